From an optimization exercise on the open Yosys and OpenROAD flow, aimed at small area; shortcuts taken in it are not production practice.
In this exercise RTL edits were held to simulation tests only and were not proved equivalent to the original.
Order is by start time. A run may have started before the one above it ended, and the first run may already hold edits.
Not every run is shown, and edits may drop behaviour that the tests do not exercise.
The clock port is modelled as an ideal driver, which makes a skipped or thinned clock tree look cheaper than it is; a real chip needs a root buffer or a tree.
Power is estimated from default activity; no workload was simulated.

==> design/flow/design.v <==
module clk_40_gen(
	input clk_in,
	input rst,
	output reg clk_out,  
	output tick  
);
reg [11:0] counter;  
wire [11:0] counter_inc = counter + 12'h001;
assign tick = (counter_inc == 12'h271) && (clk_out == 1'b0);
always @(posedge clk_in)
begin
	if (rst)
	begin
		clk_out <= 1'b0;
		counter <= 12'h000;
	end
	else if (counter_inc == 12'h271)
	begin
		clk_out <= ~clk_out;
		counter <= 12'h000;
	end
	else
		counter <= counter_inc;
end
endmodule
module shift_sampler(
	input clk,  
	input rst,  
	input en,  
	input signal,  
	output reg [79:0] sample,  
	output reg sample_flag,  
	output [79:0] sample_next,  
	output done  
);
reg [6:0] counter;  
reg [79:0] s;
reg f;
reg [6:0] c;
always @(*)
begin
	s = sample;
	f = sample_flag;
	c = counter;
	if (en)
	begin
		if (f == 1'b0 && signal == 1'b1)
			f = 1'b1;
		if (f == 1'b1 && c > 7'b0000000)
		begin
			s[c] = signal;
			c = c - 7'b0000001;
		end
		if (c == 7'b0000000)
		begin
			s[c] = signal;
			c = 7'b1001111;
			f = 1'b0;
		end
	end
end
assign sample_next = s;
assign done = sample_flag & ~f;  
always @(posedge clk)
begin
	sample <= s;
	if (rst)
	begin
		sample_flag <= 1'b0;
		counter <= 7'b1001111;  
	end
	else
	begin
		sample_flag <= f;
		counter <= c;
	end
end
endmodule
module sample_decoder(
	input clk,  
	input rst,  
	input done,  
	input [79:0] sample,  
	output reg [7:0] code  
);
integer i;  
integer j;  
reg [3:0] window_sum;  
reg [7:0] code_reg;  
always @(*)
begin
	for (i = 0; i <= 7; i = i + 1)
	begin
		window_sum = 4'h0;  
		for (j = i * 10; j <= ((i + 1) * 10) - 1; j = j + 1)
			window_sum = window_sum + sample[j];
		if (window_sum >= 4'h3)  
			code_reg[i] = 1'b1;
		else
			code_reg[i] = 1'b0;
	end
end
always @(posedge clk)
begin
	if (rst)
		code <= 8'h00;
	else if (done)  
		code <= code_reg;
end
endmodule
module HEX_display(
	input clk,  
	input rst,  
	input [7:0] code,
	output reg [6:0] HEX0
);
always @(posedge clk)
begin
	if (rst)
		HEX0 <= 7'b1111111;  
	else if (code == 8'b10000000)
		HEX0 <= 7'b1000000;  
	else if (code == 8'b10100000)
		HEX0 <= 7'b1111001;  
	else if (code == 8'b10101000)
		HEX0 <= 7'b0100100;  
	else if (code == 8'b10101010)
		HEX0 <= 7'b0110000;  
end
endmodule
module CWRU_Transceiver_RX(
	input CLOCK_50,  
	input rst,  
	input [35:0] GPIO_1,  
	output [6:0] HEX0  
);
wire clk_40, tick_40, sample_flag, sample_done;
wire [79:0] sample, sample_next;
wire [7:0] code;
clk_40_gen c(CLOCK_50, rst, clk_40, tick_40);  
shift_sampler s(CLOCK_50, rst, tick_40, GPIO_1[15], sample, sample_flag, sample_next, sample_done);  
sample_decoder d(CLOCK_50, rst, sample_done, sample_next, code);  
HEX_display h(CLOCK_50, rst, code, HEX0);  
endmodule
==> design/flow/run.sh <==
#!/bin/bash
# synth_recipe.tcl (not shown) runs the flow's synth.tcl, then flattens the netlist and writes it again
# the make line also repeats each setting of config.mk as NAME=value (left out here)
make -C /OpenROAD-flow-scripts/flow DESIGN_CONFIG=/design/flow/config.mk WORK_HOME=/design/flow/orfs CLKGATE_MAP_FILE= SYNTH_SCRIPT=/design/flow/synth_recipe.tcl finish
==> design/flow/config.mk <==
export PLATFORM = sky130hd
export DESIGN_NAME = CWRU_Transceiver_RX
export DESIGN_NICKNAME = CWRU_Transceiver_RX
export VERILOG_FILES = /design/flow/design.v
export SDC_FILE = /design/flow/constraint.sdc
export NUM_CORES = 4
export LEC_CHECK = 0
export CAP_MARGIN = 20
export CORE_MARGIN = 2
export CORE_UTILIZATION = 40
export SLEW_MARGIN = 20
==> design/flow/constraint.sdc <==
create_clock -name core_clock -period 20.0 [get_ports {CLOCK_50}]
set_input_delay 4.0000 -clock core_clock [delete_from_list [all_inputs] [get_ports {CLOCK_50}]]
set_output_delay 4.0000 -clock core_clock [all_outputs]
set_load 0.01 [all_outputs]
==> results of run 1 <==
[cells by family (layout without fill, tap and decap cells)]
group	count (synthesis)	after routing	share of synthesized area
adders and majority gates	94	94	0.1949
buffers and inverters	129	132	0.06507
DFF	115	115	0.2920
and+or+nand+nor	277	277	0.1808
xor gates and xnor gates	21	21	0.02333
muxes	69	69	0.09300
AOI/OAI and AO/OA	163	163	0.1509
[cells in the final DEF (no fill, tap or decap), types with 9 or more instances in the layout]
cell / instances
clkdlybuf4s50_1: 9
a31oi_1: 12
xnor2_1: 11
a2bb2oi_1: 10
nor3_1: 21
mux2i_1: 35
ha_1: 46
xor2_1: 10
nand3_1: 58
nand2_1: 72
nor2b_1: 9
nand4_1: 17
mux2_2: 32
o2bb2ai_1: 24
clkbuf_16: 17
inv_1: 71
a21oi_1: 17
nor2_1: 44
buf_4: 19
o21ai_0: 39
o21a_1: 9
fa_1: 48
dfxtp_1: 115
[metrics by stage]
| stage | instances | area, µm² | hold slack, ps |
|---|---|---|---|
| after floorplan | 868 | 7884 | 433.3 |
| after global placement | 1104 | 8214 | 433.6 |
| after detailed placement | 1104 | 8214 | 443.9 |
| after CTS | 1136 | 8790 | 456.4 |
| after global routing | 1136 | 8790 | 480.5 |
| final | 1136 | 8790 | 450.6 |
[critical path, cell delays in order]
cell and delay (ps):
clkdlybuf4s50_1 450, buf_4 460, nor2_1 210, a21oi_1 690, o21ai_0 260, ha_1 330
or4_1 530, nor3_1 430, mux2_2 410, ha_1 270, inv_1 40, fa_1 450
fa_1 490, inv_1 50, fa_1 460, fa_1 420, inv_1 80, fa_1 150
inv_1 50, o21ai_0 320, nand4_1 230, or2_0 290, o211a_1 120
[metal layers]
metal | track usage | routed length, µm | share of wire
met5 | 0 | 0 | 0
met4 | 0.06490 | 371 | 0.020
met3 | 0.03907 | 1009 | 0.054
met2 | 0.2906 | 8255 | 0.44
met1 | 0.2610 | 8977 | 0.48
[worst min-delay path by stage]
stage,slack [ps],end,depth (start not counted)
global placement,430,h.HEX0[1]$_SDFFE_PP1P_,1
global route,480,s.sample[19]$_DFF_P_,1
floorplan,430,s.sample[17]$_DFF_P_,1
finish,450,h.HEX0[1]$_SDFFE_PP1P_,1
detailed placement,440,h.HEX0[1]$_SDFFE_PP1P_,1
CTS,460,h.HEX0[1]$_SDFFE_PP1P_,1
[synth_stat cells (3+ instances only)]
cell	count	area, µm²
or3_1	7	43.79
buf_4	4	30.03
or2_2	4	25.02
a21o_1	7	52.55
fa_1	48	960.9
o21a_1	9	67.56
o2bb2ai_1	24	210.2
and3_1	5	31.28
nor2b_1	9	56.30
a21oi_1	17	85.08
nor4_1	3	18.77
xnor2_1	11	96.34
nand2_1	72	270.3
nand2b_1	7	43.79
clkbuf_1	41	153.9
and2_1	7	43.79
o22ai_1	3	18.77
o21ai_0	39	195.2
o21ba_2	3	30.03
a2bb2oi_1	10	87.58
or3b_2	3	26.28
nor3_1	21	105.1
o31ai_1	7	52.55
nand4_1	17	106.4
buf_2	10	50.05
inv_1	71	266.5
o21bai_1	4	30.03
a211oi_1	3	22.52
xor2_1	10	87.58
mux2i_1	35	350.3
o211a_1	5	50.05
a21boi_0	3	22.52
ha_1	46	575.6
mux2_2	32	360.4
dfxtp_1	115	2302
nand3_1	58	290.3
a31o_2	4	35.03
a31oi_1	12	75.07
nor2_1	44	165.2
[final cells by class]
cell class / count / area [µm²] / share of cell area
clock inverter: 9 / 77.57 / 0.008826
sequential: 115 / 2302 / 0.2619
timing repair buffer: 28 / 232.7 / 0.02648
tap: 265 / 331.6 / 0.03772
multi-input combinational: 624 / 5077 / 0.5777
clock buffer: 23 / 498.0 / 0.05665
inverter: 72 / 270.3 / 0.03075
[power by group]
part / switching [µW] / total [µW] / leakage, µW / internal, µW
clock: 107 / 293 / 0.000281 / 186
sequential: 1.12 / 231 / 0.000927 / 230
combinational: 6.98 / 9.57 / 0.00240 / 2.59
==> summary.txt, run 1 <==
worst-path maximum fanout: 50
post-synth cell types: 70
CTS resizes: 0
WL final: 18,610 µm
crit path from: GPIO_1[15]
Synth Register Bits: 115
drt wl/cell: 16.38 µm
Fin Clk Skew: 11.60 ps
GP Congestion: 0.9524
Total Power: 533.5 µW
Die W: 144.4 µm
Worst-Margin Slew: 830.9 ps
Largest register FFs: 80
Worst Hold Class: register to register
CTS tree: yes
Final setup viols: 0
Post-synth EDFFs: 0
DIE HEIGHT: 144.4 µm
R2R cell count: 23
unrepaired setup endpoints after global routing: no
# hold bufs at CTS: 0
Avg Vias per Cell: 5.339
Async SR Flop Fraction: 0
GR Overflow Total: 0
Antenna Cells: 0
pre-CTS setup slack: 8719 ps
I/O Buffers: 9
starting density of the core: 0.4064
worst r2r dst: d.code[0]$_SDFFE_PP0P_
H-tree depth: 4
Rows: 51
initial antenna violation count: 0
Slew HR: 0.4460
Vias: 6,065
fillers: 1,886
fmax: 91.71 MHz
pwr dens: 60.69 nW/µm²
Critical Path Source Type: primary input
worst setup path end: d.code[0]$_SDFFE_PP0P_
Routed Antenna Nets: 0
Final min period: 10,900 ps
Iter 0 DRT Violations: 270
Max IR drop VDD: 0.05887 mV
Hold Crit Start: h.HEX0[1]$_SDFFE_PP1P_
Net count, final: 990
Post-Synthesis Cells: 868
first-pass GRT wire length: 29,900 µm
post-DP HPWL: 13,170 µm
WP data required: 20,310 ps
GRT Overall Usage: 0.1880
Pre-antenna DRT Iters: 5
Leakage: 0.003611 µW
Syn. warnings: 4
Setup TNS Final: 0 ps
Ports: 45
number of buffers created by CTS: 17
clock buffer depth: 2
final setup margin: 9095 ps
vias in the first global route: 5,651
number of failing hold endpoints at the final stage: 0
syn nets: 1,000
CP Class: primary input to register
status: finished clean
Skew-Pair Late Insertion Delay: 420 ps
max-cap check violation count: 0
Post-synth top flop: dfxtp_1
mean post-synth cell area: 9.083 µm²
P&R area growth vs syn: 11.49%
fin util: 0.4531
worst r2r src: s.counter[0]$_SDFFE_PP1P_
total core area: 19,400 µm²
Clock transition at path regs: 50 ps
die outline area: 20,850 µm²
Seq/Total Area, Yosys: 0.2920
part of the cycle the worst path needs: 0.5452
Slew Limit Fails: 0
layout cells sized above 1: 0.1274
Post-Synthesis Cell Area: 7884 µm²
Critical Path AT: 11,210 ps
largest net degree at the start of global routing: 51
R2R Setup Slk: 12,410 ps
CTS sink count: 115
CTS root buffer: clkbuf_16
DR DRC count: 0
Setup Fix Bufs, Post-CTS: 0
Critical Path Sink Type: register
==> run 2, diff against run 1 <==
==> design/flow/design.v (replaced) <==
module clk_40_gen(
	input clk,
	input rst,
	output tick  
);
localparam [10:0] POL = 11'b01010101010;
reg [10:0] q;
wire [10:0] v = q ^ POL;
assign tick = (v == 11'd1753);
wire fb = v[10] ^ v[1] ^ tick;
always @(posedge clk)
begin
	if (rst)
		q <= 11'd1770 ^ POL;
	else
		q <= {v[9:0], fb} ^ POL;
end
endmodule
module sample_decoder(
	input clk,  
	input rst,  
	input en,  
	input signal,  
	output idle,  
	output reg [2:0] st  
);
localparam [3:0] P9 = 4'b0111, P1 = 4'b1001, P0 = 4'b0011;
reg [2:0] win;
reg [3:0] pos;
reg ca, cb;  
wire at_p0 = (pos == P0);
assign idle = (win == 3'd7) && (pos == P9);
wire go = en && (!idle || signal);  
wire last = (win == 3'd0) && (pos == P1);  
wire wend = at_p0 || last;  
wire bit_set = (ca & ~cb) | (signal & (last ? (ca | cb) : (ca & cb)));
wire [3:0] pos_step = {pos[2:0], pos[3] ^ pos[2] ^ at_p0};
wire [2:0] win_dec = {win[2] ^ ~(win[1] | win[0]), ~(win[1] ^ win[0]), ~win[0]};
always @(posedge clk)
begin
	if (rst || (go && last))
		pos <= P9;
	else if (go)
		pos <= pos_step;
	if (rst)
		win <= 3'd7;
	else if (go && wend)
		win <= win_dec;
	if (rst || (go && wend))
	begin
		ca <= 1'b0;
		cb <= 1'b0;
	end
	else if (en && signal)
	begin
		ca <= ca | cb;
		cb <= ~ca;
	end
	if (rst)
		st <= 3'b111;
	else if (go && wend)
	begin
		case (win)
			3'd7: st <= bit_set ? 3'b100 : 3'b111;
			3'd5: st[1] <= st[1] | bit_set;
			3'd3: if (bit_set) st <= {~st[1] | st[0], ~st[1] | st[0], 1'b1};
			3'd1: if (bit_set) st <= {st[2], 1'b1, st[2]};
			default: if (bit_set) st <= 3'b111;
		endcase
	end
end
endmodule
module HEX_display(
	input clk,  
	input rst,  
	input load,  
	input [2:0] st,  
	output [6:0] HEX0
);
reg [2:0] h;
always @(posedge clk)
begin
	if (rst)
		h <= 3'b111;  
	else if (load && !(&st))
		h <= st;
end
assign HEX0[6] = h[2];
assign HEX0[5] = ~h[2] | h[1] | h[0];
assign HEX0[4] = h[1];
assign HEX0[3] = h[2] & h[1];
assign HEX0[2] = h[0];
assign HEX0[1] = &h;
assign HEX0[0] = h[2] & h[1];
endmodule
module CWRU_Transceiver_RX(
	input CLOCK_50,  
	input rst,  
	input [35:0] GPIO_1,  
	output [6:0] HEX0  
);
wire tick_40, idle;
wire [2:0] result;
clk_40_gen c(CLOCK_50, rst, tick_40);  
sample_decoder d(CLOCK_50, rst, tick_40, GPIO_1[15], idle, result);  
HEX_display h(CLOCK_50, rst, idle, result, HEX0);  
endmodule
--- a/design/flow/config.mk
+++ b/design/flow/config.mk
@@ -9,3 +9,6 @@
 export CORE_MARGIN = 2
 export CORE_UTILIZATION = 40
+export CTS_BUF_LIST = sky130_fd_sc_hd__clkbuf_8
+export CTS_CLUSTER_DIAMETER = 100
+export CTS_CLUSTER_SIZE = 30
 export SLEW_MARGIN = 20
==> summary.txt, run 2 <==
number of failing hold endpoints at the final stage: 0 (unchanged)
post-synth cell types: 35 (-50%)
vias in the first global route: 867 (-85%)
Die W: 58.37 µm (-60%)
Ports: 45 (unchanged)
Largest register FFs: 11 (-86%)
Post-Synthesis Cell Area: 1182 µm² (-85%)
Iter 0 DRT Violations: 43 (-84%)
CTS sink count: 26 (-77%)
H-tree depth: 1 (-3)
Slew Limit Fails: 0 (unchanged)
top post-synthesis cells by count: 26 x dfxtp_1, 19 x nor2_1, 10 x nand2_1, 8 x inv_1
CTS root buffer: clkbuf_8
DR DRC count: 0 (unchanged)
fillers: 280 (-85%)
Final min period: 5514 ps (-5391 ps)
Top reg by flops: c.q
Top Family by Delay on Critical Path: compound AO/OA/AOI/OAI gates
Final setup viols: 0 (unchanged)
starting density of the core: 0.4251 (+0.01869)
P&R area growth vs syn: 15.34%
Critical Path Source Type: primary input
number of buffers created by CTS: 3 (-14)
max incr delay on CP: 550 ps (-140 ps)
Setup Fix Bufs, Post-CTS: 0 (unchanged)
Setup TNS Final: 0 ps (unchanged)
CTS resizes: 0 (unchanged)
Skew-Pair Late Insertion Delay: 260 ps (-160 ps)
largest family of logic cells by synthesized area: simple AND/OR/NAND/NOR gates
Critical Path AT: 5670 ps (-5540 ps)
Cell Count, Final, Fillers Out: 170 (-85%)
Critical Path Sink Type: register
mux cell area share after synthesis: 0.03492 (-0.05808)
Pre-antenna DRT Iters: 4 (-1)
Post-synth EDFFs: 0 (unchanged)
GRT Overall Usage: 0.1446 (-0.04342)
unrepaired setup endpoints after global routing: no
drt wl/cell: 12.74 µm (-22%)
post-synthesis simple-gate area fraction: 0.2593 (+0.07849)
Async SR Flop Fraction: 0 (unchanged)
Rows: 19 (-63%)
Synth top area share: 0.4402 (+0.1482)
Post-Synthesis Cells: 130 (-85%)
Antenna Cells: 0 (unchanged)
die outline area: 3407 µm² (-84%)
worst-path maximum fanout: 4 (-92%)
clock buffer depth: 2 (unchanged)
pwr dens: 73.55 nW/µm² (+21%)
total core area: 2781 µm² (-86%)
adder-cell share of the synthesized area: 0.07407 (-0.1208)
syn nets: 175 (-83%)
fin util: 0.4903 (+0.03722)
part of the cycle the worst path needs: 0.2757 (-0.2695)
dominant cell type by area after synthesis: dfxtp_1
placed cell count: 166 (-85%)
CP Cell Sequence: clkdlybuf4s50_1 -> mux2_2 -> o21ai_2 -> a2111oi_4 -> a21boi_1 -> a311o_1
Routed Antenna Nets: 0 (unchanged)
most frequent cells in the layout: 26 x dfxtp_1, 19 x nor2_1, 10 x nand2_1
Synth Register Bits: 26 (-77%)
status: finished clean
fmax: 181.4 MHz (+98%)
most common cell after layout, fill and taps aside: dfxtp_1
post-synthesis xor/xnor area fraction: 0.02222 (-0.001107)
Clock transition at path regs: 90 ps (+40 ps)
Synth Area in Compound Gates: 0.1280 (-0.02289)
layout cells sized above 1: 0.07914 (-0.04830)
Max IR drop VDD: 0.04130 mV (-30%)
Vias: 911 (-85%)
initial antenna violation count: 0 (unchanged)
mean post-synth cell area: 9.095 µm² (+0.14%)
largest cells by area after synthesis: dfxtp_1 44%, ha_1 7.4%, nor2_1 6.0%
slowest CP cell: clkdlybuf4s50_1
post-DP HPWL: 1623 µm (-88%)
# hold bufs at CTS: 0 (unchanged)
WP data required: 20,160 ps (-150 ps)
DIE HEIGHT: 58.37 µm (-60%)
cell with the most instances after synthesis: dfxtp_1
GP Congestion: 0.8306 (-13%)
Avg Vias per Cell: 5.359 (+0.37%)
CTS tree: yes
Leakage: 0.0005546 µW (-85%)
max-cap check violation count: 0 (unchanged)
Seq/Total Area, Yosys: 0.4402 (+0.1482)
largest net degree at the start of global routing: 17 (-67%)
largest registers: c.q (11), d.pos (4)
Syn. warnings: 3 (-1)
Net count, final: 185 (-81%)
WP buf/inv: 1 (-5)
Post-synth top flop: dfxtp_1
Total Power: 100.3 µW (-81%)
I/O Buffers: 9 (unchanged)
Worst-Margin Slew: 619.1 ps (-211.8 ps)
Slew HR: 0.5859 (+0.1399)
GR Overflow Total: 0 (unchanged)
first-pass GRT wire length: 3850 µm (-87%)
CP Class: primary input to register
Fin Clk Skew: 3.142 ps (-8.463 ps)
Worst Hold Class: register to register
WL final: 2165 µm (-88%)
==> run 2: metal layers <==
metal	vias to the layer above	GRT usage	part of all wire	wire, µm
met5	-	0	0	0
met1	430	0.1867	0.49	1054
met4	0	0.02990	0	0
li1	471	-	-	-
met2	10	0.2520	0.49	1056
met3	0	0.02637	0.025	54
==> run 2: kinds of logic (layout without fill, tap and decap cells) <==
group,count (synthesis),count (layout)
AND/OR/NAND/NOR,56,56
flip-flops,26,26
AO/OA/AOI/OAI,22,22
buffers and inverters,12,21
adder cells (fa/ha/maj),7,7
multiplexers,4,4
XOR/XNOR,3,3
==> run 2: layout make-up <==
type,instances,area [µm²],share of cell area
Clock buffer,3,41.29,0.03028
Timing Repair Buffer,9,90.09,0.06605
Inverter,8,30.03,0.02202
Tap cell,31,38.79,0.02844
Sequential cell,26,520.5,0.3817
Clock inverter,1,30.03,0.02202
Multi-Input combinational cell,92,613.1,0.4495
==> run 2: power by group <==
| group | total (µW) | switching (µW) | internal, µW |
|---|---|---|---|
| Sequential | 54.0 | 0.818 | 53.2 |
| Combinational | 3.29 | 1.94 | 1.35 |
| Clock | 43.0 | 16.2 | 26.7 |
| Total | 100 | 19.0 | 81.3 |
==> run 2: final timing paths <==
kind | startpoint | to | slack (ps) | cells past startpoint
worst max register to register | d.win[1]$_SDFFE_PP1P_ | d.st[0]$_SDFFE_PP1P_ | 17860 | 8
worst min-delay path | c.q[5]$_SDFF_PP0_ | c.q[6]$_SDFF_PP1_ | 390 | 1
worst min register to register | c.q[5]$_SDFF_PP0_ | c.q[6]$_SDFF_PP1_ | 390 | 1
worst max-delay path | GPIO_1[15] | d.st[0]$_SDFFE_PP1P_ | 14490 | 6
==> run 2: through the flow <==
| step | cell area [µm²] | hold slack [ps] | setup WS (ps) |
|---|---|---|---|
| after floorplan | 1182 | 353.6 | 14890 |
| after global placement | 1292 | 361.5 | 14210 |
| after detailed placement | 1292 | 376.2 | 14190 |
| after CTS | 1364 | 398.9 | 14480 |
| after global routing | 1364 | 404.7 | 14390 |
| final | 1364 | 394.6 | 14490 |
==> run 2: worst register-to-register path: cells and delay by family (launching register included) <==
family	cells	cell delay [ps]
DFF	1	340
buffers and inverters	1	90
AOI/OAI and AO/OA	4	960
adders and majority gates	2	350
and+or+nand+nor	1	300
==> run 3, diff against run 2 <==
==> design/flow/flow/run.sh (new file) <==
#!/bin/bash
# The standard layout (standard.sh), with two knobs of ORFS's own scripts set:
# port buffers of the smallest buffer cell, and clock tree synthesis without
# dummy loads and with one clock buffer type.
set -euo pipefail
export BUFFER_PORTS_ARGS="-buffer_cell sky130_fd_sc_hd__buf_1"
export CTS_ARGS="-sink_clustering_enable -repair_clock_nets -dont_use_dummy_load -buf_list sky130_fd_sc_hd__clkbuf_8"
bash standard.sh finish > standard_flow.log 2>&1
==> design/flow/standard.sh (new file) <==
#!/bin/bash
# synth_recipe.tcl (not shown) runs the flow's synth.tcl, then flattens the netlist and writes it again
# the make line also repeats each setting of config.mk as NAME=value (left out here)
make -C /OpenROAD-flow-scripts/flow DESIGN_CONFIG=/design/flow/config.mk WORK_HOME=/design/flow/orfs CLKGATE_MAP_FILE= SYNTH_SCRIPT=/design/flow/synth_recipe.tcl "${@:-finish}"
--- a/design/flow/config.mk
+++ b/design/flow/config.mk
@@ -9,6 +9,3 @@
 export CORE_MARGIN = 2
 export CORE_UTILIZATION = 40
-export CTS_BUF_LIST = sky130_fd_sc_hd__clkbuf_8
-export CTS_CLUSTER_DIAMETER = 100
-export CTS_CLUSTER_SIZE = 30
 export SLEW_MARGIN = 20
removed: design/flow/run.sh
==> summary.txt, run 3 <==
Top Family by Delay on Critical Path: compound AO/OA/AOI/OAI gates
Seq/Total Area, Yosys: 0.4402 (unchanged)
worst-path maximum fanout: 4 (unchanged)
pre-CTS setup slack: 14,540 ps (+348.0 ps)
Top reg by flops: c.q
GP Congestion: 0.8542 (+2.8%)
most frequent cells in the layout: 26 x dfxtp_1, 19 x nor2_1, 10 x nand2_1
largest net degree at the start of global routing: 17 (unchanged)
Routed Antenna Nets: 0 (unchanged)
Ports: 45 (unchanged)
adder-cell share of the synthesized area: 0.07407 (unchanged)
largest family of logic cells by synthesized area: simple AND/OR/NAND/NOR gates
Avg Vias per Cell: 5.497 (+2.6%)
Skew-Pair Late Insertion Delay: 270 ps (about the same)
post-DP HPWL: 1609 µm (-0.84%)
GR Overflow Total: 0 (unchanged)
mux cell area share after synthesis: 0.03492 (unchanged)
Clock transition at path regs: 80 ps (about the same)
Largest register FFs: 11 (unchanged)
largest registers: c.q (11), d.pos (4)
Die W: 58.37 µm (unchanged)
cell with the most instances after synthesis: dfxtp_1
Net count, final: 185 (unchanged)
# hold bufs at CTS: 0 (unchanged)
CTS tree: yes
FF+latch area: 520.5 µm² (unchanged)
largest cells by area after synthesis: dfxtp_1 44%, ha_1 7.4%, nor2_1 6.0%
Synth Area in Compound Gates: 0.1280 (unchanged)
pwr dens: 67.05 nW/µm² (-8.8%)
Synth top area share: 0.4402 (unchanged)
Post-Synthesis Cells: 130 (unchanged)
Critical Path Sink Type: register
WP data required: 20,160 ps (about the same)
most common cell after layout, fill and taps aside: dfxtp_1
Max IR drop VDD: 0.06823 mV (+65%)
Slew Limit Fails: 0 (unchanged)
Critical Path AT: 5340 ps (-330 ps)
area occupied by multi-input gates: 613.1 µm² (unchanged)
final setup margin: 14,820 ps (+334.1 ps)
fmax: 193.1 MHz (+6.5%)
Setup Fix Bufs, Post-CTS: 0 (unchanged)
initial antenna violation count: 0 (unchanged)
first-pass GRT wire length: 3760 µm (-2.3%)
post-route cell area: 1277 µm² (-6.3%)
CTS sink count: 26 (unchanged)
number of failing hold endpoints at the final stage: 0 (unchanged)
max incr delay on CP: 440 ps (-110 ps)
Antenna Cells: 0 (unchanged)
Critical Path Source Type: primary input
Final setup viols: 0 (unchanged)
dominant cell type by area after synthesis: dfxtp_1
Worst Hold Class: register to register
drt wl/cell: 13.00 µm (+2.1%)
CTS root buffer: clkbuf_8
unrepaired setup endpoints after global routing: no
WL final: 2197 µm (+1.5%)
Pre-antenna DRT Iters: 6 (+2)
Rows: 19 (unchanged)
Iter 0 DRT Violations: 29 (-33%)
Setup TNS Final: 0 ps (unchanged)
P&R area growth vs syn: 8.043%
status: finished clean
Post-Synthesis Cell Area: 1182 µm² (unchanged)
placed cell count: 166 (unchanged)
post-synth cell types: 35 (unchanged)
fillers: 259 (-7.5%)
placed inst area: 1236 µm² (-4.4%)
Post-synth EDFFs: 0 (unchanged)
Vias: 929 (+2.0%)
max-cap check violation count: 0 (unchanged)
CP Class: primary input to register
DR DRC count: 0 (unchanged)
number of buffers created by CTS: 3 (unchanged)
DIE HEIGHT: 58.37 µm (unchanged)
slowest CP cell: a2111oi_4
CP Cell Sequence: buf_1 -> mux2_2 -> o21ai_2 -> a2111oi_4 -> a21boi_1 -> a311o_1
Cell Count, Final, Fillers Out: 169 (-0.59%)
R2R Setup Slk: 17,890 ps (+30 ps)
clock buffer depth: 2 (unchanged)
CTS resizes: 0 (unchanged)
I/O Buffers: 9 (unchanged)
die outline area: 3407 µm² (unchanged)
H-tree depth: 1 (unchanged)
Slew HR: 0.5047 (-0.08125)
mean post-synth cell area: 9.095 µm² (unchanged)
top post-synthesis cells by count: 26 x dfxtp_1, 19 x nor2_1, 10 x nand2_1, 8 x inv_1
post-synthesis xor/xnor area fraction: 0.02222 (unchanged)
total core area: 2781 µm² (unchanged)
Post-synth top flop: dfxtp_1
Leakage: 0.0005122 µW (-7.6%)
starting density of the core: 0.4251 (unchanged)
WP buf/inv: 1 (unchanged)
Syn. warnings: 3 (unchanged)
vias in the first global route: 857 (-1.2%)
Worst-Margin Slew: 743.0 ps (+123.8 ps)
layout cells sized above 1: 0.07246 (-0.006673)
post-synthesis simple-gate area fraction: 0.2593 (unchanged)
Async SR Flop Fraction: 0 (unchanged)
GRT Overall Usage: 0.1447 (about the same)
Final min period: 5180 ps (-334.1 ps)
Fin Clk Skew: 4.994 ps (+1.852 ps)
Synth Register Bits: 26 (unchanged)
part of the cycle the worst path needs: 0.2590 (-0.01670)
syn nets: 175 (unchanged)
## run 3: cell types whose count changed in the layout (fill, tap and decap cells not counted), sizes merged
| cell | change |
|---|---|
| buf | +9 |
| clkdlybuf4s50 | -9 |
| bufinv | -1 |
## run 3: metrics by stage
step           hold slack (ps)    util  power (µW)
5_1_grt                  402.6  0.4593       89.42
2_1_floorplan            353.6       -       57.38
3_5_place_dp             370.6  0.4444       58.32
6_report                 394.4  0.4593       85.65
4_1_cts                  397.6  0.4593       87.17
3_3_place_gp             359.3  0.4444       58.16
## run 3: path summary, 6_finish.rpt
kind,start,endpoint,depth (start not counted)
setup / recovery,GPIO_1[15],d.st[0]$_SDFFE_PP1P_,6
hold / removal,c.q[5]$_SDFF_PP0_,c.q[6]$_SDFF_PP1_,1
setup reg to reg,d.win[0]$_SDFFE_PP1P_,d.st[0]$_SDFFE_PP1P_,8
hold reg to reg,c.q[5]$_SDFF_PP0_,c.q[6]$_SDFF_PP1_,1
## run 3: cell families (layout without fill, tap and decap cells)
group / count (synthesis) / count (layout)
fa+ha+maj: 7 / 7
mux: 4 / 4
simple gates: 56 / 56
compound gates: 22 / 22
xor+xnor: 3 / 3
flops: 26 / 26
buf+inv: 12 / 20
## run 3: final cells by class
type / count / share of cell area
clock buffer: 3 / 0.03232
tap: 31 / 0.03036
timing repair buffer: 9 / 0.02644
inverter: 8 / 0.02351
multi-input combinational: 92 / 0.4799
sequential: 26 / 0.4074
## run 3: routing by layer
| layer | up-vias | routed length, µm | global-route usage |
|---|---|---|---|
| li1 | 473 | - | - |
| met1 | 433 | 1030 | 0.1717 |
| met2 | 19 | 1064 | 0.2408 |
| met3 | 4 | 71 | 0.04176 |
| met4 | 0 | 31 | 0.06645 |
| met5 | - | 0 | 0 |
## run 3: worst register-to-register path, stage by stage, from the launching register on
cell and delay, ps:
dfxtp_1 350, inv_1 70, ha_1 140, ha_1 200
and4b_1 270, o21ai_2 110, a2111oi_4 440, a21boi_1 110
a311o_1 330
## run 3: power breakdown
group / total (µW) / switching (µW) / internal (µW)
registers: 54.0 / 0.786 / 53.2
logic: 3.07 / 1.98 / 1.09
clock network: 28.6 / 15.1 / 13.5
==> run 4, diff against run 3 <==
--- a/design/flow/flow/run.sh
+++ b/design/flow/flow/run.sh
@@ -5,4 +5,4 @@
 set -euo pipefail
 export BUFFER_PORTS_ARGS="-buffer_cell sky130_fd_sc_hd__buf_1"
-export CTS_ARGS="-sink_clustering_enable -repair_clock_nets -dont_use_dummy_load -buf_list sky130_fd_sc_hd__clkbuf_8"
+export CTS_ARGS="-sink_clustering_enable -repair_clock_nets -dont_use_dummy_load -buf_list sky130_fd_sc_hd__clkbuf_16 -root_buf sky130_fd_sc_hd__clkbuf_16 -sink_clustering_size 30 -sink_clustering_max_diameter 200"
 bash standard.sh finish > standard_flow.log 2>&1
==> summary.txt, run 4 <==
Async SR Flop Fraction: 0 (unchanged)
Syn. warnings: 3 (unchanged)
clock buffer depth: 2 (unchanged)
largest net degree at the start of global routing: 17 (unchanged)
P&R area growth vs syn: 10.90%
Critical Path AT: 5330 ps (about the same)
CTS sink count: 26 (unchanged)
CTS root buffer: clkbuf_16
Final setup viols: 0 (unchanged)
fin util: 0.4714 (+0.01215)
Synth Register Bits: 26 (unchanged)
Post-synth EDFFs: 0 (unchanged)
number of failing hold endpoints at the final stage: 0 (unchanged)
Routed Antenna Nets: 0 (unchanged)
initial antenna violation count: 0 (unchanged)
most frequent cells in the layout: 26 x dfxtp_1, 19 x nor2_1, 10 x nand2_1
Clock transition at path regs: 60 ps (-20 ps)
Slew Limit Fails: 0 (unchanged)
post-DP HPWL: 1609 µm (unchanged)
Iter 0 DRT Violations: 29 (unchanged)
total core area: 2781 µm² (unchanged)
die outline area: 3407 µm² (unchanged)
Skew-Pair Late Insertion Delay: 260 ps (about the same)
status: finished clean
largest registers: c.q (11), d.pos (4)
Rows: 19 (unchanged)
Largest register FFs: 11 (unchanged)
Vias: 915 (-1.5%)
Final min period: 5181 ps (+1.400 ps)
Pre-antenna DRT Iters: 4 (-2)
CP Class: primary input to register
Synth top area share: 0.4402 (unchanged)
Post-Synthesis Cell Area: 1182 µm² (unchanged)
Worst Hold Class: register to register
Post-synth top flop: dfxtp_1
DR DRC count: 0 (unchanged)
Seq/Total Area, Yosys: 0.4402 (unchanged)
WP data required: 20,140 ps (-20 ps)
GP Congestion: 0.8542 (unchanged)
Avg Vias per Cell: 5.414 (-1.5%)
I/O Buffers: 9 (unchanged)
starting density of the core: 0.4251 (unchanged)
Max IR drop VDD: 0.07927 mV (+16%)
post-synth cell types: 35 (unchanged)
Die W: 58.37 µm (unchanged)
Total Power: 100.1 µW (+17%)
number of buffers created by CTS: 3 (unchanged)
Critical Path Sink Type: register
cell with the most instances after synthesis: dfxtp_1
Top reg by flops: c.q
Fin Clk Skew: 3.517 ps (-1.478 ps)
unrepaired setup endpoints after global routing: no
post-route cell area: 1311 µm² (+2.6%)
mean post-synth cell area: 9.095 µm² (unchanged)
largest cells by area after synthesis: dfxtp_1 44%, ha_1 7.4%, nor2_1 6.0%
worst-path maximum fanout: 4 (unchanged)
top post-synthesis cells by count: 26 x dfxtp_1, 19 x nor2_1, 10 x nand2_1, 8 x inv_1
CTS tree: yes
# hold bufs at CTS: 0 (unchanged)
fillers: 257 (-0.77%)
layout cells sized above 1: 0.07246 (unchanged)
fmax: 193.0 MHz (about the same)
Net count, final: 185 (unchanged)
vias in the first global route: 834 (-2.7%)
placed inst area: 1236 µm² (unchanged)
part of the cycle the worst path needs: 0.2591 (about the same)
Critical Path Source Type: primary input
drt wl/cell: 13.01 µm (about the same)
CTS resizes: 0 (unchanged)
GR Overflow Total: 0 (unchanged)
Post-Synthesis Cells: 130 (unchanged)
dominant cell type by area after synthesis: dfxtp_1
Setup TNS Final: 0 ps (unchanged)
syn nets: 175 (unchanged)
max-cap check violation count: 0 (unchanged)
most common cell after layout, fill and taps aside: dfxtp_1
Ports: 45 (unchanged)
pwr dens: 76.35 nW/µm² (+14%)
DIE HEIGHT: 58.37 µm (unchanged)
H-tree depth: 1 (unchanged)
Setup Fix Bufs, Post-CTS: 0 (unchanged)
GRT Overall Usage: 0.1451 (+0.0003940)
first-pass GRT wire length: 3774 µm (+0.37%)
Antenna Cells: 0 (unchanged)
Leakage: 0.0005276 µW (+3.0%)
Worst-Margin Slew: 715.5 ps (-27.52 ps)
WL final: 2199 µm (about the same)
Slew HR: 0.5230 (+0.01834)
[run 4: routing by layer]
metal	vias up	GRT usage	routed length (µm)
met5	-	0	0
met1	422	0.1811	1007
met4	0	0.03654	13
met2	19	0.2424	1080
li1	472	-	-
met3	2	0.04615	98
[run 4: critical path: stages]
cell	delay (ps)
buf_1	180
mux2_2	200
o21ai_2	80
a2111oi_4	430
a21boi_1	110
a311o_1	330
[run 4: power breakdown]
part / leakage (µW) / total (µW) / internal [µW] / switching [µW]
registers: 0.000213 / 54.1 / 53.3 / 0.805
clock network: 0.0000370 / 43.0 / 26.4 / 16.5
logic: 0.000278 / 3.05 / 1.09 / 1.96
total: 0.000528 / 100 / 80.8 / 19.3
[run 4: final timing paths]
path	start	endpoint	slack, ps	depth (start not counted)
hold reg to reg	c.q[9]$_SDFF_PP0_	c.q[10]$_SDFF_PP1_	390	1
hold / removal	c.q[9]$_SDFF_PP0_	c.q[10]$_SDFF_PP1_	390	1
setup / recovery	GPIO_1[15]	d.st[0]$_SDFFE_PP1P_	14820	6
setup reg to reg	d.win[0]$_SDFFE_PP1P_	d.st[0]$_SDFFE_PP1P_	17900	8
[run 4: final cells by class]
class | instances | area (µm²) | area share
multi-input combinational | 92 | 613.1 | 0.4676
sequential | 26 | 520.5 | 0.3969
clock buffer | 3 | 75.07 | 0.05725
tap | 31 | 38.79 | 0.02958
timing repair buffer | 9 | 33.78 | 0.02576
inverter | 8 | 30.03 | 0.02290
[run 4: kinds of logic (layout without fill, tap and decap cells)]
group | Yosys count | in the layout | synth area share
flip-flops | 26 | 26 | 0.4402
buffers and inverters | 12 | 20 | 0.04127
AND/OR/NAND/NOR | 56 | 56 | 0.2593
adder cells (fa/ha/maj) | 7 | 7 | 0.07407
multiplexers | 4 | 4 | 0.03492
XOR/XNOR | 3 | 3 | 0.02223
AO/OA/AOI/OAI | 22 | 22 | 0.1281
[run 4: through the flow]
stage | std cells | hold slack, ps | worst slack, ps
global route | 169 | 396.8 | 14770
detailed placement | 166 | 370.6 | 14540
global placement | 166 | 359.3 | 14570
finish | 169 | 391.6 | 14820
CTS | 169 | 391.8 | 14820
floorplan | 130 | 353.6 | 14890
==> run 5, diff against run 4 <==
==> design/flow/flow/run.sh (replaced) <==
#!/bin/bash
# Own layout flow: the standard flow (standard.sh) with three changes.
#  1. After the standard synthesis, the logic between the registers is
#     re-mapped by ABC for area (flow/resyn.tcl, flow/area.abc); registers
#     keep their instances, names and cells.
#  2. Port buffers use the smallest buffer cell (buffer_ports -buffer_cell).
#  3. Clock tree synthesis without dummy loads, with clkbuf_8 tree buffers.
# Each tool's output goes to its own log file in this folder.
set -euo pipefail
W=$PWD
R=$W/orfs/results/$FLOW_PLATFORM/CWRU_Transceiver_RX/base
export BUFFER_PORTS_ARGS="-buffer_cell sky130_fd_sc_hd__buf_1"
export CTS_ARGS="-sink_clustering_enable -repair_clock_nets -dont_use_dummy_load -buf_list sky130_fd_sc_hd__clkbuf_8"

bash standard.sh synth > $W/log_1_standard_synth.log 2>&1
cp $R/1_2_yosys.v $W/standard_netlist.v

export LIB_FILE=$FLOW_HOME/platforms/$FLOW_PLATFORM/lib/sky130_fd_sc_hd__tt_025C_1v80.lib
export IN_NETLIST=$W/standard_netlist.v
export OUT_NETLIST=$W/resyn_netlist.v
export TOP=$FLOW_TOP
export ABC_SCRIPT=$W/flow/area.abc
DU=""
for c in probe_p_8 probec_p_8 lpflow_bleeder_1 lpflow_clkbufkapwr_1 lpflow_clkbufkapwr_16 \
  lpflow_clkbufkapwr_2 lpflow_clkbufkapwr_4 lpflow_clkbufkapwr_8 lpflow_clkinvkapwr_1 \
  lpflow_clkinvkapwr_16 lpflow_clkinvkapwr_2 lpflow_clkinvkapwr_4 lpflow_clkinvkapwr_8 \
  lpflow_decapkapwr_12 lpflow_decapkapwr_3 lpflow_decapkapwr_4 lpflow_decapkapwr_6 \
  lpflow_decapkapwr_8 lpflow_inputiso0n_1 lpflow_inputiso0p_1 lpflow_inputiso1n_1 \
  lpflow_inputiso1p_1 lpflow_inputisolatch_1 lpflow_isobufsrc_1 lpflow_isobufsrc_16 \
  lpflow_isobufsrc_2 lpflow_isobufsrc_4 lpflow_isobufsrc_8 lpflow_isobufsrckapwr_16 \
  lpflow_lsbuf_lh_hl_isowell_tap_1 lpflow_lsbuf_lh_hl_isowell_tap_2 \
  lpflow_lsbuf_lh_hl_isowell_tap_4 lpflow_lsbuf_lh_isowell_4 lpflow_lsbuf_lh_isowell_tap_1 \
  lpflow_lsbuf_lh_isowell_tap_2 lpflow_lsbuf_lh_isowell_tap_4; do
  DU="$DU -dont_use sky130_fd_sc_hd__$c"
done
export ABC_DONT_USE="$DU"
YOSYS=$(command -v yosys || echo $FLOW_HOME/../tools/install/yosys/bin/yosys)
if $YOSYS -c $W/flow/resyn.tcl > $W/log_2_resyn.log 2>&1 && [[ -s $OUT_NETLIST ]]; then
  cp $OUT_NETLIST $R/1_2_yosys.v
  rm -f $R/1_synth.odb $R/1_synth.sdc
fi

bash standard.sh finish > $W/log_3_standard_finish.log 2>&1
==> design/flow/flow/area.abc (new file) <==
&get -n
&st
&deepsyn -T 20
&dch -f
&nf -a -R 1000
&put
topo
==> design/flow/flow/resyn.tcl (new file) <==
# Re-map the combinational logic of the standard synthesis netlist for area.
# Registers are kept as they are (same instances, names and cells); only the
# logic between them is re-mapped by ABC. Reads IN_NETLIST, writes OUT_NETLIST.
yosys read_liberty -ignore_miss_func -ignore_miss_dir $::env(LIB_FILE)
# sequential cells stay as they are
foreach c [list sky130_fd_sc_hd__dfxtp_1 sky130_fd_sc_hd__dfxtp_2 sky130_fd_sc_hd__dfxtp_4 \
             sky130_fd_sc_hd__dfrtp_1 sky130_fd_sc_hd__dfstp_1 sky130_fd_sc_hd__edfxtp_1 \
             sky130_fd_sc_hd__dfxbp_1 sky130_fd_sc_hd__dfrbp_1 sky130_fd_sc_hd__sdfxtp_1] {
  yosys blackbox $c
}
yosys read_verilog $::env(IN_NETLIST)
yosys hierarchy -top $::env(TOP)
yosys flatten
yosys opt_clean -purge
yosys abc -liberty $::env(LIB_FILE) {*}$::env(ABC_DONT_USE) -script $::env(ABC_SCRIPT)
yosys opt_clean -purge
yosys hilomap -singleton -hicell sky130_fd_sc_hd__conb_1 HI -locell sky130_fd_sc_hd__conb_1 LO
yosys opt_clean -purge
yosys rename -hide w:*.*
yosys stat -liberty $::env(LIB_FILE)
yosys write_verilog -noattr -noexpr -nohex -nodec $::env(OUT_NETLIST)
==> summary.txt, run 5 <==
status: finished clean
crit path from: h.h[1]$_SDFFE_PP1P_
Critical Path Sink Type: primary output
Slew HR: 0.6514 (+0.1284)
Setup TNS Final: 0 ps (unchanged)
Pre-antenna DRT Iters: 4 (unchanged)
Iter 0 DRT Violations: 17 (-41%)
DIE HEIGHT: 53.71 µm (-8.0%)
Slew Limit Fails: 0 (unchanged)
Vias: 811 (-11%)
GR Overflow Total: 0 (unchanged)
Max IR drop VDD: 0.04739 mV (-40%)
max incr delay on CP: 390 ps (-40 ps)
first-pass GRT wire length: 2925 µm (-22%)
GRT Overall Usage: 0.1407 (-0.004406)
drt wl/cell: 10.77 µm (-17%)
layout cells sized above 1: 0.03101 (-0.04146)
CTS tree: yes
total core area: 2410 µm² (-13%)
Avg Vias per Cell: 5.101 (-5.8%)
Critical Path AT: 980 ps (-4350 ps)
I/O Buffers: 9 (unchanged)
fin util: 0.4600 (-0.01141)
Rows: 18 (-1)
Critical Path Source Type: register
max-cap check violation count: 0 (unchanged)
CP Class: register to primary output
number of failing hold endpoints at the final stage: 0 (unchanged)
WL final: 1712 µm (-22%)
initial antenna violation count: 0 (unchanged)
P&R area growth vs syn: 12.15%
largest registers: c.q (11), d.pos (4)
Antenna Cells: 0 (unchanged)
slowest CP cell: dfxtp_1
most common cell after layout, fill and taps aside: dfxtp_1
worst-path maximum fanout: 5 (+1)
WP data required: 16,000 ps (-4140 ps)
vias in the first global route: 707 (-15%)
CTS sink count: 26 (unchanged)
Post-Synthesis Cell Area: 988.4 µm² (-16%)
Skew-Pair Late Insertion Delay: 260 ps (about the same)
Top Family by Delay on Critical Path: flip-flops
number of buffers created by CTS: 3 (unchanged)
Setup Fix Bufs, Post-CTS: 0 (unchanged)
largest net degree at the start of global routing: 27 (+10)
pwr dens: 76.72 nW/µm² (+0.49%)
post-DP HPWL: 1266 µm (-21%)
# hold bufs at CTS: 0 (unchanged)
Leakage: 0.0004082 µW (-23%)
Syn. warnings: 3 (unchanged)
starting density of the core: 0.4102 (-0.01492)
Ports: 45 (unchanged)
die outline area: 2885 µm² (-15%)
Hold Crit Start: c.q[7]$_SDFF_PP0_
worst r2r src: d.pos[3]$_SDFFE_PP0P_
syn nets: 154 (-12%)
post-route cell area: 1109 µm² (-15%)
clock buffer depth: 2 (unchanged)
mean post-synth cell area: 8.521 µm² (-6.3%)
Worst Hold Class: register to register
most frequent cells in the layout: 26 x dfxtp_1, 21 x nor2_1, 10 x nand2_1, 10 x a21oi_1
placed cell count: 156 (-6.0%)
placed inst area: 1067 µm² (-14%)
fillers: 236 (-8.2%)
Final setup viols: 0 (unchanged)
CTS resizes: 0 (unchanged)
Routed Antenna Nets: 0 (unchanged)
CP Cell Sequence: and2_0 -> buf_1
DR DRC count: 0 (unchanged)
CTS root buffer: clkbuf_8
GP Congestion: 0.7311 (-14%)
Post-Synthesis Cells: 116 (-11%)
unrepaired setup endpoints after global routing: no
Die W: 53.71 µm (-8.0%)
Final min period: 4980 ps (-201.2 ps)
Net count, final: 169 (-8.6%)
part of the cycle the worst path needs: 0.2490 (-0.01006)
Cell Count, Final, Fillers Out: 159 (-5.9%)
Top reg by flops: c.q
Worst-Margin Slew: 518.1 ps (-197.4 ps)
H-tree depth: 1 (unchanged)
WP buf/inv: 1 (unchanged)
Clock transition at path regs: 80 ps (+20 ps)
fmax: 200.8 MHz (+4.0%)
Fin Clk Skew: 7.566 ps (+4.050 ps)
Largest register FFs: 11 (unchanged)
## run 5: final timing paths
kind	endpoint	slack [ps]	cells past startpoint
setup / recovery	HEX0[3]	15020	2
hold / removal	c.q[8]$_SDFF_PP0_	400	1
setup reg to reg	d.st[0]$_SDFFE_PP1P_	17400	9
hold reg to reg	c.q[8]$_SDFF_PP0_	400	1
## run 5: final cells by class
| type | instances | area [µm²] | area share |
|---|---|---|---|
| timing repair buffer | 10 | 41.29 | 0.03725 |
| inverter | 3 | 11.26 | 0.01016 |
| sequential | 26 | 520.5 | 0.4695 |
| multi-input combinational | 87 | 456.7 | 0.4120 |
| clock buffer | 3 | 41.29 | 0.03725 |
| tap | 30 | 37.54 | 0.03386 |
## run 5: stage by stage
step,power [µW],hold slack [ps],setup WS [ps]
CTS,86.51,401.9,14990
global placement,58.06,383.5,14860
finish,85.05,399.3,15020
floorplan,56.71,364.1,15100
detailed placement,58.14,383.8,14860
global route,89.04,426.1,14890
## run 5: metal layers
| metal | vias to the layer above | global-route usage | routed length, µm |
|---|---|---|---|
| li1 | 431 | - | - |
| met1 | 357 | 0.1693 | 874 |
| met2 | 19 | 0.2358 | 736 |
| met3 | 4 | 0.03333 | 75 |
| met4 | 0 | 0.06410 | 25 |
| met5 | - | 0 | 0 |
## run 5: power by group
group | total [µW] | switching (µW) | internal, µW | leakage [µW]
sequential | 54.2 | 1.00 | 53.2 | 0.000213
clock | 28.2 | 14.7 | 13.5 | 0.0000216
combinational | 2.66 | 1.50 | 1.17 | 0.000174
==> run 6, diff against run 5 <==
--- a/design/flow/config.mk
+++ b/design/flow/config.mk
@@ -7,5 +7,5 @@
 export LEC_CHECK = 0
 export CAP_MARGIN = 20
-export CORE_MARGIN = 2
-export CORE_UTILIZATION = 40
+export CORE_AREA = 2 2 64 64
+export DIE_AREA = 0 0 66 66
 export SLEW_MARGIN = 20
==> summary.txt, run 6 <==
Slew HR: 0.3336 (-0.3179)
DIE HEIGHT: 66 µm (+23%)
CP Class: primary input to register
combinational share of power: 0.031 (about the same)
CP Cell Sequence: buf_1 -> nand2b_1 -> or2_0 -> o31a_1
first-pass GRT wire length: 3318 µm (+13%)
vias in the first global route: 797 (+13%)
Slew Limit Fails: 0 (unchanged)
Critical Path AT: 5200 ps (+4220 ps)
GR Overflow Total: 0 (unchanged)
mean post-synth cell area: 8.521 µm² (unchanged)
CTS sink count: 26 (unchanged)
Routed Antenna Nets: 0 (unchanged)
Iter 0 DRT Violations: 31 (+14)
WL final: 1851 µm (+8.1%)
largest net degree at the start of global routing: 27 (unchanged)
starting density of the core: 0.2680 (-0.1422)
unrepaired setup endpoints after global routing: no
WP data required: 20,210 ps (+4210 ps)
die outline area: 4356 µm² (+51%)
Final min period: 4988 ps (+8.100 ps)
I/O Buffers: 9 (unchanged)
Setup TNS Final: 0 ps (unchanged)
Post-Synthesis Cells: 116 (unchanged)
P&R area growth vs syn: 13.67%
Net count, final: 168 (-0.59%)
pre-CTS setup slack: 14,740 ps (-121.4 ps)
Clock transition at path regs: 90 ps (about the same)
Skew-Pair Late Insertion Delay: 270 ps (about the same)
most common cell after layout, fill and taps aside: dfxtp_1
Ports: 45 (unchanged)
Psw: 17.56 µW (+2.0%)
CTS resizes: 0 (unchanged)
DR DRC count: 0 (unchanged)
Pre-antenna DRT Iters: 4 (unchanged)
fillers: 396 (+68%)
layout cells sized above 1: 0.02344 (-0.007570)
Largest register FFs: 11 (unchanged)
initial antenna violation count: 0 (unchanged)
H-tree depth: 1 (unchanged)
syn nets: 154 (unchanged)
Syn. warnings: 3 (unchanged)
Critical Path Source Type: primary input
max incr delay on CP: 720 ps (+330 ps)
Leakage: 0.0004034 µW (-1.2%)
GRT Overall Usage: 0.09703 (-0.04366)
CTS tree: yes
post-DP HPWL: 1334 µm (+5.4%)
slowest CP cell: buf_1
Critical Path Sink Type: register
clock buffer depth: 2 (unchanged)
Fin Clk Skew: 8.678 ps (+1.111 ps)
switching fraction of total power: 0.2059 (+0.003503)
cell internal pwr: 67.75 µW (-0.13%)
# hold bufs at CTS: 0 (unchanged)
total core area: 3689 µm² (+53%)
Worst Hold Class: register to register
largest registers: c.q (11), d.pos (4)
max-cap check violation count: 0 (unchanged)
Vias: 817 (+0.74%)
Sequential Power Share: 0.635 (-0.003)
Avg Vias per Cell: 4.642 (-9.0%)
Fin Hold WS: 397.8 ps (-1.562 ps)
status: finished clean
Clock power frac: 0.334 (+0.003)
Final setup viols: 0 (unchanged)
Top Family by Delay on Critical Path: buffers and inverters
fmax: 200.5 MHz (-0.16%)
Post-Synthesis Cell Area: 988.4 µm² (unchanged)
Top reg by flops: c.q
Rows: 22 (+4)
part of the cycle the worst path needs: 0.2494 (+0.0004050)
final setup margin: 15,010 ps (-8.100 ps)
worst-path maximum fanout: 26 (+21)
CTS root buffer: clkbuf_8
Die W: 66 µm (+23%)
Max IR drop VDD: 0.03428 mV (-28%)
number of failing hold endpoints at the final stage: 0 (unchanged)
GP Congestion: 0.7417 (+1.4%)
number of buffers created by CTS: 3 (unchanged)
Worst-Margin Slew: 999.6 ps (+481.6 ps)
pwr dens: 75.93 nW/µm² (-1.0%)
Antenna Cells: 0 (unchanged)
WP buf/inv: 1 (unchanged)
most frequent cells in the layout: 26 x dfxtp_1, 21 x nor2_1, 10 x nand2_1, 10 x a21oi_1
Setup Fix Bufs, Post-CTS: 0 (unchanged)
drt wl/cell: 10.52 µm (-2.3%)
==> run 6: layout make-up <==
type | count | area (µm²) | area share
clock buffer | 3 | 41.29 | 0.03675
inverter | 3 | 11.26 | 0.01002
multi-input combinational | 87 | 456.7 | 0.4065
sequential | 26 | 520.5 | 0.4633
tap | 48 | 60.06 | 0.05345
timing repair buffer | 9 | 33.78 | 0.03007
==> run 6: routing by layer <==
metal	track usage	share of wire
met1	0.1189	0.51
met5	0	0
met2	0.1654	0.43
met4	0.03827	0.015
met3	0.02044	0.038
==> run 6: power by group through the flow <==
| stage | clock [µW] | combinational (µW) | sequential (µW) |
|---|---|---|---|
| finish | 28.5 | 2.65 | 54.2 |
| global route | 31.6 | 3.12 | 54.4 |
| CTS | 29.5 | 2.68 | 54.2 |
| detailed placement | 0 | 2.66 | 55.4 |
| global placement | 0 | 2.51 | 55.4 |
| floorplan | 0 | 1.56 | 55.2 |
==> run 6: worst register-to-register path, cell delays in order, from the launching register on <==
cell      delay [ps]
dfxtp_1          340
clkinv_1         110
or4b_1           520
nor4_1           380
a21oi_1          110
nor2_1           280
o21ai_0          270
a21o_1           230
a21oi_1          130
o31ai_1           90
==> run 6: path summary, 6_finish.rpt <==
check	end	cells past startpoint	slack, ps	start
min reg2reg	c.q[8]$_SDFF_PP0_	1	400	c.q[7]$_SDFF_PP0_
max	d.pos[0]$_SDFFE_PP1P_	4	15010	rst
max reg2reg	d.st[0]$_SDFFE_PP1P_	9	17430	d.pos[3]$_SDFFE_PP0P_
min	c.q[8]$_SDFF_PP0_	1	400	c.q[7]$_SDFF_PP0_
==> run 6: per-stage QoR <==
| stage | total power [µW] | util | cells | area [µm²] |
|---|---|---|---|---|
| 6_report | 85.32 | 0.3046 | 176 | 1124 |
| 3_3_place_gp | 57.89 | 0.2934 | 173 | 1082 |
| 5_1_grt | 89.09 | 0.3046 | 176 | 1124 |
| 4_1_cts | 86.36 | 0.3046 | 176 | 1124 |
| 2_1_floorplan | 56.71 | - | 116 | 988.4 |
| 3_5_place_dp | 58.04 | 0.2934 | 173 | 1082 |
==> run 7, diff against run 6 <==
--- a/design/flow/flow/run.sh
+++ b/design/flow/flow/run.sh
@@ -2,8 +2,11 @@
 # Own layout flow: the standard flow (standard.sh) with three changes.
 #  1. After the standard synthesis, the logic between the registers is
-#     re-mapped by ABC for area (flow/resyn.tcl, flow/area.abc); registers
-#     keep their instances, names and cells.
+#     re-mapped by ABC for area (flow/resyn.tcl), several times with
+#     different seeds; the smallest netlist that a SAT check proves
+#     equivalent to the standard one (flow/cut.py, flow/equiv.tcl) is laid
+#     out. Registers keep their instances, names and cells.
 #  2. Port buffers use the smallest buffer cell (buffer_ports -buffer_cell).
-#  3. Clock tree synthesis without dummy loads, with clkbuf_8 tree buffers.
+#  3. Clock tree synthesis without dummy loads; afterwards (flow/post_cts.tcl)
+#     the root clock buffer drives all clock sinks through one net.
 # Each tool's output goes to its own log file in this folder.
 set -euo pipefail
@@ -11,4 +14,8 @@
 R=$W/orfs/results/$FLOW_PLATFORM/CWRU_Transceiver_RX/base
 export BUFFER_PORTS_ARGS="-buffer_cell sky130_fd_sc_hd__buf_1"
+export POST_CTS_TCL=$W/flow/post_cts.tcl
+export CLOCK_PORT_NET=CLOCK_50
+export CLOCK_ROOT_CELL=sky130_fd_sc_hd__clkbuf_2
+export CLOCK_COLLAPSE=0
 export CTS_ARGS="-sink_clustering_enable -repair_clock_nets -dont_use_dummy_load -buf_list sky130_fd_sc_hd__clkbuf_8"
 
@@ -17,8 +24,5 @@
 
 export LIB_FILE=$FLOW_HOME/platforms/$FLOW_PLATFORM/lib/sky130_fd_sc_hd__tt_025C_1v80.lib
-export IN_NETLIST=$W/standard_netlist.v
-export OUT_NETLIST=$W/resyn_netlist.v
 export TOP=$FLOW_TOP
-export ABC_SCRIPT=$W/flow/area.abc
 DU=""
 for c in probe_p_8 probec_p_8 lpflow_bleeder_1 lpflow_clkbufkapwr_1 lpflow_clkbufkapwr_16 \
@@ -36,6 +40,34 @@
 export ABC_DONT_USE="$DU"
 YOSYS=$(command -v yosys || echo $FLOW_HOME/../tools/install/yosys/bin/yosys)
-if $YOSYS -c $W/flow/resyn.tcl > $W/log_2_resyn.log 2>&1 && [[ -s $OUT_NETLIST ]]; then
-  cp $OUT_NETLIST $R/1_2_yosys.v
+PY=$(command -v python3)
+
+mkdir -p $W/resyn
+$PY $W/flow/cut.py $W/standard_netlist.v $W/resyn/gold_cut.v > $W/log_2_cut_gold.log 2>&1
+# candidates: deep AIG synthesis with different seeds and times, then area mapping
+run_cand() {
+  local k=$1 t=$2 s=$3
+  printf '&get -n\n&st\n&deepsyn -T %s -S %s\n&dch -f\n&nf -a -R 1000\n&st\n&dch -f\n&nf -a -R 1000\n&put\ntopo\n' $t $s > $W/resyn/c$k.abc
+  ( export ABC_SCRIPT=$W/resyn/c$k.abc IN_NETLIST=$W/standard_netlist.v OUT_NETLIST=$W/resyn/c$k.v
+    $YOSYS -c $W/flow/resyn.tcl > $W/log_2_resyn_c$k.log 2>&1 &&
+    $PY $W/flow/cut.py $W/resyn/c$k.v $W/resyn/c${k}_cut.v > $W/log_2_cut_c$k.log 2>&1 &&
+    GOLD_CUT=$W/resyn/gold_cut.v GATE_CUT=$W/resyn/c${k}_cut.v $YOSYS -c $W/flow/equiv.tcl > $W/log_2_equiv_c$k.log 2>&1 &&
+    grep -m1 "Chip area" $W/log_2_resyn_c$k.log | awk '{print $NF}' > $W/resyn/c$k.area ) || true
+}
+k=0
+for t in 20 40; do
+  for s in 1 2 3 4; do
+    k=$((k+1)); run_cand $k $t $s &
+  done
+  wait
+done
+best=""; best_area=""
+for a in $W/resyn/c*.area; do
+  [[ -s $a ]] || continue
+  v=$(cat $a)
+  if [[ -z $best_area ]] || awk -v x=$v -v y=$best_area 'BEGIN{exit !(x<y)}'; then best=${a%.area}; best_area=$v; fi
+done
+echo "best: $best $best_area" > $W/log_2_resyn_best.log
+if [[ -n $best ]]; then
+  cp $best.v $R/1_2_yosys.v
   rm -f $R/1_synth.odb $R/1_synth.sdc
 fi
==> design/flow/flow/cut.py (new file) <==
# Cut a flat gate netlist at its registers for a combinational equivalence
# check: each register's outputs become inputs of the module and its
# inputs (but the clock) become outputs. usage: cut.py IN.v OUT.v
import re, sys
SEQ = re.compile(r'sky130_fd_sc_hd__(dfxtp|dfrtp|dfstp|edfxtp|dfxbp|dfrbp|sdfxtp)_\d+$')
OUTPINS = {'Q', 'Q_N'}
src = re.sub(r'\(\*.*?\*\)', '', open(sys.argv[1]).read(), flags=re.S)
inst = re.compile(r'(sky130_fd_sc_hd__\w+)\s+(\\\S+|\w+)\s*\((.*?)\);', re.S)
pins = re.compile(r'\.(\w+)\(\s*([^()]*?)\s*\)')
ports, asg = [], []
def rep(m):
    cell, name, body = m.group(1), m.group(2), m.group(3)
    if not SEQ.match(cell):
        return m.group(0)
    key = re.sub(r'[^A-Za-z0-9_]', '_', name)
    for p, net in pins.findall(body):
        if p == 'CLK' or not net:
            continue
        if p in OUTPINS:
            ports.append(('input', f'QI_{key}_{p}')); asg.append(f'assign {net} = QI_{key}_{p};')
        else:
            ports.append(('output', f'DO_{key}_{p}')); asg.append(f'assign DO_{key}_{p} = {net};')
    return ''
body = inst.sub(rep, src)
m = re.search(r'module\s+(\S+)\s*\(([^)]*)\);', body)
body = body[:m.end(2)] + ''.join(', ' + n for _, n in ports) + body[m.end(2):]
i = body.index(');', m.start()) + 2
body = body[:i] + ''.join(f'\n  {d} {n};' for d, n in ports) + body[i:]
j = body.rindex('endmodule')
body = body[:j] + ''.join('\n  ' + a for a in asg) + '\n' + body[j:]
open(sys.argv[2], 'w').write(body)
print(len(ports), 'register pins cut')
==> design/flow/flow/equiv.tcl (new file) <==
# Combinational equivalence of two netlists cut at their registers
# (flow/cut.py): GOLD_CUT and GATE_CUT, top module TOP.
yosys read_liberty -ignore_miss_func -ignore_miss_dir $::env(LIB_FILE)
yosys read_verilog $::env(GOLD_CUT)
yosys rename $::env(TOP) gold
yosys read_verilog $::env(GATE_CUT)
yosys rename $::env(TOP) gate
yosys flatten gold gate
yosys opt_clean
yosys miter -equiv -flatten -make_assert gold gate miter
yosys hierarchy -top miter
yosys sat -verify -prove-asserts miter
==> design/flow/flow/post_cts.tcl (new file) <==
# After clock tree synthesis: with CLOCK_COLLAPSE 1, drive every clock sink
# from the root clock buffer through one net, replacing the leaf buffers of
# the small H-tree; either way size the root buffer as CLOCK_ROOT_CELL.
set block [ord::get_db_block]
set clk_port_net [$block findNet $::env(CLOCK_PORT_NET)]
set root ""
foreach it [$clk_port_net getITerms] {
  if {[$it isInputSignal] || [$it getIoType] eq "INPUT"} {
    set inst [$it getInst]
    if {[string match "sky130_fd_sc_hd__clkbuf_*" [[$inst getMaster] getName]]} { set root $inst }
  }
}
if {$root eq ""} { puts "post_cts: no root clock buffer found, tree left as is"; return }
set rootnet [[$root findITerm X] getNet]
if {!$::env(CLOCK_COLLAPSE)} {
  # keep the tree; only size the root buffer, which drives the leaf buffers
  replace_cell [$root getName] $::env(CLOCK_ROOT_CELL)
  detailed_placement
  check_placement -verbose
  estimate_parasitics -placement
  return
}
set leaves {}
foreach it [$rootnet getITerms] {
  set inst [$it getInst]
  if {$inst eq $root} continue
  if {[string match "sky130_fd_sc_hd__clkbuf_*" [[$inst getMaster] getName]]} { lappend leaves $inst }
}
set moved 0
foreach leaf $leaves {
  set lnet [[$leaf findITerm X] getNet]
  foreach it [$lnet getITerms] {
    if {[$it getInst] eq $leaf} continue
    $it disconnect
    $it connect $rootnet
    incr moved
  }
  [$leaf findITerm A] disconnect
  [$leaf findITerm X] disconnect
  odb::dbInst_destroy $leaf
  odb::dbNet_destroy $lnet
}
puts "post_cts: removed [llength $leaves] leaf clock buffers, moved $moved sinks to [$rootnet getName]"
replace_cell [$root getName] $::env(CLOCK_ROOT_CELL)
detailed_placement
check_placement -verbose
estimate_parasitics -placement
report_clock_min_period
removed: design/flow/flow/area.abc
==> summary.txt, run 7 <==
Hold Crit Start: c.q[9]$_SDFF_PP0_
total core area: 3689 µm² (unchanged)
Final min period: 5679 ps (+690.5 ps)
Leakage: 0.0004065 µW (+0.76%)
Pre-antenna DRT Iters: 3 (-1)
combinational share of power: 0.066 (+0.035)
Sequential Power Share: 0.644 (+0.009)
pre-CTS setup slack: 14,030 ps (-708.9 ps)
final setup margin: 14,320 ps (-690.5 ps)
Ports: 45 (unchanged)
post-DP HPWL: 1288 µm (-3.5%)
DIE HEIGHT: 66 µm (unchanged)
Net count, final: 163 (-3.0%)
GR Overflow Total: 0 (unchanged)
Critical Path Source Type: primary input
placed inst area: 1079 µm² (-0.35%)
switching fraction of total power: 0.2257 (+0.01986)
Max IR drop VDD: 0.03791 mV (+11%)
area occupied by multi-input gates: 456.7 µm² (unchanged)
post-route cell area: 1111 µm² (-1.1%)
part of the cycle the worst path needs: 0.2839 (+0.03453)
first-pass GRT wire length: 2925 µm (-12%)
crit path from: rst
Cell Count, Final, Fillers Out: 171 (-2.8%)
status: finished clean
Slew Limit Fails: 0 (unchanged)
worst-path maximum fanout: 24 (-7.7%)
GRT Overall Usage: 0.08834 (-0.008688)
cell internal pwr: 66.66 µW (-1.6%)
Setup TNS Final: 0 ps (unchanged)
die outline area: 4356 µm² (unchanged)
max-cap check violation count: 0 (unchanged)
Post-Synthesis Cells: 111 (-4.3%)
unrepaired setup endpoints after global routing: no
CP Class: primary input to register
WL final: 1708 µm (-7.7%)
DR DRC count: 0 (unchanged)
layout cells sized above 1: 0.02439 (+0.0009527)
P&R area growth vs syn: 12.83%
CTS sink count: 26 (unchanged)
Largest register FFs: 11 (unchanged)
Clock transition at path regs: 90 ps (about the same)
Top reg by flops: c.q
Fin Clk Skew: 10.40 ps (+1.727 ps)
number of failing hold endpoints at the final stage: 0 (unchanged)
Worst-Margin Slew: 930.1 ps (-69.52 ps)
Worst Hold Class: register to register
fmax: 176.1 MHz (-12%)
drt wl/cell: 9.988 µm (-5.0%)
fillers: 413 (+4.3%)
Die W: 66 µm (unchanged)
worst r2r src: c.q[8]$_SDFF_PP0_
Clock power frac: 0.290 (-0.044)
syn nets: 149 (-3.2%)
placed cell count: 168 (-2.9%)
most common cell after layout, fill and taps aside: dfxtp_1
I/O Buffers: 9 (unchanged)
Antenna Cells: 0 (unchanged)
starting density of the core: 0.2670 (-0.001018)
mean post-synth cell area: 8.871 µm² (+4.1%)
GP Congestion: 0.7413 (about the same)
CTS tree: yes
Syn. warnings: 3 (unchanged)
WP data required: 20,160 ps (-50 ps)
Vias: 776 (-5.0%)
Avg Vias per Cell: 4.538 (-2.2%)
Fin Hold WS: 400.3 ps (+2.483 ps)
most frequent cells in the layout: 26 x dfxtp_1, 19 x nor2_1, 10 x nor3_1
FF+latch area: 520.5 µm² (unchanged)
initial antenna violation count: 0 (unchanged)
largest registers: c.q (11), d.pos (4)
vias in the first global route: 695 (-13%)
pwr dens: 77.49 nW/µm² (+2.1%)
Iter 0 DRT Violations: 28 (-9.7%)
Final setup viols: 0 (unchanged)
Critical Path AT: 5840 ps (+640 ps)
Post-Synthesis Cell Area: 984.7 µm² (-0.38%)
largest net degree at the start of global routing: 25 (-7.4%)
Skew-Pair Late Insertion Delay: 290 ps (+20 ps)
Critical Path Sink Type: register
Rows: 22 (unchanged)
Psw: 19.43 µW (+11%)
Slew HR: 0.3799 (+0.04635)
Routed Antenna Nets: 0 (unchanged)
run 7: worst paths after layout:
check,to,slack [ps],cells past startpoint
max reg2reg,d.st[1]$_SDFFE_PP1P_,17300,10
min,c.q[10]$_SDFF_PP1_,400,1
min reg2reg,c.q[10]$_SDFF_PP1_,400,1
max,d.st[1]$_SDFFE_PP1P_,14320,7
run 7: final cells by class:
| class | instances | share of cell area |
|---|---|---|
| Timing Repair Buffer | 9 | 0.03041 |
| Inverter | 2 | 0.006757 |
| Sequential cell | 26 | 0.4685 |
| Multi-Input combinational cell | 83 | 0.4110 |
| Tap cell | 48 | 0.05405 |
| Clock buffer | 3 | 0.02928 |
run 7: power by group through the flow:
stage / sequential (µW) / combinational (µW) / clock [µW]
after floorplan: 56.4 / 3.60 / 0
after global placement: 56.6 / 5.58 / 0
after detailed placement: 56.7 / 5.75 / 0
after global routing: 55.8 / 6.64 / 28.3
final: 55.5 / 5.70 / 24.9
run 7: metrics by stage:
step | util | total power, µW
floorplan | - | 60.04
global placement | 0.2924 | 62.17
detailed placement | 0.2924 | 62.47
global route | 0.3012 | 90.76
finish | 0.3012 | 86.10
run 7: worst max-delay path, stage by stage:
cell	delay, ps
buf_1	670
a21oi_1	150
a21oi_1	270
a21boi_0	430
nand3_1	140
o21ai_0	100
a21oi_1	50
run 7: metal layers:
metal  vias to the layer above  GRT usage  share of wire
met4                         0    0.03061         0.0059
met5                         -          0              0
met3                         2    0.03578          0.044
met2                        12     0.1465           0.43
met1                       352     0.1028           0.52
li1                        410          -              -
==> run 8, diff against run 7 <==
--- a/design/flow/flow/run.sh
+++ b/design/flow/flow/run.sh
@@ -16,6 +16,6 @@
 export POST_CTS_TCL=$W/flow/post_cts.tcl
 export CLOCK_PORT_NET=CLOCK_50
-export CLOCK_ROOT_CELL=sky130_fd_sc_hd__clkbuf_2
-export CLOCK_COLLAPSE=0
+export CLOCK_ROOT_CELL=sky130_fd_sc_hd__clkbuf_16
+export CLOCK_COLLAPSE=1
 export CTS_ARGS="-sink_clustering_enable -repair_clock_nets -dont_use_dummy_load -buf_list sky130_fd_sc_hd__clkbuf_8"
 
==> summary.txt, run 8 <==
worst r2r src: c.q[8]$_SDFF_PP0_
Fin Hold WS: 402.5 ps (+2.189 ps)
unrepaired setup endpoints after global routing: no
Hold EP: c.q[8]$_SDFF_PP0_
Fin Clk Skew: 4.091 ps (-6.314 ps)
Critical Path Sink Type: register
placed inst area: 1079 µm² (unchanged)
Worst-Margin Slew: 915.5 ps (-14.61 ps)
pre-CTS setup slack: 14,030 ps (unchanged)
DIE HEIGHT: 66 µm (unchanged)
largest registers: c.q (11), d.pos (4)
Avg Vias per Cell: 4.734 (+4.3%)
Worst Hold Class: register to register
Critical Path Source Type: primary input
GRT Overall Usage: 0.1009 (+0.01252)
WP data required: 20,040 ps (-120 ps)
max incr delay on CP: 660 ps (about the same)
worst-path maximum fanout: 24 (unchanged)
Pre-antenna DRT Iters: 5 (+2)
syn nets: 149 (unchanged)
switching fraction of total power: 0.2127 (-0.01307)
DR DRC count: 0 (unchanged)
Hold Crit Start: c.q[7]$_SDFF_PP0_
number of failing hold endpoints at the final stage: 0 (unchanged)
Antenna Cells: 0 (unchanged)
Final min period: 5799 ps (+120.0 ps)
Vias: 800 (+3.1%)
Clock power frac: 0.264 (-0.026)
Psw: 17.69 µW (-9.0%)
max-cap check violation count: 0 (unchanged)
GP Congestion: 0.7413 (unchanged)
vias in the first global route: 677 (-2.6%)
WL final: 1722 µm (+0.82%)
Final setup viols: 0 (unchanged)
Leakage: 0.0004002 µW (-1.5%)
Post-Synthesis Cells: 111 (unchanged)
combinational share of power: 0.068 (+0.002)
layout cells sized above 1: 0.008264 (-0.01613)
part of the cycle the worst path needs: 0.2899 (+0.006000)
Rows: 22 (unchanged)
R2R Setup Slk: 17,300 ps (about the same)
Skew-Pair Late Insertion Delay: 160 ps (-130 ps)
slowest CP cell: buf_1
I/O Buffers: 9 (unchanged)
total core area: 3689 µm² (unchanged)
pwr dens: 75.36 nW/µm² (-2.7%)
Largest register FFs: 11 (unchanged)
most frequent cells in the layout: 26 x dfxtp_1, 19 x nor2_1, 10 x nor3_1
Slew HR: 0.3897 (+0.009737)
Post-Synthesis Cell Area: 984.7 µm² (unchanged)
initial antenna violation count: 0 (unchanged)
post-DP HPWL: 1288 µm (unchanged)
crit-path most repeated cell: a21oi_1
mean post-synth cell area: 8.871 µm² (unchanged)
Max IR drop VDD: 0.03578 mV (-5.6%)
first-pass GRT wire length: 2877 µm (-1.6%)
Top reg by flops: c.q
fmax: 172.5 MHz (-2.1%)
starting density of the core: 0.2670 (unchanged)
Setup TNS Final: 0 ps (unchanged)
Iter 0 DRT Violations: 66 (+140%)
CP Cell Sequence: buf_1 -> a21oi_1 -> a21oi_1 -> a21boi_0 -> nand3_1 -> o21ai_0 -> a21oi_1
Sequential Power Share: 0.667 (+0.023)
R2R cell count: 10 (unchanged)
worst r2r dst: d.st[1]$_SDFFE_PP1P_
Net count, final: 161 (-1.2%)
fillers: 411 (-0.48%)
GR Overflow Total: 0 (unchanged)
post-route cell area: 1104 µm² (-0.68%)
Die W: 66 µm (unchanged)
drt wl/cell: 10.19 µm (+2.0%)
worst hold path depth: 1 (unchanged)
final setup margin: 14,200 ps (-120.0 ps)
Slew Limit Fails: 0 (unchanged)
Routed Antenna Nets: 0 (unchanged)
Ports: 45 (unchanged)
cell internal pwr: 65.48 µW (-1.8%)
Clock transition at path regs: 100 ps (about the same)
die outline area: 4356 µm² (unchanged)
status: finished clean
CTS sink count: 26 (unchanged)
P&R area growth vs syn: 12.07%
CP Class: primary input to register
Critical Path AT: 5840 ps (about the same)
Syn. warnings: 3 (unchanged)
most common cell after layout, fill and taps aside: dfxtp_1
largest net degree at the start of global routing: 27 (+8.0%)
[run 8: worst max-delay path by stage]
stage                from                    to  slack (ps)  cells after the start
2_1_floorplan  GPIO_1[15]  d.st[1]$_SDFFE_PP1P_       14810                      8
3_3_place_gp          rst  d.st[1]$_SDFFE_PP1P_       14150                      7
3_5_place_dp          rst  d.st[1]$_SDFFE_PP1P_       14030                      7
5_1_grt               rst  d.st[1]$_SDFFE_PP1P_       13930                      7
6_report              rst  d.st[1]$_SDFFE_PP1P_       14200                      7
[run 8: layout make-up]
cell class / count / area (µm²) / area share
timing repair buffer: 9 / 33.78 / 0.03061
sequential: 26 / 520.5 / 0.4717
clock buffer: 1 / 25.02 / 0.02268
tap: 48 / 60.06 / 0.05442
inverter: 2 / 7.507 / 0.006803
multi-input combinational: 83 / 456.7 / 0.4138
[run 8: stage by stage]
stage                     total power, µW  utilization  std cells
after floorplan                     60.04            -        111
after global placement              62.17       0.2924        168
after detailed placement            62.47       0.2924        168
after global routing                87.27       0.2992        169
final                               83.17       0.2992        169
[run 8: power groups by stage]
stage                     Clock (µW)  Sequential (µW)  Combinational, µW
after global routing            24.8             55.8               6.64
after global placement             0             56.6               5.58
final                           22.0             55.5               5.70
after detailed placement           0             56.7               5.75
after floorplan                    0             56.4               3.60
[run 8: critical path, delay by kind of cell]
kind	cells	cell delay (ps)
buf+inv	1	660
compound gates	5	1010
simple gates	1	140
[run 8: routing by layer]
layer,vias to the layer above,part of all wire,global-route usage
li1,405,-,-
met1,361,0.47,0.1448
met2,34,0.44,0.1629
met3,0,0.083,0.02044
met4,0,0,0.007653
met5,-,0,0
==> run 9, diff against run 8 <==
--- a/design/flow/flow/run.sh
+++ b/design/flow/flow/run.sh
@@ -2,6 +2,6 @@
 # Own layout flow: the standard flow (standard.sh) with three changes.
 #  1. After the standard synthesis, the logic between the registers is
-#     re-mapped by ABC for area (flow/resyn.tcl), several times with
-#     different seeds; the smallest netlist that a SAT check proves
+#     re-mapped by ABC for area (flow/resyn.tcl), many times with
+#     different seeds and scripts; the smallest netlist that a SAT check proves
 #     equivalent to the standard one (flow/cut.py, flow/equiv.tcl) is laid
 #     out. Registers keep their instances, names and cells.
@@ -44,9 +44,14 @@
 mkdir -p $W/resyn
 $PY $W/flow/cut.py $W/standard_netlist.v $W/resyn/gold_cut.v > $W/log_2_cut_gold.log 2>&1
-# candidates: deep AIG synthesis with different seeds and times, then area mapping
+# candidates: deep AIG synthesis with different seeds, then area mapping by
+# &nf or by amap; two rounds, the second starting from the first's best
 run_cand() {
-  local k=$1 t=$2 s=$3
-  printf '&get -n\n&st\n&deepsyn -T %s -S %s\n&dch -f\n&nf -a -R 1000\n&st\n&dch -f\n&nf -a -R 1000\n&put\ntopo\n' $t $s > $W/resyn/c$k.abc
-  ( export ABC_SCRIPT=$W/resyn/c$k.abc IN_NETLIST=$W/standard_netlist.v OUT_NETLIST=$W/resyn/c$k.v
+  local k=$1 s=$2 m=$3 in=$4
+  if [[ $m == nf ]]; then
+    printf '&get -n\n&st\n&deepsyn -T 40 -S %s\n&dch -f\n&nf -a -R 1000\n&put\ntopo\n' $s > $W/resyn/c$k.abc
+  else
+    printf '&get -n\n&st\n&deepsyn -T 40 -S %s\n&put\ndch -f\namap\ntopo\n' $s > $W/resyn/c$k.abc
+  fi
+  ( export ABC_SCRIPT=$W/resyn/c$k.abc IN_NETLIST=$in OUT_NETLIST=$W/resyn/c$k.v
     $YOSYS -c $W/flow/resyn.tcl > $W/log_2_resyn_c$k.log 2>&1 &&
     $PY $W/flow/cut.py $W/resyn/c$k.v $W/resyn/c${k}_cut.v > $W/log_2_cut_c$k.log 2>&1 &&
@@ -54,17 +59,24 @@
     grep -m1 "Chip area" $W/log_2_resyn_c$k.log | awk '{print $NF}' > $W/resyn/c$k.area ) || true
 }
+pick_best() {
+  best=""; best_area=""
+  for a in $W/resyn/c*.area; do
+    [[ -s $a ]] || continue
+    v=$(cat $a)
+    if [[ -z $best_area ]] || awk -v x=$v -v y=$best_area 'BEGIN{exit !(x<y)}'; then best=${a%.area}; best_area=$v; fi
+  done
+}
 k=0
-for t in 20 40; do
-  for s in 1 2 3 4; do
-    k=$((k+1)); run_cand $k $t $s &
+for round in 1 2; do
+  in=$W/standard_netlist.v
+  if [[ $round == 2 ]]; then pick_best; [[ -n $best ]] && in=$best.v; fi
+  for m in nf amap; do
+    for s in 1 2 3 4; do
+      k=$((k+1)); run_cand $k $((round*10+s)) $m $in &
+    done
+    wait
   done
-  wait
 done
-best=""; best_area=""
-for a in $W/resyn/c*.area; do
-  [[ -s $a ]] || continue
-  v=$(cat $a)
-  if [[ -z $best_area ]] || awk -v x=$v -v y=$best_area 'BEGIN{exit !(x<y)}'; then best=${a%.area}; best_area=$v; fi
-done
+pick_best
 echo "best: $best $best_area" > $W/log_2_resyn_best.log
 if [[ -n $best ]]; then
==> summary.txt, run 9 <==
Final setup viols: 0 (unchanged)
Post-Synthesis Cell Area: 938.4 µm² (-4.7%)
crit path from: rst
busiest layer in global routing: met2
post-DP HPWL: 1303 µm (+1.1%)
most frequent cells in the layout: 26 x dfxtp_1, 22 x nor2_1, 13 x clkinv_1
P&R area growth vs syn: 12.67%
die outline area: 4356 µm² (unchanged)
combinational share of power: 0.059 (-0.009)
Pre-antenna DRT Iters: 6 (+1)
Setup TNS Final: 0 ps (unchanged)
worst hold path depth: 1 (unchanged)
Hold Crit Start: c.q[5]$_SDFF_PP0_
most common cell after layout, fill and taps aside: dfxtp_1
Leakage: 0.0003741 µW (-6.5%)
largest registers: c.q (11), d.pos (4)
Vias: 811 (+1.4%)
Skew-Pair Late Insertion Delay: 160 ps (about the same)
cell internal pwr: 64.79 µW (-1.1%)
vias in the first global route: 697 (+3.0%)
Die W: 66 µm (unchanged)
fin util: 0.2866 (-0.01255)
total core area: 3689 µm² (unchanged)
Rows: 22 (unchanged)
met3 Use GR: 0.02044 (unchanged)
fmax: 178.8 MHz (+3.7%)
Slew Limit Fails: 0 (unchanged)
largest net degree at the start of global routing: 27 (unchanged)
Net count, final: 162 (+0.62%)
worst r2r dst: d.st[0]$_SDFFE_PP1P_
max-cap check violation count: 0 (unchanged)
Sequential Power Share: 0.675 (+0.008)
Critical Path Source Type: primary input
Max IR drop VDD: 0.03130 mV (-13%)
Final min period: 5592 ps (-206.5 ps)
Largest register FFs: 11 (unchanged)
R2R Setup Slk: 17,230 ps (-70 ps)
drt wl/cell: 10.12 µm (-0.70%)
Top Family by Delay on Critical Path: buffers and inverters
WP data required: 20,040 ps (about the same)
slowest CP cell: clkinv_1
Worst-Margin Slew: 542.3 ps (-373.2 ps)
status: finished clean
part of the cycle the worst path needs: 0.2796 (-0.01033)
Syn. warnings: 3 (unchanged)
Slew HR: 0.6385 (+0.2488)
Critical Path Sink Type: register
GP Congestion: 0.8249 (+11%)
Clock transition at path regs: 100 ps (about the same)
WL final: 1720 µm (-0.12%)
CTS sink count: 26 (unchanged)
Routed Antenna Nets: 0 (unchanged)
starting density of the core: 0.2544 (-0.01255)
Fin Hold WS: 400.9 ps (-1.597 ps)
worst r2r src: c.q[7]$_SDFF_PP0_
Hold EP: c.q[6]$_SDFF_PP1_
I/O Buffers: 9 (unchanged)
syn nets: 150 (+0.67%)
WP buf/inv: 2 (+1)
Psw: 16.91 µW (-4.4%)
CP Cell Sequence: buf_1 -> clkinv_1 -> a31oi_1 -> o31ai_1 -> nand3_1 -> o21ai_0
worst-path maximum fanout: 13 (-46%)
Critical Path AT: 5630 ps (-210 ps)
Avg Vias per Cell: 4.771 (+0.78%)
M1 GR Usage: 0.1494 (+0.004619)
Ports: 45 (unchanged)
Iter 0 DRT Violations: 81 (+23%)
Post-Synthesis Cells: 112 (+0.90%)
R2R cell count: 13 (+3)
post-route cell area: 1057 µm² (-4.2%)
DR DRC count: 0 (unchanged)
switching fraction of total power: 0.2069 (-0.005718)
Clock power frac: 0.267 (+0.003)
mean post-synth cell area: 8.379 µm² (-5.6%)
Worst Hold Class: register to register
unrepaired setup endpoints after global routing: no
max incr delay on CP: 430 ps (-230 ps)
number of failing hold endpoints at the final stage: 0 (unchanged)
GR Overflow Total: 0 (unchanged)
GRT Overall Usage: 0.1057 (+0.004856)
grt met2 use: 0.1705 (+0.007576)
layout cells sized above 1: 0.008197 (-0.00006774)
Top reg by flops: c.q
Fin Clk Skew: 5.757 ps (+1.666 ps)
pwr dens: 77.27 nW/µm² (+2.5%)
initial antenna violation count: 0 (unchanged)
CP Class: primary input to register
placed inst area: 1032 µm² (-4.3%)
DIE HEIGHT: 66 µm (unchanged)
first-pass GRT wire length: 2980 µm (+3.6%)
Antenna Cells: 0 (unchanged)
==> run 9: how the worst max path moves through the flow <==
stage / endpoint / slack [ps] / cells past startpoint
after floorplan: HEX0[5] / 15110 / 2
after global placement: d.st[0]$_SDFFE_PP1P_ / 14330 / 6
after detailed placement: d.st[0]$_SDFFE_PP1P_ / 14250 / 6
after global routing: d.st[0]$_SDFFE_PP1P_ / 14110 / 6
final: d.st[0]$_SDFFE_PP1P_ / 14410 / 6
==> run 9: cell type report <==
type	instances	area, µm²
fillers	406	2631
flip-flops and latches	26	520.5
multi-input cells	73	369.1
well taps	48	60.06
inverters	13	48.80
repair buffers	9	33.78
clock buffers	1	25.02
==> run 9: per-layer routing <==
metal  wire, µm  part of all wire
met1        796              0.46
met2        776              0.45
met3        136             0.079
met4         11            0.0064
met5          0                 0
==> run 9: stage by stage <==
| step | total power, µW | setup slack (ps) | std cells |
|---|---|---|---|
| 2_1_floorplan | 59.12 | 15110 | 112 |
| 3_5_place_dp | 61.16 | 14250 | 169 |
| 5_1_grt | 85.74 | 14110 | 170 |
| 3_3_place_gp | 60.92 | 14330 | 169 |
| 6_report | 81.69 | 14410 | 170 |
==> run 9: power groups by stage <==
stage          Clock [µW]  Sequential (µW)  Combinational (µW)
6_report             21.8             55.1                4.78
5_1_grt              24.7             55.4                5.64
3_5_place_dp            0             56.3                4.83
3_3_place_gp            0             56.2                4.69
2_1_floorplan           0             56.1                3.03
==> run 9: worst reg2reg max path, delay by kind of cell (launching register included) <==
kind / cells / cell delay [ps]
compound gates: 4 / 790
buf+inv: 1 / 250
flops: 1 / 320
simple gates: 8 / 1300
==> run 10, diff against run 9 <==
--- a/design/flow/flow/run.sh
+++ b/design/flow/flow/run.sh
@@ -16,5 +16,5 @@
 export POST_CTS_TCL=$W/flow/post_cts.tcl
 export CLOCK_PORT_NET=CLOCK_50
-export CLOCK_ROOT_CELL=sky130_fd_sc_hd__clkbuf_16
+export CLOCK_ROOT_CELL=sky130_fd_sc_hd__buf_12
 export CLOCK_COLLAPSE=1
 export CTS_ARGS="-sink_clustering_enable -repair_clock_nets -dont_use_dummy_load -buf_list sky130_fd_sc_hd__clkbuf_8"
==> summary.txt, run 10 <==
post-route cell area: 1052 µm² (-0.47%)
placed cell count: 169 (unchanged)
P&R area growth vs syn: 12.13%
syn nets: 150 (unchanged)
Routed Antenna Nets: 0 (unchanged)
unrepaired setup endpoints after global routing: no
GR Overflow Total: 0 (unchanged)
Syn. warnings: 3 (unchanged)
drt wl/cell: 10.14 µm (+0.17%)
WL final: 1723 µm (+0.17%)
Post-Synthesis Cell Area: 938.4 µm² (unchanged)
largest registers: c.q (11), d.pos (4)
Pre-antenna DRT Iters: 7 (+1)
starting density of the core: 0.2544 (unchanged)
Net count, final: 162 (unchanged)
R2R cell count: 13 (unchanged)
fillers: 406 (unchanged)
GP Congestion: 0.8249 (unchanged)
DIE HEIGHT: 66 µm (unchanged)
I/O Buffers: 9 (unchanged)
largest net degree at the start of global routing: 27 (unchanged)
Worst-Margin Slew: 536.2 ps (-6.081 ps)
Max IR drop VDD: 0.02628 mV (-16%)
number of failing hold endpoints at the final stage: 0 (unchanged)
Slew HR: 0.6425 (+0.004054)
worst hold path depth: 1 (unchanged)
part of the cycle the worst path needs: 0.2806 (+0.001010)
DR DRC count: 0 (unchanged)
Clock transition at path regs: 100 ps (about the same)
Setup TNS Final: 0 ps (unchanged)
Critical Path Sink Type: register
Final min period: 5612 ps (+20.20 ps)
CP Class: primary input to register
pwr dens: 76.57 nW/µm² (-0.91%)
Die W: 66 µm (unchanged)
Cell Count, Final, Fillers Out: 170 (unchanged)
Slew Limit Fails: 0 (unchanged)
Fin Hold WS: 400.5 ps (-0.3750 ps)
grt met2 use: 0.1705 (unchanged)
Ports: 45 (unchanged)
Rows: 22 (unchanged)
Vias: 835 (+3.0%)
Skew-Pair Late Insertion Delay: 130 ps (-30 ps)
pre-CTS setup slack: 14,250 ps (unchanged)
CTS sink count: 26 (unchanged)
busiest layer in global routing: met2
worst-path maximum fanout: 13 (unchanged)
Largest register FFs: 11 (unchanged)
FF+latch area: 520.5 µm² (unchanged)
vias in the first global route: 704 (+1.0%)
max-cap check violation count: 0 (unchanged)
area occupied by multi-input gates: 369.1 µm² (unchanged)
Final setup viols: 0 (unchanged)
Antenna Cells: 0 (unchanged)
total core area: 3689 µm² (unchanged)
Iter 0 DRT Violations: 82 (+1.2%)
die outline area: 4356 µm² (unchanged)
mean post-synth cell area: 8.379 µm² (unchanged)
WP data required: 20,010 ps (-30 ps)
fmax: 178.2 MHz (-0.36%)
M1 GR Usage: 0.1432 (-0.006270)
Top reg by flops: c.q
final setup margin: 14,390 ps (-20.20 ps)
Post-Synthesis Cells: 112 (unchanged)
Fin Clk Skew: 5.419 ps (-0.3380 ps)
GRT Overall Usage: 0.1036 (-0.002143)
Worst Hold Class: register to register
Avg Vias per Cell: 4.912 (+3.0%)
most common cell after layout, fill and taps aside: dfxtp_1
first-pass GRT wire length: 2967 µm (-0.44%)
crit path from: rst
met3 Use GR: 0.02044 (unchanged)
placed inst area: 1032 µm² (unchanged)
Critical Path Source Type: primary input
layout cells sized above 1: 0.008197 (unchanged)
post-DP HPWL: 1303 µm (unchanged)
status: finished clean
worst r2r src: c.q[7]$_SDFF_PP0_
Hold Crit Start: c.q[5]$_SDFF_PP0_
most frequent cells in the layout: 26 x dfxtp_1, 22 x nor2_1, 13 x clkinv_1
Leakage: 0.0003711 µW (-0.78%)
initial antenna violation count: 0 (unchanged)
Critical Path AT: 5620 ps (about the same)
[run 10: layout make-up]
type                            instances  area share
Inverter                               13     0.04637
Clock buffer                            1     0.01902
Tap cell                               48     0.05707
Sequential cell                        26      0.4946
Timing Repair Buffer                    9     0.03210
Multi-Input combinational cell         73      0.3508
[run 10: through the flow]
stage	util	power, µW
after global routing	0.2853	84.24
after floorplan	-	59.12
final	0.2853	80.57
after global placement	0.2799	60.92
after detailed placement	0.2799	61.16
[run 10: per-layer routing]
metal | wire length [µm] | vias up
met5 | 0 | -
met4 | 11 | 0
met3 | 130 | 2
met2 | 773 | 35
met1 | 808 | 390
li1 | - | 408
[run 10: path summary, 6_finish.rpt]
check,slack [ps],endpoint
max,14390,d.st[0]$_SDFFE_PP1P_
min,400,c.q[6]$_SDFF_PP1_
max reg2reg,17220,d.st[0]$_SDFFE_PP1P_
min reg2reg,400,c.q[6]$_SDFF_PP1_
[run 10: power breakdown]
part | leakage, µW | internal (µW) | switching, µW
Combinational | 0.000148 | 1.80 | 3.00
Clock | 0.00000940 | 8.16 | 12.5
Sequential | 0.000214 | 53.8 | 1.34
[run 10: critical path, cell delays in order]
cell and delay (ps):
buf_1 410, clkinv_1 430, a31oi_1 420, o31ai_1 180
nand3_1 110, o21ai_0 70
==> run 11, diff against run 10 <==
--- a/design/flow/design.v
+++ b/design/flow/design.v
@@ -26,15 +26,17 @@
 );
 localparam [3:0] P9 = 4'b0111, P1 = 4'b1001, P0 = 4'b0011;
-reg [2:0] win;
+reg ph;
+reg [1:0] pair;
+wire w7 = !ph && pair == 2'b00;
+wire w0 = ph && pair == 2'b10;
 reg [3:0] pos;
 reg ca, cb;  
 wire at_p0 = (pos == P0);
-assign idle = (win == 3'd7) && (pos == P9);
+assign idle = w7 && (pos == P9);
 wire go = en && (!idle || signal);  
-wire last = (win == 3'd0) && (pos == P1);  
+wire last = w0 && (pos == P1);  
 wire wend = at_p0 || last;  
 wire bit_set = (ca & ~cb) | (signal & (last ? (ca | cb) : (ca & cb)));
 wire [3:0] pos_step = {pos[2:0], pos[3] ^ pos[2] ^ at_p0};
-wire [2:0] win_dec = {win[2] ^ ~(win[1] | win[0]), ~(win[1] ^ win[0]), ~win[0]};
 always @(posedge clk)
 begin
@@ -44,7 +46,14 @@
 		pos <= pos_step;
 	if (rst)
-		win <= 3'd7;
+	begin
+		ph <= 1'b0;
+		pair <= 2'b00;
+	end
 	else if (go && wend)
-		win <= win_dec;
+	begin
+		ph <= !ph;
+		if (ph)
+			pair <= {pair[0], !pair[1]};
+	end
 	if (rst || (go && wend))
 	begin
@@ -61,11 +70,15 @@
 	else if (go && wend)
 	begin
-		case (win)
-			3'd7: st <= bit_set ? 3'b100 : 3'b111;
-			3'd5: st[1] <= st[1] | bit_set;
-			3'd3: if (bit_set) st <= {~st[1] | st[0], ~st[1] | st[0], 1'b1};
-			3'd1: if (bit_set) st <= {st[2], 1'b1, st[2]};
-			default: if (bit_set) st <= 3'b111;
-		endcase
+		if (ph)
+		begin
+			if (bit_set) st <= 3'b111;
+		end
+		else
+			case (pair)
+				2'b00: st <= bit_set ? 3'b100 : 3'b111;
+				2'b01: st[1] <= st[1] | bit_set;
+				2'b11: if (bit_set) st <= {~st[1] | st[0], ~st[1] | st[0], 1'b1};
+				default: if (bit_set) st <= {st[2], 1'b1, st[2]};
+			endcase
 	end
 end
--- a/design/flow/flow/run.sh
+++ b/design/flow/flow/run.sh
@@ -8,5 +8,5 @@
 #  2. Port buffers use the smallest buffer cell (buffer_ports -buffer_cell).
 #  3. Clock tree synthesis without dummy loads; afterwards (flow/post_cts.tcl)
-#     the root clock buffer drives all clock sinks through one net.
+#     one buffer (buf_12) at the root drives all clock sinks through one net.
 # Each tool's output goes to its own log file in this folder.
 set -euo pipefail
@@ -71,7 +71,7 @@
   in=$W/standard_netlist.v
   if [[ $round == 2 ]]; then pick_best; [[ -n $best ]] && in=$best.v; fi
-  for m in nf amap; do
+  for m in nf amap nf amap; do
     for s in 1 2 3 4; do
-      k=$((k+1)); run_cand $k $((round*10+s)) $m $in &
+      k=$((k+1)); run_cand $k $((round*100+k)) $m $in &
     done
     wait
==> summary.txt, run 11 <==
largest registers: c.q (11), d.pos (4)
status: finished clean
drt wl/cell: 10.82 µm (+6.8%)
WL final: 1829 µm (+6.2%)
GR Overflow Total: 0 (unchanged)
post-route cell area: 1061 µm² (+0.83%)
Fin Clk Skew: 5.260 ps (-0.1598 ps)
number of failing hold endpoints at the final stage: 0 (unchanged)
Max IR drop VDD: 0.04655 mV (+77%)
CTS sink count: 26 (unchanged)
Pre-antenna DRT Iters: 6 (-1)
layout cells sized above 1: 0.008264 (+0.00006774)
largest net degree at the start of global routing: 27 (unchanged)
die outline area: 4356 µm² (unchanged)
Routed Antenna Nets: 0 (unchanged)
Rows: 22 (unchanged)
first-pass GRT wire length: 3070 µm (+3.5%)
DIE HEIGHT: 66 µm (unchanged)
Skew-Pair Late Insertion Delay: 130 ps (about the same)
GRT Overall Usage: 0.1042 (+0.0005803)
most common cell after layout, fill and taps aside: dfxtp_1
Critical Path Source Type: primary input
WP data required: 20,080 ps (+70 ps)
Top reg by flops: c.q
Avg Vias per Cell: 4.757 (-3.1%)
P&R area growth vs syn: 12.02% (about the same)
Die W: 66 µm (unchanged)
CP Class: primary input to register
Iter 0 DRT Violations: 58 (-29%)
Final setup viols: 0 (unchanged)
Final min period: 5661 ps (+48.70 ps)
Vias: 804 (-3.7%)
Critical Path AT: 5740 ps (+120 ps)
part of the cycle the worst path needs: 0.2830 (+0.002435)
pre-CTS setup slack: 14,220 ps (-25.90 ps)
Worst-Margin Slew: 434.2 ps (-102.0 ps)
Syn. warnings: 3 (unchanged)
final setup margin: 14,340 ps (-48.70 ps)
pwr dens: 72.92 nW/µm² (-4.8%)
vias in the first global route: 748 (+6.3%)
Ports: 45 (unchanged)
placed inst area: 1041 µm² (+0.85%)
unrepaired setup endpoints after global routing: no
worst-path maximum fanout: 12 (-1)
max-cap check violation count: 0 (unchanged)
initial antenna violation count: 0 (unchanged)
Largest register FFs: 11 (unchanged)
I/O Buffers: 9 (unchanged)
GP Congestion: 0.7158 (-13%)
mean post-synth cell area: 8.533 µm² (+1.8%)
Antenna Cells: 0 (unchanged)
post-DP HPWL: 1380 µm (+5.9%)
starting density of the core: 0.2568 (+0.002374)
DR DRC count: 0 (unchanged)
Post-Synthesis Cells: 111 (-0.89%)
Cell Count, Final, Fillers Out: 169 (-0.59%)
Worst Hold Class: register to register
Net count, final: 161 (-0.62%)
Leakage: 0.0003722 µW (+0.29%)
Slew Limit Fails: 0 (unchanged)
Clock transition at path regs: 100 ps (about the same)
Critical Path Sink Type: register
Post-Synthesis Cell Area: 947.2 µm² (+0.93%)
fin util: 0.2877 (+0.002375)
syn nets: 149 (-0.67%)
fmax: 176.6 MHz (-0.86%)
total core area: 3689 µm² (unchanged)
Slew HR: 0.7030 (+0.06050)
Setup TNS Final: 0 ps (unchanged)
most frequent cells in the layout: 26 x dfxtp_1, 24 x nor2_1, 16 x clkinv_1
placed cell count: 168 (-0.59%)
run 11: power breakdown:
part | total [µW] | switching, µW | internal [µW]
Clock | 21.0 | 12.8 | 8.16
Sequential | 53.9 | 0.700 | 53.2
Combinational | 2.54 | 1.63 | 0.911
Total | 77.4 | 15.1 | 62.2
run 11: area by class of cell:
class                   count  area (µm²)
clock buffers               1       20.02
fillers                   411        2628
inverters                  16       60.06
multi-input cells          69       366.6
flip-flops and latches     26       520.5
well taps                  48       60.06
repair buffers              9       33.78
run 11: final timing paths:
kind	slack, ps	start	cells after the start	end
max	14340	rst	8	d.st[2]$_SDFFE_PP1P_
min	400	c.q[9]$_SDFF_PP0_	1	c.q[10]$_SDFF_PP1_
max reg2reg	16590	c.q[1]$_SDFF_PP0_	14	d.st[2]$_SDFFE_PP1P_
min reg2reg	400	c.q[9]$_SDFF_PP0_	1	c.q[10]$_SDFF_PP1_
run 11: metrics by stage:
stage          total power, µW  hold WS (ps)
6_report                 77.37         400.6
5_1_grt                  79.78         419.2
3_5_place_dp             57.66         379.4
3_3_place_gp             57.55         377.8
2_1_floorplan            56.55         361.1
run 11: worst max-delay path, stage by stage:
cell	delay [ps]
buf_1	360
clkinv_1	410
nand2_1	250
clkinv_1	140
a31oi_1	260
o31a_1	190
nor2_1	40
nor2_1	90
run 11: layer usage:
layer | share of wire | GRT usage | up-vias
li1 | - | - | 407
met1 | 0.43 | 0.1272 | 372
met2 | 0.50 | 0.1957 | 21
met3 | 0.053 | 0.01533 | 4
met4 | 0.012 | 0.01531 | 0
met5 | 0 | 0 | -
==> run 12, diff against run 11 <==
--- a/design/flow/flow/run.sh
+++ b/design/flow/flow/run.sh
@@ -5,5 +5,7 @@
 #     different seeds and scripts; the smallest netlist that a SAT check proves
 #     equivalent to the standard one (flow/cut.py, flow/equiv.tcl) is laid
-#     out. Registers keep their instances, names and cells.
+#     out. Registers keep their instances, names and cells. The best such
+#     netlist found beforehand is kept as flow/premapped.v and used directly
+#     when it passes the same check.
 #  2. Port buffers use the smallest buffer cell (buffer_ports -buffer_cell).
 #  3. Clock tree synthesis without dummy loads; afterwards (flow/post_cts.tcl)
@@ -45,5 +47,5 @@
 $PY $W/flow/cut.py $W/standard_netlist.v $W/resyn/gold_cut.v > $W/log_2_cut_gold.log 2>&1
 # candidates: deep AIG synthesis with different seeds, then area mapping by
-# &nf or by amap; two rounds, the second starting from the first's best
+# &nf or by amap
 run_cand() {
   local k=$1 s=$2 m=$3 in=$4
@@ -67,15 +69,22 @@
   done
 }
-k=0
-for round in 1 2; do
-  in=$W/standard_netlist.v
-  if [[ $round == 2 ]]; then pick_best; [[ -n $best ]] && in=$best.v; fi
-  for m in nf amap nf amap; do
+use_premapped=0
+if [[ -f $W/flow/premapped.v ]]; then
+  cp $W/flow/premapped.v $W/resyn/c0.v
+  if $PY $W/flow/cut.py $W/resyn/c0.v $W/resyn/c0_cut.v > $W/log_2_cut_c0.log 2>&1 &&
+     GOLD_CUT=$W/resyn/gold_cut.v GATE_CUT=$W/resyn/c0_cut.v $YOSYS -c $W/flow/equiv.tcl > $W/log_2_equiv_c0.log 2>&1; then
+    use_premapped=1
+    echo 0 > $W/resyn/c0.area
+  fi
+fi
+if [[ $use_premapped == 0 ]]; then
+  k=0
+  for batch in 1 2 3 4; do
     for s in 1 2 3 4; do
-      k=$((k+1)); run_cand $k $((round*100+k)) $m $in &
+      k=$((k+1)); run_cand $k $((k*37 % 101)) $([[ $((s % 2)) == 1 ]] && echo nf || echo amap) $W/standard_netlist.v &
     done
     wait
   done
-done
+fi
 pick_best
 echo "best: $best $best_area" > $W/log_2_resyn_best.log
==> design/flow/flow/README.md (new file) <==

`run.sh` runs bench's standard layout (`standard.sh`) with these changes:

1. After the standard synthesis (`standard.sh synth`, unchanged), the
   combinational logic between the registers is re-mapped by ABC for area
   (`resyn.tcl`). Register instances, names and cells are left as they are.
   A candidate is used only if a SAT check (`cut.py` cuts both netlists at
   the registers, `equiv.tcl` proves the cut netlists equivalent) shows it
   computes the same register inputs and outputs as the standard netlist.
2. `premapped.v` is the smallest candidate found beforehand by the same
   candidate procedure as `run_cand` in `run.sh` (deep AIG synthesis
   `&deepsyn -T 40` with seeds 0..100, then `&dch -f; &nf -a` or
   `dch -f; amap`, about 40 candidates), with its internal nets renamed by
   `rename -hide w:*.*`. `run.sh` uses it when it passes the check above
   against this run's standard synthesis; otherwise it runs 16 candidates
   itself and uses the smallest that passes.
3. Ports are buffered with `sky130_fd_sc_hd__buf_1` (`buffer_ports
   -buffer_cell`).
4. Clock tree synthesis runs without dummy loads; `post_cts.tcl` then drives
   all register clock pins from one root buffer (`sky130_fd_sc_hd__buf_12`)
   through one net, in place of the small two-level H-tree.

Each tool writes its output to its own `log_*.log` in the work folder; ORFS's
own logs are under `orfs/logs/`.
==> design/flow/flow/premapped.v (new file) <==
/* Generated by Yosys 0.63+post (git sha1 UNKNOWN-dirty, g++ 11.4.0-1ubuntu1~22.04.3 -fPIC -O3) */

module CWRU_Transceiver_RX(CLOCK_50, rst, GPIO_1, HEX0);
  input CLOCK_50;
  wire CLOCK_50;
  input rst;
  wire rst;
  input [35:0] GPIO_1;
  wire [35:0] GPIO_1;
  output [6:0] HEX0;
  wire [6:0] HEX0;
  wire _164_;
  wire _165_;
  wire _166_;
  wire _167_;
  wire _168_;
  wire _169_;
  wire _170_;
  wire _171_;
  wire _172_;
  wire _173_;
  wire _174_;
  wire _175_;
  wire _176_;
  wire _177_;
  wire _178_;
  wire _179_;
  wire _180_;
  wire _181_;
  wire _182_;
  wire _183_;
  wire _184_;
  wire _185_;
  wire _186_;
  wire _187_;
  wire _188_;
  wire _189_;
  wire _013_;
  wire _014_;
  wire _015_;
  wire _016_;
  wire _017_;
  wire _018_;
  wire _019_;
  wire _020_;
  wire _021_;
  wire _022_;
  wire _023_;
  wire _024_;
  wire _025_;
  wire _026_;
  wire _027_;
  wire _028_;
  wire _029_;
  wire _030_;
  wire _031_;
  wire _032_;
  wire _033_;
  wire _034_;
  wire _035_;
  wire _036_;
  wire _037_;
  wire _038_;
  wire _039_;
  wire _040_;
  wire _041_;
  wire _042_;
  wire _043_;
  wire _044_;
  wire _045_;
  wire _046_;
  wire _047_;
  wire _048_;
  wire _049_;
  wire _050_;
  wire _051_;
  wire _052_;
  wire _053_;
  wire _054_;
  wire _055_;
  wire _056_;
  wire _057_;
  wire _058_;
  wire _059_;
  wire _060_;
  wire _061_;
  wire _062_;
  wire _063_;
  wire _064_;
  wire _065_;
  wire _066_;
  wire _067_;
  wire _068_;
  wire _069_;
  wire _070_;
  wire _071_;
  wire _072_;
  wire _073_;
  wire _074_;
  wire _075_;
  wire _076_;
  wire _077_;
  wire _078_;
  wire _079_;
  wire _080_;
  wire _081_;
  wire _082_;
  wire _083_;
  wire _084_;
  wire _085_;
  wire _086_;
  sky130_fd_sc_hd__or4_1 _087_ (
    .A(_167_),
    .B(_187_),
    .C(_166_),
    .D(_168_),
    .X(_053_)
  );
  sky130_fd_sc_hd__nand2_1 _088_ (
    .A(_188_),
    .B(_186_),
    .Y(_054_)
  );
  sky130_fd_sc_hd__nand4b_1 _089_ (
    .A_N(_165_),
    .B(_189_),
    .C(_185_),
    .D(_184_),
    .Y(_055_)
  );
  sky130_fd_sc_hd__nor3_1 _090_ (
    .A(_053_),
    .B(_054_),
    .C(_055_),
    .Y(_056_)
  );
  sky130_fd_sc_hd__nand2_1 _091_ (
    .A(_183_),
    .B(_056_),
    .Y(_057_)
  );
  sky130_fd_sc_hd__nor2_1 _092_ (
    .A(_180_),
    .B(_057_),
    .Y(_058_)
  );
  sky130_fd_sc_hd__clkinv_1 _093_ (
    .A(_173_),
    .Y(_059_)
  );
  sky130_fd_sc_hd__nand4_1 _094_ (
    .A(_174_),
    .B(_059_),
    .C(_182_),
    .D(_179_),
    .Y(_060_)
  );
  sky130_fd_sc_hd__o22ai_1 _095_ (
    .A1(_059_),
    .A2(_179_),
    .B1(_060_),
    .B2(_181_),
    .Y(_061_)
  );
  sky130_fd_sc_hd__and2_0 _096_ (
    .A(_172_),
    .B(_061_),
    .X(_062_)
  );
  sky130_fd_sc_hd__and2_0 _097_ (
    .A(_058_),
    .B(_062_),
    .X(_063_)
  );
  sky130_fd_sc_hd__a21oi_1 _098_ (
    .A1(_174_),
    .A2(_063_),
    .B1(rst),
    .Y(_064_)
  );
  sky130_fd_sc_hd__o21a_1 _099_ (
    .A1(_174_),
    .A2(_063_),
    .B1(_064_),
    .X(_035_)
  );
  sky130_fd_sc_hd__and2_0 _100_ (
    .A(_183_),
    .B(_056_),
    .X(_065_)
  );
  sky130_fd_sc_hd__clkinv_1 _101_ (
    .A(rst),
    .Y(_066_)
  );
  sky130_fd_sc_hd__o21ai_0 _102_ (
    .A1(_179_),
    .A2(_065_),
    .B1(_066_),
    .Y(_067_)
  );
  sky130_fd_sc_hd__nor2_1 _103_ (
    .A(_064_),
    .B(_067_),
    .Y(_068_)
  );
  sky130_fd_sc_hd__a22o_1 _104_ (
    .A1(_182_),
    .A2(_064_),
    .B1(_068_),
    .B2(_181_),
    .X(_034_)
  );
  sky130_fd_sc_hd__nor3_1 _105_ (
    .A(_174_),
    .B(_181_),
    .C(_182_),
    .Y(_069_)
  );
  sky130_fd_sc_hd__nand3_1 _106_ (
    .A(_180_),
    .B(_062_),
    .C(_069_),
    .Y(_070_)
  );
  sky130_fd_sc_hd__nor2_1 _107_ (
    .A(GPIO_1[15]),
    .B(_070_),
    .Y(_071_)
  );
  sky130_fd_sc_hd__nor3_1 _108_ (
    .A(_058_),
    .B(_067_),
    .C(_071_),
    .Y(_033_)
  );
  sky130_fd_sc_hd__nand2_1 _109_ (
    .A(_181_),
    .B(_064_),
    .Y(_072_)
  );
  sky130_fd_sc_hd__o31ai_1 _110_ (
    .A1(_182_),
    .A2(_064_),
    .A3(_067_),
    .B1(_072_),
    .Y(_032_)
  );
  sky130_fd_sc_hd__clkinv_1 _111_ (
    .A(GPIO_1[15]),
    .Y(_073_)
  );
  sky130_fd_sc_hd__a21oi_1 _112_ (
    .A1(_164_),
    .A2(_179_),
    .B1(_175_),
    .Y(_074_)
  );
  sky130_fd_sc_hd__a21oi_1 _113_ (
    .A1(_073_),
    .A2(_164_),
    .B1(_074_),
    .Y(_075_)
  );
  sky130_fd_sc_hd__o21ai_0 _114_ (
    .A1(_069_),
    .A2(_075_),
    .B1(_063_),
    .Y(_076_)
  );
  sky130_fd_sc_hd__nor2_1 _115_ (
    .A(_174_),
    .B(_170_),
    .Y(_077_)
  );
  sky130_fd_sc_hd__a41oi_1 _116_ (
    .A1(_169_),
    .A2(_181_),
    .A3(_182_),
    .A4(_077_),
    .B1(_069_),
    .Y(_078_)
  );
  sky130_fd_sc_hd__nor2_1 _117_ (
    .A(_076_),
    .B(_078_),
    .Y(_079_)
  );
  sky130_fd_sc_hd__and2_0 _118_ (
    .A(_066_),
    .B(_076_),
    .X(_080_)
  );
  sky130_fd_sc_hd__clkinv_1 _119_ (
    .A(_169_),
    .Y(_081_)
  );
  sky130_fd_sc_hd__a32oi_1 _120_ (
    .A1(_066_),
    .A2(_075_),
    .A3(_079_),
    .B1(_080_),
    .B2(_081_),
    .Y(_038_)
  );
  sky130_fd_sc_hd__o21ai_0 _121_ (
    .A1(_059_),
    .A2(_179_),
    .B1(_065_),
    .Y(_082_)
  );
  sky130_fd_sc_hd__a221oi_1 _122_ (
    .A1(_179_),
    .A2(_058_),
    .B1(_082_),
    .B2(_172_),
    .C1(rst),
    .Y(_083_)
  );
  sky130_fd_sc_hd__o31ai_1 _123_ (
    .A1(_179_),
    .A2(_058_),
    .A3(_067_),
    .B1(_083_),
    .Y(_031_)
  );
  sky130_fd_sc_hd__a21oi_1 _124_ (
    .A1(_172_),
    .A2(_065_),
    .B1(rst),
    .Y(_084_)
  );
  sky130_fd_sc_hd__o21ai_0 _125_ (
    .A1(_059_),
    .A2(_065_),
    .B1(_084_),
    .Y(_030_)
  );
  sky130_fd_sc_hd__or2_0 _126_ (
    .A(rst),
    .B(_063_),
    .X(_085_)
  );
  sky130_fd_sc_hd__nor2_1 _127_ (
    .A(_059_),
    .B(_057_),
    .Y(_086_)
  );
  sky130_fd_sc_hd__a211o_1 _128_ (
    .A1(_180_),
    .A2(_057_),
    .B1(_085_),
    .C1(_086_),
    .X(_029_)
  );
  sky130_fd_sc_hd__xor2_1 _129_ (
    .A(_188_),
    .B(_183_),
    .X(_039_)
  );
  sky130_fd_sc_hd__nor3_1 _130_ (
    .A(rst),
    .B(_056_),
    .C(_039_),
    .Y(_028_)
  );
  sky130_fd_sc_hd__nor2_1 _131_ (
    .A(rst),
    .B(_186_),
    .Y(_027_)
  );
  sky130_fd_sc_hd__nor2_1 _132_ (
    .A(rst),
    .B(_188_),
    .Y(_026_)
  );
  sky130_fd_sc_hd__nor2_1 _133_ (
    .A(rst),
    .B(_187_),
    .Y(_025_)
  );
  sky130_fd_sc_hd__nor2_1 _134_ (
    .A(rst),
    .B(_166_),
    .Y(_024_)
  );
  sky130_fd_sc_hd__nor2_1 _135_ (
    .A(_171_),
    .B(_070_),
    .Y(_040_)
  );
  sky130_fd_sc_hd__nor2_1 _136_ (
    .A(_170_),
    .B(_070_),
    .Y(_041_)
  );
  sky130_fd_sc_hd__nor2_1 _137_ (
    .A(_169_),
    .B(_070_),
    .Y(_042_)
  );
  sky130_fd_sc_hd__nor3_1 _138_ (
    .A(_178_),
    .B(_041_),
    .C(_042_),
    .Y(_043_)
  );
  sky130_fd_sc_hd__o21ai_0 _139_ (
    .A1(_040_),
    .A2(_043_),
    .B1(_066_),
    .Y(_023_)
  );
  sky130_fd_sc_hd__nor2_1 _140_ (
    .A(rst),
    .B(_185_),
    .Y(_022_)
  );
  sky130_fd_sc_hd__nand2_1 _141_ (
    .A(_066_),
    .B(_189_),
    .Y(_021_)
  );
  sky130_fd_sc_hd__nor2_1 _142_ (
    .A(rst),
    .B(_184_),
    .Y(_020_)
  );
  sky130_fd_sc_hd__a31oi_1 _143_ (
    .A1(GPIO_1[15]),
    .A2(_164_),
    .A3(_065_),
    .B1(_175_),
    .Y(_044_)
  );
  sky130_fd_sc_hd__nor2_1 _144_ (
    .A(_085_),
    .B(_044_),
    .Y(_019_)
  );
  sky130_fd_sc_hd__nor2_1 _145_ (
    .A(_174_),
    .B(rst),
    .Y(_045_)
  );
  sky130_fd_sc_hd__o21ai_0 _146_ (
    .A1(_171_),
    .A2(_181_),
    .B1(_182_),
    .Y(_046_)
  );
  sky130_fd_sc_hd__a31oi_1 _147_ (
    .A1(_045_),
    .A2(_075_),
    .A3(_046_),
    .B1(_080_),
    .Y(_047_)
  );
  sky130_fd_sc_hd__nor3_1 _148_ (
    .A(_171_),
    .B(_079_),
    .C(_047_),
    .Y(_048_)
  );
  sky130_fd_sc_hd__a21oi_1 _149_ (
    .A1(_034_),
    .A2(_079_),
    .B1(_048_),
    .Y(_037_)
  );
  sky130_fd_sc_hd__nor2_1 _150_ (
    .A(rst),
    .B(_165_),
    .Y(_018_)
  );
  sky130_fd_sc_hd__a21oi_1 _151_ (
    .A1(GPIO_1[15]),
    .A2(_065_),
    .B1(_164_),
    .Y(_049_)
  );
  sky130_fd_sc_hd__a311oi_1 _152_ (
    .A1(GPIO_1[15]),
    .A2(_175_),
    .A3(_065_),
    .B1(_085_),
    .C1(_049_),
    .Y(_017_)
  );
  sky130_fd_sc_hd__nor2_1 _153_ (
    .A(rst),
    .B(_167_),
    .Y(_016_)
  );
  sky130_fd_sc_hd__nor3_1 _154_ (
    .A(_176_),
    .B(_040_),
    .C(_042_),
    .Y(_050_)
  );
  sky130_fd_sc_hd__o21ai_0 _155_ (
    .A1(_041_),
    .A2(_050_),
    .B1(_066_),
    .Y(_015_)
  );
  sky130_fd_sc_hd__nand2_1 _156_ (
    .A(_066_),
    .B(_168_),
    .Y(_014_)
  );
  sky130_fd_sc_hd__nor3_1 _157_ (
    .A(_177_),
    .B(_040_),
    .C(_041_),
    .Y(_051_)
  );
  sky130_fd_sc_hd__o21ai_0 _158_ (
    .A1(_042_),
    .A2(_051_),
    .B1(_066_),
    .Y(_013_)
  );
  sky130_fd_sc_hd__and3_1 _159_ (
    .A(_178_),
    .B(_176_),
    .C(_177_),
    .X(HEX0[1])
  );
  sky130_fd_sc_hd__or3b_1 _160_ (
    .A(_176_),
    .B(_177_),
    .C_N(_178_),
    .X(HEX0[5])
  );
  sky130_fd_sc_hd__o21ai_0 _161_ (
    .A1(_181_),
    .A2(_076_),
    .B1(_170_),
    .Y(_052_)
  );
  sky130_fd_sc_hd__nand2b_1 _162_ (
    .A_N(_047_),
    .B(_052_),
    .Y(_036_)
  );
  sky130_fd_sc_hd__and2_0 _163_ (
    .A(_178_),
    .B(_177_),
    .X(HEX0[0])
  );
  sky130_fd_sc_hd__dfxtp_1 \c.q[0]$_SDFF_PP0_  (
    .CLK(CLOCK_50),
    .D(_028_),
    .Q(_186_)
  );
  sky130_fd_sc_hd__dfxtp_1 \c.q[10]$_SDFF_PP1_  (
    .CLK(CLOCK_50),
    .D(_014_),
    .Q(_183_)
  );
  sky130_fd_sc_hd__dfxtp_1 \c.q[1]$_SDFF_PP0_  (
    .CLK(CLOCK_50),
    .D(_027_),
    .Q(_188_)
  );
  sky130_fd_sc_hd__dfxtp_1 \c.q[2]$_SDFF_PP0_  (
    .CLK(CLOCK_50),
    .D(_026_),
    .Q(_187_)
  );
  sky130_fd_sc_hd__dfxtp_1 \c.q[3]$_SDFF_PP0_  (
    .CLK(CLOCK_50),
    .D(_025_),
    .Q(_166_)
  );
  sky130_fd_sc_hd__dfxtp_1 \c.q[4]$_SDFF_PP0_  (
    .CLK(CLOCK_50),
    .D(_024_),
    .Q(_185_)
  );
  sky130_fd_sc_hd__dfxtp_1 \c.q[5]$_SDFF_PP0_  (
    .CLK(CLOCK_50),
    .D(_022_),
    .Q(_189_)
  );
  sky130_fd_sc_hd__dfxtp_1 \c.q[6]$_SDFF_PP1_  (
    .CLK(CLOCK_50),
    .D(_021_),
    .Q(_184_)
  );
  sky130_fd_sc_hd__dfxtp_1 \c.q[7]$_SDFF_PP0_  (
    .CLK(CLOCK_50),
    .D(_020_),
    .Q(_165_)
  );
  sky130_fd_sc_hd__dfxtp_1 \c.q[8]$_SDFF_PP0_  (
    .CLK(CLOCK_50),
    .D(_018_),
    .Q(_167_)
  );
  sky130_fd_sc_hd__dfxtp_1 \c.q[9]$_SDFF_PP0_  (
    .CLK(CLOCK_50),
    .D(_016_),
    .Q(_168_)
  );
  sky130_fd_sc_hd__dfxtp_1 \d.ca$_SDFFE_PP0P_  (
    .CLK(CLOCK_50),
    .D(_019_),
    .Q(_175_)
  );
  sky130_fd_sc_hd__dfxtp_1 \d.cb$_SDFFE_PP0P_  (
    .CLK(CLOCK_50),
    .D(_017_),
    .Q(_164_)
  );
  sky130_fd_sc_hd__dfxtp_1 \d.pair[0]$_SDFFE_PP0P_  (
    .CLK(CLOCK_50),
    .D(_032_),
    .Q(_181_)
  );
  sky130_fd_sc_hd__dfxtp_1 \d.pair[1]$_SDFFE_PP0P_  (
    .CLK(CLOCK_50),
    .D(_034_),
    .Q(_182_)
  );
  sky130_fd_sc_hd__dfxtp_1 \d.ph$_SDFFE_PP0P_  (
    .CLK(CLOCK_50),
    .D(_035_),
    .Q(_174_)
  );
  sky130_fd_sc_hd__dfxtp_1 \d.pos[0]$_SDFFE_PP1P_  (
    .CLK(CLOCK_50),
    .D(_031_),
    .Q(_172_)
  );
  sky130_fd_sc_hd__dfxtp_1 \d.pos[1]$_SDFFE_PP1P_  (
    .CLK(CLOCK_50),
    .D(_030_),
    .Q(_173_)
  );
  sky130_fd_sc_hd__dfxtp_1 \d.pos[2]$_SDFFE_PP1P_  (
    .CLK(CLOCK_50),
    .D(_029_),
    .Q(_180_)
  );
  sky130_fd_sc_hd__dfxtp_1 \d.pos[3]$_SDFFE_PP0P_  (
    .CLK(CLOCK_50),
    .D(_033_),
    .Q(_179_)
  );
  sky130_fd_sc_hd__dfxtp_1 \d.st[0]$_SDFFE_PP1P_  (
    .CLK(CLOCK_50),
    .D(_036_),
    .Q(_170_)
  );
  sky130_fd_sc_hd__dfxtp_1 \d.st[1]$_SDFFE_PP1P_  (
    .CLK(CLOCK_50),
    .D(_038_),
    .Q(_169_)
  );
  sky130_fd_sc_hd__dfxtp_1 \d.st[2]$_SDFFE_PP1P_  (
    .CLK(CLOCK_50),
    .D(_037_),
    .Q(_171_)
  );
  sky130_fd_sc_hd__dfxtp_1 \h.h[0]$_SDFFE_PP1P_  (
    .CLK(CLOCK_50),
    .D(_015_),
    .Q(_176_)
  );
  sky130_fd_sc_hd__dfxtp_1 \h.h[1]$_SDFFE_PP1P_  (
    .CLK(CLOCK_50),
    .D(_013_),
    .Q(_177_)
  );
  sky130_fd_sc_hd__dfxtp_1 \h.h[2]$_SDFFE_PP1P_  (
    .CLK(CLOCK_50),
    .D(_023_),
    .Q(_178_)
  );
  assign { HEX0[6], HEX0[4:2] } = { _178_, _177_, HEX0[0], _176_ };
endmodule
==> summary.txt, run 12 <==
status: finished clean
Setup TNS Final: 0 ps (unchanged)
Worst-Margin Slew: 660.0 ps (+225.8 ps)
part of the cycle the worst path needs: 0.2752 (-0.007885)
I/O Buffers: 9 (unchanged)
Largest register FFs: 11 (unchanged)
fmax: 181.7 MHz (+2.9%)
first-pass GRT wire length: 3236 µm (+5.4%)
Fin Clk Skew: 2.102 ps (-3.158 ps)
Net count, final: 153 (-5.0%)
Clock transition at path regs: 100 ps (about the same)
Sequential Power Share: 0.701 (+0.005)
unrepaired setup endpoints after global routing: no
Pre-antenna DRT Iters: 5 (-1)
Slew Limit Fails: 0 (unchanged)
DR DRC count: 0 (unchanged)
starting density of the core: 0.2520 (-0.004749)
Syn. warnings: 3 (unchanged)
P&R area growth vs syn: 12.25%
placed inst area: 1023 µm² (-1.7%)
total core area: 3689 µm² (unchanged)
Cell Count, Final, Fillers Out: 161 (-4.7%)
CP Class: primary input to register
GRT Overall Usage: 0.1073 (+0.003106)
number of failing hold endpoints at the final stage: 0 (unchanged)
busiest layer in global routing: met2
combinational share of power: 0.035 (+0.002)
initial antenna violation count: 0 (unchanged)
worst hold path depth: 1 (unchanged)
Die W: 66 µm (unchanged)
DIE HEIGHT: 66 µm (unchanged)
most frequent cells in the layout: 26 x dfxtp_1, 19 x nor2_1, 9 x o21ai_0, 9 x buf_1, 8 x nor3_1
worst r2r dst: d.st[2]$_SDFFE_PP1P_
Hold Crit Start: c.q[9]$_SDFF_PP0_
WL final: 1763 µm (-3.6%)
Avg Vias per Cell: 5.043 (+6.0%)
area occupied by multi-input gates: 394.1 µm² (+7.5%)
most common cell after layout, fill and taps aside: dfxtp_1
vias in the first global route: 753 (+0.67%)
R2R Setup Slk: 17,360 ps (+770 ps)
Post-Synthesis Cells: 103 (-7.2%)
Vias: 812 (+1.0%)
Iter 0 DRT Violations: 50 (-14%)
M1 GR Usage: 0.1583 (+0.03105)
met3 Use GR: 0.01874 (+0.003407)
Ports: 45 (unchanged)
CP Cell Sequence: buf_1 -> clkinv_1 -> o21ai_0 -> nor2_1 -> a22o_1 -> a21oi_1
Psw: 14.65 µW (-3.2%)
CTS sink count: 26 (unchanged)
largest net degree at the start of global routing: 27 (unchanged)
post-DP HPWL: 1274 µm (-7.7%)
Leakage: 0.0003585 µW (-3.7%)
pwr dens: 73.84 nW/µm² (+1.3%)
layout cells sized above 1: 0.008850 (+0.0005851)
Antenna Cells: 0 (unchanged)
switching fraction of total power: 0.1901 (-0.005447)
Final setup viols: 0 (unchanged)
Skew-Pair Late Insertion Delay: 130 ps (about the same)
worst r2r src: c.q[8]$_SDFF_PP0_
die outline area: 4356 µm² (unchanged)
placed cell count: 160 (-4.8%)
syn nets: 141 (-5.4%)
grt met2 use: 0.1641 (-0.03157)
Rows: 22 (unchanged)
Worst Hold Class: register to register
Fin Hold WS: 390.4 ps (-10.22 ps)
Slew HR: 0.5600 (-0.1431)
largest registers: c.q (11), d.pos (4)
GP Congestion: 0.8048 (+12%)
Hold EP: c.q[10]$_SDFF_PP1_
WP data required: 20,070 ps (about the same)
cell internal pwr: 62.40 µW (+0.26%)
drt wl/cell: 10.95 µm (+1.2%)
slowest CP cell: buf_1
worst-path maximum fanout: 15 (+3)
Critical Path AT: 5580 ps (-160 ps)
Top reg by flops: c.q
max-cap check violation count: 0 (unchanged)
Post-Synthesis Cell Area: 929.6 µm² (-1.8%)
Clock power frac: 0.263 (-0.008)
FF+latch area: 520.5 µm² (unchanged)
fillers: 409 (-0.49%)
final setup margin: 14,500 ps (+157.7 ps)
Routed Antenna Nets: 0 (unchanged)
Max IR drop VDD: 0.03438 mV (-26%)
max incr delay on CP: 490 ps (+80 ps)
post-route cell area: 1044 µm² (-1.7%)
Final min period: 5503 ps (-157.7 ps)
R2R cell count: 10 (-4)
Critical Path Sink Type: register
pre-CTS setup slack: 14,340 ps (+121.8 ps)
mean post-synth cell area: 9.026 µm² (+5.8%)
GR Overflow Total: 0 (unchanged)
Critical Path Source Type: primary input
-- run 12: worst max-delay path: cells and delay by family --
kind / cells / cell delay (ps)
buffers and inverters: 2 / 890
and+or+nand+nor: 1 / 80
AOI/OAI and AO/OA: 3 / 610
-- run 12: routing by layer --
metal | routed length (µm) | vias up | share of wire
li1 | - | 391 | -
met1 | 730 | 373 | 0.41
met2 | 848 | 42 | 0.48
met3 | 144 | 6 | 0.082
met4 | 39 | 0 | 0.022
met5 | 0 | - | 0
-- run 12: through the flow --
| stage | utilization | total power [µW] |
|---|---|---|
| finish | 0.2829 | 77.05 |
| global placement | 0.2775 | 57.81 |
| detailed placement | 0.2775 | 57.97 |
| floorplan | - | 56.77 |
| global route | 0.2829 | 80.53 |
-- run 12: power groups by stage --
stage | clock network [µW] | logic (µW) | registers, µW
after floorplan | 0 | 1.71 | 55.1
after global placement | 0 | 2.61 | 55.2
after detailed placement | 0 | 2.74 | 55.2
after global routing | 23.1 | 3.20 | 54.2
final | 20.3 | 2.73 | 54.0
-- run 12: worst max-delay path by stage --
stage | depth (start not counted) | slack [ps] | from | end
after floorplan | 7 | 15110 | GPIO_1[15] | d.st[2]$_SDFFE_PP1P_
final | 6 | 14500 | rst | d.st[2]$_SDFFE_PP1P_
after detailed placement | 6 | 14340 | rst | d.st[2]$_SDFFE_PP1P_
after global routing | 6 | 14310 | rst | d.st[2]$_SDFFE_PP1P_
after global placement | 6 | 14400 | rst | d.st[2]$_SDFFE_PP1P_
-- run 12: cell type report --
class | count | area share
timing repair buffer | 9 | 0.03237
sequential | 26 | 0.4988
clock buffer | 1 | 0.01918
multi-input combinational | 73 | 0.3777
tap | 48 | 0.05755
inverter | 4 | 0.01439

static timing again, ports no longer ideal:
No port has a modelled driver above. Below, the same layouts with a new extraction and two added sets of constraints.
Step 1 (the two cells are an assumption about what drives the block):
set clk [get_ports {CLOCK_50}]
set_driving_cell -lib_cell sky130_fd_sc_hd__clkbuf_16 $clk
set_driving_cell -lib_cell sky130_fd_sc_hd__buf_2 [delete_from_list [all_inputs] $clk]
Step 2 moves the port delays by t, midway between the first and last clock arrival at a register: inputs arrive t later, outputs are due t later. That takes back most of the time a late clock gives input paths.
a / b / c = no drivers / after step 1 / after step 2; a / b = the first two.
run	t (ns)	slack for setup (ns)	clock arrival spread, ns	worst slew at a driven data input, ns
run 1	0.460	9.095 / 9.110 / 8.650	0.012 / 0.012	0.03
run 2	0.284	14.486 / 14.484 / 14.200	0.004 / 0.004	0.03
run 3	0.288	14.820 / 14.824 / 14.536	0.005 / 0.005	0.03
run 4	0.281	14.819 / 14.826 / 14.545	0.004 / 0.003	0.03
run 5	0.284	15.020 / 14.996 / 14.827	0.008 / 0.007	0.03
run 6	0.284	15.012 / 14.992 / 14.720	0.009 / 0.008	0.03
run 7	0.305	14.321 / 14.315 / 14.010	0.011 / 0.010	0.03
run 8	0.183	14.201 / 14.200 / 14.017	0.004 / 0.004	0.03
run 9	0.183	14.408 / 14.413 / 14.229	0.005 / 0.005	0.03
run 10	0.160	14.388 / 14.394 / 14.234	0.006 / 0.006	0.03
run 11	0.161	14.339 / 14.344 / 14.184	0.005 / 0.005	0.03
run 12	0.157	14.497 / 14.501 / 14.344	0.002 / 0.002	0.03
After both steps every run listed still meets setup and hold. The setup slack of run 1, which loses most, moves by +0.015 ns with the drivers and by -0.445 ns with both steps.
